Background: an optimization exercise with open tools, aiming at small area. Do not read the settings as production practice.
In this exercise RTL edits were held to simulation tests only and were not proved equivalent to the original.
Order is by start time. A run may have started before the one above it ended, and the first run may already hold edits.
The series may have gaps, and a smaller design here may also do less where the tests do not look.
In runs 10 to 13 the design's own scripts or RTL, not TritonCTS, make the clock network.
The clock input has no modelled driver; a real chip could not lean on it and would need a root buffer or a full tree.

**flow/design.v**
```verilog
`timescale 1ns / 1ps
module ff_dce(q, clk, d, reset, en);
	input clk, reset, en, d;
	output reg q;
	always @(posedge clk)
	if (reset) q <= 0; 
	else if (en) q <= d;
endmodule
`timescale 1ns / 1ps
module register(dout, clk, din, reset, load);
		input clk, reset, load;
		input [15:0] din;
		output reg [15:0] dout;
		always @(posedge clk)
			if (reset) dout <= 16'd0;
			else if (load) dout <= din;
endmodule
`timescale 1ns / 1ps
module mux21n(q, sel, a, b);
		parameter WID = 16;
		input sel;
		input[WID-1:0] a, b;
		output[WID-1:0] q;
		assign q = sel?b:a;
endmodule
`timescale 1ns / 1ps
module ADDR2MUX(result, sel, a,b,c,d);
		parameter WID = 16;
		input[1:0] sel;
		input[WID-1:0] a,b,c,d;
		output[WID-1:0] result;
assign result  = (sel == 2'b00) ? a:
                 (sel == 2'b01) ? b:
                 (sel == 2'b10) ? c:
                      d;
endmodule
`timescale 1ns / 1ps
module PCMUX(result, sel, a, b, c, d);
		output[15:0] result;
		input[1:0] sel;
		input[15:0] a,b,c,d;
		assign result  = (sel == 2'b00) ? a:
                             (sel == 2'b01) ? b:
                             (sel == 2'b10) ? c:
                                    d;
endmodule
`timescale 1ns / 1ps
module ALU(Ra, Rb, IR, aluControl, aluOut);
	input[5:0] IR;
	input[1:0] aluControl;
	input[15:0] Ra, Rb;
	output[15:0] aluOut;
	wire[15:0] sext, b;
	wire selMux;
	assign selMux = IR[5];
	assign sext = {{11{IR[4]}} , IR[4:0]};
	mux21n m21(b, selMux, Rb, sext);
	assign aluOut  = (aluControl == 2'b00) ? Ra:
                    (aluControl == 2'b01) ? Ra + b:
                    (aluControl == 2'b10) ? Ra & b:
                                    ~Ra;				
endmodule
`timescale 1ns / 1ps
module EAB(eabOut, IR, Ra, PC, selEAB1, selEAB2);
		output[15:0] eabOut;
		input[10:0] IR;
		input[15:0] Ra, PC;
		input selEAB1;
		input[1:0] selEAB2;
		wire[15:0] temp1, temp2, a,b,c,d;
		assign eabOut = temp1 + temp2;
		assign a =  16'd0;
		assign b =  {{10{IR[5]}},IR[5:0]};
		assign c =  {{7{IR[8]}},IR[8:0]};
		assign d =  {{5{IR[10]}},IR[10:0]};
		ADDR2MUX addmux2(temp1, selEAB2, a,b,c,d);
		mux21n addmux1(temp2, selEAB1, PC, Ra);
endmodule
`timescale 1ns / 1ps
module IR(IR, clk, ldIR, reset, Buss);
	input[15:0] Buss;
	input clk, ldIR, reset;
	output[15:0] IR;
	register r1(IR, clk, Buss, reset, ldIR);
endmodule
`timescale 1ns / 1ps
module MARMux(MARMuxOut, IR, eabOut, selMAR);
		output[15:0] MARMuxOut;
		input[15:0] eabOut;
		input[7:0] IR;
		input selMAR;
		wire[15:0] temp;
		assign temp = {{8'd0},IR};
		mux21n mux1(MARMuxOut, selMAR, eabOut, temp);
endmodule
`timescale 1ns / 1ps
module NZP(N, Z, P, clk, flagWE, reset, Buss);
	input[15:0] Buss;
	input clk, flagWE, reset;
	output N, Z, P;
	wire Nn, Nz, Np;
	assign Nn = Buss[15];
	assign Nz = ~|Buss;
	assign Np = ~Buss[15] && ~Nz;
	ff_dce ffn(N, clk, Nn, reset, flagWE);
	ff_dce ffz(Z, clk, Nz, reset, flagWE);
   ff_dce ffp(P, clk, Np, reset, flagWE);
endmodule
`timescale 1ns / 1ps
module PC(Buss, clk, reset, ldPC, eabOut, selPC, PC);
		input[15:0] Buss, eabOut;
		input clk, reset, ldPC;
		input[1:0] selPC;
		output[15:0] PC;
		wire[15:0] temp;
		register R1(PC, clk, temp, reset, ldPC);	
		PCMUX p1(temp, selPC, PC+16'd1, eabOut, Buss, 16'd0);  
endmodule
`timescale 1ns / 1ps
module RegFile(Ra, Rb, Buss, clk, regWE, reset, DR, SR1, SR2);
	input[15:0] Buss;
	input clk, regWE, reset;
	input[2:0] DR, SR1, SR2;
	output[15:0] Ra, Rb;
	wire[15:0] r0, r1, r2, r3, r4, r5, r6, r7;
	wire[7:0] ld;
	assign Ra = (SR1 == 3'b000)? r0:
					(SR1 == 3'b001)? r1:
					(SR1 == 3'b010)? r2:
					(SR1 == 3'b011)? r3:
					(SR1 == 3'b100)? r4:
					(SR1 == 3'b101)? r5:
					(SR1 == 3'b110)? r6:
					r7;
	assign Rb = (SR2 == 3'b000)? r0:
					(SR2 == 3'b001)? r1:
					(SR2 == 3'b010)? r2:
					(SR2 == 3'b011)? r3:
					(SR2 == 3'b100)? r4:
					(SR2 == 3'b101)? r5:
					(SR2 == 3'b110)? r6:
					r7;
	assign ld = (regWE == 1'b1 && DR == 3'b000)? 8'd1:
					(regWE == 1'b1 && DR == 3'b001)? 8'd2:
					(regWE == 1'b1 && DR == 3'b010)? 8'd4:
					(regWE == 1'b1 && DR == 3'b011)? 8'd8:
					(regWE == 1'b1 && DR == 3'b100)? 8'd16:
					(regWE == 1'b1 && DR == 3'b101)? 8'd32:
					(regWE == 1'b1 && DR == 3'b110)? 8'd64:
					(regWE == 1'b1 && DR == 3'b111)?8'd128:
					8'd0;
	register R0(r0, clk, Buss, reset, ld[0]);
	register R1(r1, clk, Buss, reset, ld[1]);
	register R2(r2, clk, Buss, reset, ld[2]);
	register R3(r3, clk, Buss, reset, ld[3]);
	register R4(r4, clk, Buss, reset, ld[4]);
	register R5(r5, clk, Buss, reset, ld[5]);
	register R6(r6, clk, Buss, reset, ld[6]);
	register R7(r7, clk, Buss, reset, ld[7]);
endmodule
`timescale 1ns / 1ps
module Memory(mdrOut, Buss, clk, reset, ldMAR, ldMDR, selMDR, memWE, mem_addr, mem_wdata, mem_we, mem_rdata);
input [15:0] Buss;
input clk, reset, ldMAR, selMDR, ldMDR, memWE;
output [15:0] mdrOut;
output [15:0] mem_addr, mem_wdata;
output mem_we;
input [15:0] mem_rdata;
wire [15:0] MARReg, memOut;
MAR MAR0(Buss, clk, reset, ldMAR, MARReg);
MDR MDR0(Buss, memOut, selMDR, clk, reset, ldMDR, mdrOut);
assign memOut = mem_rdata;
assign mem_addr = MARReg;
assign mem_wdata = mdrOut;
assign mem_we = memWE;
endmodule
module MAR(Buss, clk, reset, ldMAR, MAR);
input [15:0] Buss;
input clk, reset, ldMAR;
output reg [15:0] MAR;
  always @(posedge clk)
    if (reset == 1'b1)
			MAR <= 0;
	else if (ldMAR)
			MAR <= Buss;
endmodule
module MDR(Buss, memOut, selMDR, clk, reset, ldMDR, MDR);
input [15:0] Buss, memOut;
input clk, reset, ldMDR, selMDR;
output reg [15:0] MDR;
  always @(posedge clk)
    if (reset == 1'b1)
			MDR <= 0;
	else if (ldMDR)
			MDR <= selMDR?memOut:Buss;
endmodule
`timescale 1ns / 1ps
module Datapath(
	 input reset,
	 input clk,
    output [15:0] IR,
    output N,
    output Z,
    output P,
    input [1:0] aluControl,
    input [2:0] SR1,
    input [2:0] SR2,
    input [2:0] DR,
    input [1:0] selPC,
    input [1:0] selEAB2,
    input enaALU,
    input regWE,
    input enaMARM,
    input selMAR,
    input selEAB1,
    input enaPC,
    input ldPC,
    input ldIR,
    input ldMAR,
    input ldMDR,
    input selMDR,
    input memWE,
    input enaMDR,
    input flagWE,
    output [15:0] mem_addr,
    output [15:0] mem_wdata,
    output mem_we,
    input [15:0] mem_rdata
    );
	wire[15:0] Ra, Rb, aluOut, eabOut, PC, Buss, MARMuxOut, mdrOut;
	assign Buss = ({16{enaMARM}} & MARMuxOut) | ({16{enaPC}} & PC) |
	              ({16{enaMDR}} & mdrOut) | ({16{enaALU}} & aluOut);
 ALU alu0(Ra, Rb, IR[5:0], aluControl, aluOut);
 EAB eab(eabOut, IR[10:0], Ra, PC, selEAB1, selEAB2);
 IR ir(IR, clk, ldIR, reset, Buss);
 MARMux marmux(MARMuxOut, IR[7:0], eabOut, selMAR);
 Memory mem0(mdrOut, Buss, clk, reset, ldMAR, ldMDR, selMDR, memWE, mem_addr, mem_wdata, mem_we, mem_rdata);
 NZP znp(N, Z, P, clk, flagWE, reset, Buss);
 PC pc(Buss, clk, reset, ldPC, eabOut, selPC, PC);
 RegFile reg0(Ra, Rb, Buss, clk, regWE, reset, DR, SR1, SR2);
endmodule
`timescale 1ns / 1ps
module LC3_Control(IR,N,Z,P,aluControl,SR1,SR2,DR,selPC,selEAB1,selEAB2,
						enaALU,regWE,flagWE,enaMARM,selMAR,enaPC,ldPC,ldIR,ldMAR,ldMDR,selMDR,memWE,enaMDR,reset,clk);
		input reset,clk;
		input[15:0] IR;
		input N,Z,P;
		output reg[1:0] aluControl,selPC,selEAB2;
		output reg[2:0] SR1,SR2,DR;
		output reg selEAB1,enaALU,regWE,flagWE,enaMARM,selMAR,enaPC,ldPC,ldIR,ldMAR,ldMDR,selMDR,memWE,enaMDR;
		reg[14:0] CS;
		wire[3:0] OPcode = IR[15:12];
		parameter fetch0 = 15'h0001;
		parameter fetch1 = 15'h0002;
		parameter fetch2 = 15'h0004;
		parameter decode = 15'h0008;
		parameter AAN = 15'h0010;
		parameter JSR0 = 15'h0020;
		parameter JSR1 = 15'h0040;
		parameter BR = 15'h0080;
		parameter LD0 = 15'h0100;
		parameter LD1 = 15'h0200;
		parameter LD2 = 15'h0400;
		parameter ST0 = 15'h0800;
		parameter ST1 = 15'h1000;
		parameter ST2 = 15'h2000;
		parameter JMRE = 15'h4000;
		always @(posedge clk)
		begin	
			if(reset)
				CS <= fetch0;
			else
				case(CS)
					fetch0:
						CS <= fetch1;
					fetch1:
						CS <= fetch2;
					fetch2:
						CS <= decode;
					decode:
					begin
						if(OPcode == 4'b0001 || OPcode == 4'b0101 || OPcode == 4'b1001)
							CS <= AAN;
						else if(OPcode == 4'b0100)
							CS <= JSR0;
						else if(OPcode == 4'b0000)
							CS <= BR;
						else if(OPcode == 4'b0010)
							CS <= LD0;
						else if(OPcode == 4'b0011)
							CS <= ST0;
						else if(OPcode == 4'b1100)
							CS <= JMRE;
						else
							CS <= fetch0;
					end
					AAN:
						CS <= fetch0;
					JSR0:
						CS <= JSR1;
					JSR1:
						CS <= fetch0;
					BR:
						CS <= fetch0;
					LD0:
						CS <= LD1;
					LD1:
						CS <= LD2;
					LD2:
						CS <= fetch0;
					ST0:
						CS <= ST1;
					ST1:
						CS <= ST2;
					ST2:
						CS <= fetch0;
					JMRE:
						CS <= fetch0;
					default:
						CS <= fetch0;
				endcase
		end
		always @(*)
		begin
			enaALU = 1'b0;
			enaMARM = 1'b0;
			enaPC = 1'b0;
			enaMDR = 1'b0;
			ldIR  = 1'b0;
			ldPC = 1'b0;
			ldMAR = 1'b0;
			ldMDR = 1'b0;
			regWE = 1'b0;
			memWE = 1'b0;
			flagWE = 1'b0;
			aluControl = 2'b00;
			selPC = 2'b00;
			selEAB2 = 2'b00;
			SR1 = 3'b000;
			SR2 = 3'b000;
			DR = 3'b000;
			selEAB1 = 1'b0;
			enaMARM = 1'b0;
			selMAR = 1'b0;
			selMDR = 1'b0;
			case(CS)
				fetch0: 
				begin
					enaPC = 1'b1;
					ldMAR  = 1'b1;
				end
				fetch1: 
				begin
					ldPC = 1'b1;
					selPC = 2'b00;
					ldMDR = 1'b1;
					selMDR = 1'b1;
				end
				fetch2: 
				begin
					ldIR = 1'b1;
					enaMDR = 1'b1;
				end
				AAN: 
				begin
					enaALU = 1'b1;
					regWE = 1'b1;
					flagWE = 1'b1;
					aluControl = (IR[15:12] == 4'b0001)? 2'b01:
									(IR[15:12] == 4'b0101)? 2'b10:
									2'b11;
					SR1 = IR[8:6];
					SR2 = IR[2:0];
					DR = IR[11:9];
				end
				JSR0: 
				begin
					DR = 3'b111;
					regWE = 1'b1;
					enaPC = 1'b1;
				end
				JSR1: 
				begin
					selPC = 2'b01;
					selEAB1 = 1'b0;
					selEAB2 = 2'b11;
					ldPC = 1'b1;
				end
				BR: 
				begin
					selPC = 2'b01;
					selEAB1 = 1'b0;
					selEAB2 = 2'b10;
					ldPC = ((N & IR[11]) | (Z & IR[10]) | (P & IR[9]));
				end
				LD0: 
				begin
					selEAB1 = 1'b0;
					selEAB2 = 2'b10;
					enaMARM = 1'b1;
					selMAR = 1'b0;
					ldMAR = 1'b1;
				end
				LD1: 
				begin
					ldMDR = 1'b1;
					selMDR = 1'b1;
				end
				LD2: 
				begin
					DR = IR[11:9];
					regWE = 1'b1;
					flagWE = 1'b1;
					enaMDR = 1'b1;
				end
				ST0: 
				begin
					selEAB1 = 1'b0;
					selEAB2 = 2'b10;
					enaMARM = 1'b1;
					selMAR = 1'b0;
					ldMAR = 1'b1;
				end
				ST1: 
				begin
					aluControl = 2'b00;
					SR1 = IR[11:9];
					enaALU = 1'b1;
					ldMDR = 1'b1;    
					selMDR = 1'b0;
				end
				ST2: 
				begin
					memWE = 1'b1;
				end
				JMRE: 
				begin
					SR1 = IR[8:6];
					selPC = 2'b01;
					selEAB1 = 1'b1;
					selEAB2 = 2'b00;
					ldPC = 1'b1;
				end				
			endcase			
		end
endmodule
`timescale 1ns / 1ps
module LC3(reset, clk, mem_addr, mem_wdata, mem_we, mem_rdata);
	input reset, clk;
	output [15:0] mem_addr, mem_wdata;
	output mem_we;
	input [15:0] mem_rdata;
	wire[15:0] IR;
	wire N,Z,P;
	wire[1:0] aluControl,selPC,selEAB2;
	wire[2:0] SR1,SR2,DR;
	wire selEAB1,enaALU,regWE,flagWE,enaMARM,selMAR,enaPC,ldPC,ldIR,ldMAR,ldMDR,selMDR,memWE,enaMDR;
	LC3_Control LC3_C(IR,N,Z,P,aluControl,SR1,SR2,DR,selPC,selEAB1,selEAB2,
					enaALU,regWE,flagWE,enaMARM,selMAR,enaPC,ldPC,ldIR,ldMAR,ldMDR,selMDR,memWE,enaMDR,reset,clk);
	Datapath DP(reset, clk, IR, N, Z, P, aluControl, SR1, SR2, DR, selPC, selEAB2, enaALU, 
	regWE, enaMARM, selMAR, selEAB1, enaPC, ldPC, ldIR, ldMAR, ldMDR, selMDR, memWE, enaMDR, flagWE,
	mem_addr, mem_wdata, mem_we, mem_rdata);
endmodule
```
**flow/run.sh**
```bash
#!/bin/bash
# synth_recipe.tcl (not shown) runs the flow's synth.tcl, then flattens the netlist and writes it again
# the make line also repeats each setting of config.mk as NAME=value (left out here)
make -C /OpenROAD-flow-scripts/flow DESIGN_CONFIG=/design/flow/config.mk WORK_HOME=/design/flow/orfs CLKGATE_MAP_FILE= SYNTH_SCRIPT=/design/flow/synth_recipe.tcl finish
```
**flow/config.mk**
```make
export PLATFORM = sky130hd
export DESIGN_NAME = LC3
export DESIGN_NICKNAME = LC3
export VERILOG_FILES = /design/flow/design.v
export SDC_FILE = /design/flow/constraint.sdc
export NUM_CORES = 4
export LEC_CHECK = 0
export CAP_MARGIN = 20
export CORE_MARGIN = 2
export CORE_UTILIZATION = 40
export SLEW_MARGIN = 20
```
**flow/constraint.sdc**
```tcl
create_clock -name core_clock -period 7.0 [get_ports {clk}]
set_input_delay 1.4000 -clock core_clock [delete_from_list [all_inputs] [get_ports {clk}]]
set_output_delay 1.4000 -clock core_clock [all_outputs]
set_load 0.01 [all_outputs]
```
==> results of run 1 <==
## cell families after synthesis
family / count (synthesis)
DFF: 210
adders and majority gates: 34
buffers and inverters: 183
AOI/OAI and AO/OA: 683
muxes: 32
xor gates and xnor gates: 31
and+or+nand+nor: 896
## path summary, 6_finish.rpt
path,start,end,slack [ns]
setup / recovery,LC3_C.CS[1]$_SDFF_PP0_,DP.znp.ffp.q$_SDFFE_PP0N_,0.31
hold / removal,DP.mem0.MAR0.MAR[13]$_SDFFE_PP0P_,DP.mem0.MAR0.MAR[13]$_SDFFE_PP0P_,0.45
setup reg to reg,LC3_C.CS[1]$_SDFF_PP0_,DP.znp.ffp.q$_SDFFE_PP0N_,0.31
hold reg to reg,DP.mem0.MAR0.MAR[13]$_SDFFE_PP0P_,DP.mem0.MAR0.MAR[13]$_SDFFE_PP0P_,0.45
## per-stage QoR
step	setup slack, ns	instances	cell area (µm²)
after CTS	0.1704	2593	16870
final	0.3107	2598	16920
after global routing	0.05234	2595	16910
after global placement	0.1946	2549	16050
after floorplan	0.4930	2069	14620
after detailed placement	0.1993	2549	16050
## routing by layer
layer | share of wire [%] | track usage [%] | vias to the layer above
met5 | 0.035 | 0 | -
met4 | 4.3 | 15.47 | 4
met3 | 10 | 8.187 | 174
met2 | 43 | 60.05 | 974
met1 | 42 | 52.66 | 8085
li1 | - | - | 7663
## Yosys cell counts, drive strengths merged, types with 28 or more instances
cell,number,area share (%)
o21ai,108,3.8
dfxtp,210,29
a211oi,62,3.2
nand2,381,9.8
nor3,62,2.1
nand3,38,1.3
clkbuf,124,3.2
nor2,226,5.8
o211ai,28,1.4
ha,32,2.7
inv,32,0.82
a21oi,230,7.9
## area by class of cell
type	count	area, µm²	share of cell area [%]
Multi-Input combinational cell	1676	9791	57.87
Antenna cell	3	7.507	0.04438
Timing Repair Buffer	165	1390	8.217
Inverter	32	120.1	0.7100
Tap cell	468	585.6	3.461
Sequential cell	210	4204	24.85
Clock buffer	34	709.4	4.193
Clock inverter	10	110.1	0.6508
## repair_timing
action	in CTS	in global routing
setup endpoints to repair	0	29
buffers inserted	0	1
hold endpoints to repair	0	0
gates resized for setup	0	6
## worst max-delay path: stages (launching register included)
cell and delay [ns]:
dfxtp_1 0.35, or4_1 0.77, nor4_2 0.53, a32o_1 0.45, buf_4 0.21, mux2i_1 0.09, o2111ai_1 0.48, a21oi_1 0.12
nor3_1 0.24, a21o_1 0.15, inv_1 0.06, fa_1 0.43, nor2b_1 0.11, o21ai_0 0.11, a211o_1 0.34, a31oi_1 0.26
xor2_1 0.14, and2_1 0.19, a221oi_1 0.35, o211ai_1 0.21, or4_1 0.55, nor4_2 0.27, o41ai_1 0.10
==> flow_summary.json, run 1 <==
{
  "max_slew.worst_pin.slew_ns": 1.147,
  "clkLatencyLatePin_ns": 0.56,
  "synthMuxAreaShare_pct": 2.234,
  "ys_async_sr_fraction_pct": 0,
  "fmax_mhz": 149.5,
  "hp-class": "flop to flop",
  "critPathMaxFanout": 7,
  "dr_total_vias": 16900,
  "synth_top_family_by_area": "compound AO/OA/AOI/OAI gates",
  "ys_seq_area_share_pct": 28.76,
  "postCtsHoldBufs": 0,
  "io_buffers": 50,
  "ios": 51,
  "grt_usage_pct": 38.80,
  "hold_ws_ns": 0.4538,
  "final_common_cell": "nand2_1",
  "cap_violations": 0,
  "synth_edf_count": 0,
  "cts_buffers": 25,
  "fill_cells": 3787,
  "final_cell_mix": "nand2_1, a21oi_1, nor2_1, dfxtp_1, buf_4",
  "path_class": "flop to flop",
  "dr.pass1.iters": 6,
  "synth-seq-cells": 210,
  "post-route-min-period_ns": 6.689,
  "utilization_pct": 46.66,
  "finalHoldViolations": 0,
  "root_buffer": "clkbuf_16",
  "synth_xor_area_share_pct": 1.857,
  "syn-instance-count": 2069,
  "overflow": 0,
  "synth-compound-area-share_pct": 30.97,
  "fin_tns_setup_ns": 0,
  "ant_nets": 0,
  "grt_max_degree": 93,
  "syn_nets": 2121,
  "rsz0062_at_grt": "no",
  "slew_headroom_pct": 23.31,
  "grt_pass1_vias": 15638,
  "clk_pin_slew_ns": 0.07,
  "rows": 70,
  "fp.dieArea_um2": 38090,
  "clock-sinks": 210,
  "fin_crit_sh_pct": 95.56,
  "vias_per_cell": 6.505,
  "layout-drive-gt1-share_pct": 9.873,
  "htreeDepth": 1,
  "netlist_area_um2": 14620,
  "holdPathStages": 2,
  "setup_viol": 0,
  "status": "timing/DRC/antenna clean",
  "post-dp-hpwl_mm": 57.58,
  "grt_first_pass_wirelength_mm": 109.4,
  "synth.avg_cell_area_um2": 7.066,
  "routed_wl_mm": 75.00,
  "r2r.worst_path.cells": 22,
  "ys.flop_type": "dfxtp_1",
  "final_max_slew_viol_count": 0,
  "synthAdderAreaFrac_pct": 3.013,
  "startpoint_type": "flop",
  "endpoint_kind": "flop",
  "die_h_um": 195.2,
  "gp_congestion": 1.041,
  "ctsLongestPathBuffers": 3,
  "yosys_warnings": 5,
  "critPathArrivalTime_ns": 7.09,
  "core-area_um2": 36260,
  "synth_cell_type_count": 83,
  "critPathRequiredTime_ns": 7.41,
  "initial_core_util_pct": 40.32,
  "clock_skew_ns": 0.01473,
  "yosys.area_share.simple_pct": 28.24,
  "synthToLayoutAreaGrowth_pct": 15.72,
  "antenna_found_initial": 3,
  "nNetsFinal": 2162,
  "cts_tree": "built",
  "remaining_drc_errors": 0,
  "drtIter0Drc": 2127,
  "die_x_um": 195.2,
  "wl_per_cell_um": 28.87
}
Power of run 1 is not shown: the default activity estimate is doubtful for this run.
==> run 2: changes to the inputs <==
==> flow/design.v (replaced) <==
`timescale 1ns / 1ps
module LC3(reset, clk, mem_addr, mem_wdata, mem_we, mem_rdata);
	input reset, clk;
	output [15:0] mem_addr, mem_wdata;
	output mem_we;
	input [15:0] mem_rdata;
	reg [3:0] ph;
	reg clr, p2;
	reg [15:0] ir, pc, mdr;
	reg [15:0] r0, r1, r2, r3, r4, r5, r6, r7;
	reg n, z, p;
	reg ac, pcc;
	wire first = ~clr & ~p2 & (ph == 4'd0);
	wire [15:0] ire = first ? mem_rdata : ir;
	wire [3:0] op = ire[15:12];
	wire isADD = (op == 4'b0001);
	wire isAND = (op == 4'b0101);
	wire isNOT = (op == 4'b1001);
	wire isBR  = (op == 4'b0000);
	wire isLD  = (op == 4'b0010);
	wire isST  = (op == 4'b0011);
	wire isJSR = (op == 4'b0100);
	wire isJMP = (op == 4'b1100);
	wire isALU = isADD | isAND | isNOT;
	wire [7:0] tail = {r7[0], r6[0], r5[0], r4[0], r3[0], r2[0], r1[0], r0[0]};
	wire [2:0] sa = isST ? ire[11:9] : ire[8:6];
	wire a = tail[sa];
	wire rb = tail[ire[2:0]];
	reg [3:0] idx;
	always @(*) begin
		if (isALU) idx = (ph > 4'd4) ? 4'd4 : ph;
		else if (isJSR) idx = (ph > 4'd10) ? 4'd10 : ph;
		else idx = (ph > 4'd8) ? 4'd8 : ph;
	end
	wire obit = ire[idx];
	wire b = ire[5] ? obit : rb;
	wire acin = (ph == 4'd0) ? 1'b0 : ac;
	wire asum = a ^ b ^ acin;
	wire ar = isADD ? asum : isAND ? (a & b) : ~a;
	wire taken = (n & ire[11]) | (z & ire[10]) | (p & ire[9]);
	wire useoff = p2 | (isBR & taken) | isLD | isST;
	wire q = useoff & (obit ^ (p2 & ~isJSR));
	wire pcin = (ph == 4'd0) ? ~(p2 & isJSR) : pcc;
	wire psum = pc[0] ^ q ^ pcin;
	wire ldbit = (ph == 4'd0) ? mem_rdata[0] : mdr[0];
	wire wen = p2 ? isLD : (isALU | isJSR);
	wire [2:0] wsel = isJSR ? 3'd7 : ire[11:9];
	wire wbit = isJSR ? psum : p2 ? ldbit : ar;
	wire setcc = ~clr & (p2 ? isLD : isALU);
	wire clearing = reset | clr;
	wire [7:0] wk;
	genvar k;
	generate for (k = 0; k < 8; k = k + 1) begin : wd
		assign wk[k] = wen & (wsel == k);
	end endgenerate
	wire [7:0] rin = clearing ? 8'd0 : ((wk & {8{wbit}}) | (~wk & tail));
	wire pnew = clearing ? 1'b0 : (isJMP & ~p2) ? a : psum;
	always @(posedge clk) begin
		ir <= ire;
		r0 <= {rin[0], r0[15:1]};
		r1 <= {rin[1], r1[15:1]};
		r2 <= {rin[2], r2[15:1]};
		r3 <= {rin[3], r3[15:1]};
		r4 <= {rin[4], r4[15:1]};
		r5 <= {rin[5], r5[15:1]};
		r6 <= {rin[6], r6[15:1]};
		r7 <= {rin[7], r7[15:1]};
		pc <= {pnew, pc[15:1]};
		ac <= (a & b) | (a & acin) | (b & acin);
		pcc <= (pc[0] & q) | (pc[0] & pcin) | (q & pcin);
		if (p2 & (ph == 4'd0))
			mdr <= {1'b0, mem_rdata[15:1]};
		else
			mdr <= {a, mdr[15:1]};
	end
	always @(posedge clk) begin
		if (reset) begin
			n <= 1'b0; z <= 1'b0; p <= 1'b0;
		end else if (setcc) begin
			if (ph == 4'd15) begin
				n <= wbit;
				z <= z & ~wbit;
				p <= ~wbit & ~z;
			end else if (ph == 4'd0)
				z <= ~wbit;
			else
				z <= z & ~wbit;
		end
	end
	always @(posedge clk) begin
		if (reset) begin
			ph <= 4'd0; clr <= 1'b1; p2 <= 1'b0;
		end else begin
			ph <= ph + 4'd1;
			if (ph == 4'd15) begin
				clr <= 1'b0;
				p2 <= ~clr & ~p2 & (isLD | isST | isJSR);
			end
		end
	end
	assign mem_addr = pc;
	assign mem_wdata = mdr;
	assign mem_we = p2 & (ph == 4'd0) & isST;
endmodule
--- a/flow/config.mk
+++ b/flow/config.mk
@@ -5,6 +5,7 @@
 export SDC_FILE = /design/flow/constraint.sdc
 export NUM_CORES = 4
 export LEC_CHECK = 0
+export ABC_AREA = 1
 export CAP_MARGIN = 20
 export CORE_MARGIN = 2
 export CORE_UTILIZATION = 40
==> run 2 against run 1 <==
Compared with the run above:
- routed wire length fell by 87%
- global-route usage is 24 points lower
- critical endpoint is now mem_we
- setup slack better by 1.9 ns
- clock-buffer cell count down 15
- flip-flop and latch count fell by 23
- still clean
==> flow_summary.json, run 2 <==
{
  "status": "timing/DRC/antenna clean",
  "crit_start": "ph[0]$_SDFF_PP0_",
  "busiest_layer": "met2",
  "slew_headroom_pct": 41.61,
  "wl_per_cell_um": 12.85,
  "startpoint_type": "flop",
  "io_buffers": 50,
  "grt_usage_pct": 14.59,
  "ys.flop_type": "dfxtp_1",
  "utilization_pct": 50.15,
  "clock_skew_ns": 0.009144,
  "die_h_um": 119.8,
  "nNetsFinal": 592,
  "drtIter0Drc": 168,
  "endpoint_kind": "output port",
  "cts.repair.resized": 0,
  "rows": 42,
  "layout-drive-gt1-share_pct": 10.31,
  "synth-seq-cells": 187,
  "fmax_mhz": 206.9,
  "post-route-min-period_ns": 4.834,
  "antenna_found_initial": 0,
  "ios": 51,
  "ys_async_sr_fraction_pct": 0,
  "critPathRequiredTime_ns": 5.60,
  "max_slew.worst_pin.slew_ns": 0.8726,
  "dr.pass1.iters": 4,
  "syn_nets": 530,
  "overflow": 0,
  "root_buffer": "clkbuf_16",
  "cts_buffers": 17,
  "ant_nets": 0,
  "cp.depth": 7,
  "grt_first_pass_wirelength_mm": 15.90,
  "critPathMaxFanout": 20,
  "dr_total_vias": 3428,
  "grt_pass1_vias": 3296,
  "reg2reg_to": "p$_SDFFE_PP0P_",
  "fin_area_um2": 6615,
  "hp-class": "flop to flop",
  "grt_max_degree": 25,
  "ctsLongestPathBuffers": 2,
  "gp_congestion": 0.8903,
  "cap_violations": 0,
  "synth_area_leaders": "dfxtp_1, nand2_1, o21ai_0",
  "use_met3_pct": 5.798,
  "syn-instance-count": 507,
  "path_cells": "inv_1 -> ha_1 -> nand2_2 -> nor2_1 -> inv_1 -> nor2_1 -> clkdlybuf4s50_1",
  "post-dp-hpwl_mm": 6.873,
  "placed_cell_area_um2": 6026,
  "ys_seq_area_share_pct": 69.82,
  "fin_crit_sh_pct": 69.06,
  "slowest_delay_ns": 0.68,
  "cpMaxStageDelayCell": "nor2_1",
  "fin_tns_setup_ns": 0,
  "grtUsageMet2_pct": 21.21,
  "yosysTopAreaCell": "dfxtp_1",
  "r2r.worst_path.cells": 25,
  "yosys_warnings": 1,
  "met1_usage_pct": 19.01,
  "core-area_um2": 13190,
  "min-delay-start": "r2[9]$_DFF_P_",
  "vias_per_cell": 4.522,
  "crit_buf_inv": 3,
  "r2r_setup_slack_ns": 2.61,
  "clock-sinks": 187,
  "synth_cell_type_count": 32,
  "cts_tree": "built",
  "fp.dieArea_um2": 14350,
  "yosysMostFrequentCell": "dfxtp_1",
  "endpoint": "mem_we",
  "htreeDepth": 4,
  "routed_wl_mm": 9.738,
  "path_class": "flop to output port",
  "critPathArrivalTime_ns": 3.43,
  "setup_viol": 0,
  "synth.avg_cell_area_um2": 10.57,
  "postCtsHoldBufs": 0,
  "synth_top_area_share_pct": 69.82,
  "rsz0062_at_grt": "no",
  "cpLargestDelayFamily": "buffers and inverters",
  "synthTopCellsByCount": "dfxtp_1, nand2_1, inv_1",
  "final_max_slew_viol_count": 0,
  "clkLatencyLatePin_ns": 0.42,
  "reg2reg_from": "ph[0]$_SDFF_PP0_",
  "final_cell_mix": "dfxtp_1, nand2_1, clkdlybuf4s50_1, inv_1, o21ai_0",
  "clk_pin_slew_ns": 0.07,
  "finalHoldViolations": 0,
  "initial_core_util_pct": 40.65,
  "synth_edf_count": 0,
  "post-cts-setup-buffer-count": 0,
  "remaining_drc_errors": 0,
  "final_common_cell": "dfxtp_1",
  "netlist_area_um2": 5361,
  "die_x_um": 119.8,
  "diodes": 0,
  "synthToLayoutAreaGrowth_pct": 23.38
}
-- run 2: worst min path at each step --
stage	endpoint	slack (ns)	cells past startpoint
global placement	r5[7]$_DFF_P_	0.31	0
CTS	r2[8]$_DFF_P_	0.32	0
detailed placement	r7[8]$_DFF_P_	0.31	0
finish	r2[8]$_DFF_P_	0.32	0
floorplan	r0[0]$_DFF_P_	0.31	0
global route	r2[8]$_DFF_P_	0.33	0
-- run 2: cells by family after synthesis --
family | share of synthesized area, %
fa+ha+maj | 1.447
simple gates | 15.40
compound gates | 8.658
buf+inv | 4.481
mux | 0.1867
flops | 69.82
-- run 2: per-stage QoR --
stage	cells	hold WS, ns	setup slack (ns)
3_3_place_gp	726	0.3103	2.056
3_5_place_dp	726	0.3121	1.900
5_1_grt	758	0.3252	1.781
6_report	758	0.3222	2.166
2_1_floorplan	507	0.3096	2.905
4_1_cts	758	0.3221	2.099
-- run 2: routing by layer --
metal	vias to the layer above	share of wire (%)	routed length [µm]
met1	1595	49	4750
met4	0	1.8	172
met5	-	0	0
li1	1747	-	-
met3	12	4.8	464
met2	74	45	4350
-- run 2: cell type report --
type	count	area, µm²
Fill cell	1198	6575
Sequential cell	187	3744
Clock buffer	19	452.9
Timing Repair Buffer	50	500.5
Inverter	49	183.9
Tap cell	176	220.2
Multi-Input combinational cell	264	1378
Clock inverter	13	136.4
Power of run 2 is not shown: the default activity estimate is doubtful for this run.
==> run 3: changes to the inputs <==
--- a/flow/design.v
+++ b/flow/design.v
@@ -8,7 +8,7 @@
 	reg clr, p2;
 	reg [15:0] ir, pc, mdr;
 	reg [15:0] r0, r1, r2, r3, r4, r5, r6, r7;
-	reg n, z, p;
+	reg f1, f0;	 
 	reg ac, pcc;
 	wire first = ~clr & ~p2 & (ph == 4'd0);
 	wire [15:0] ire = first ? mem_rdata : ir;
@@ -37,7 +37,7 @@
 	wire acin = (ph == 4'd0) ? 1'b0 : ac;
 	wire asum = a ^ b ^ acin;
 	wire ar = isADD ? asum : isAND ? (a & b) : ~a;
-	wire taken = (n & ire[11]) | (z & ire[10]) | (p & ire[9]);
+	wire taken = (~f1 & f0 & ire[11]) | (f1 & ~f0 & ire[10]) | (f1 & f0 & ire[9]);
 	wire useoff = p2 | (isBR & taken) | isLD | isST;
 	wire q = useoff & (obit ^ (p2 & ~isJSR));
 	wire pcin = (ph == 4'd0) ? ~(p2 & isJSR) : pcc;
@@ -53,7 +53,9 @@
 	generate for (k = 0; k < 8; k = k + 1) begin : wd
 		assign wk[k] = wen & (wsel == k);
 	end endgenerate
-	wire [7:0] rin = clearing ? 8'd0 : ((wk & {8{wbit}}) | (~wk & tail));
+	wire [7:0] wkc = wk | {8{clearing}};
+	wire wbc = wbit & ~clearing;
+	wire [7:0] rin = (wkc & {8{wbc}}) | (~wkc & tail);
 	wire pnew = clearing ? 1'b0 : (isJMP & ~p2) ? a : psum;
 	always @(posedge clk) begin
 		ir <= ire;
@@ -75,16 +77,15 @@
 	end
 	always @(posedge clk) begin
 		if (reset) begin
-			n <= 1'b0; z <= 1'b0; p <= 1'b0;
+			f1 <= 1'b0; f0 <= 1'b0;
 		end else if (setcc) begin
 			if (ph == 4'd15) begin
-				n <= wbit;
-				z <= z & ~wbit;
-				p <= ~wbit & ~z;
+				f1 <= ~wbit;
+				f0 <= wbit | ~f1;
 			end else if (ph == 4'd0)
-				z <= ~wbit;
+				f1 <= ~wbit;
 			else
-				z <= z & ~wbit;
+				f1 <= f1 & ~wbit;
 		end
 	end
 	always @(posedge clk) begin
--- a/flow/config.mk
+++ b/flow/config.mk
@@ -8,5 +8,6 @@
 export ABC_AREA = 1
 export CAP_MARGIN = 20
 export CORE_MARGIN = 2
-export CORE_UTILIZATION = 40
+export CORE_UTILIZATION = 70
+export CTS_BUF_LIST = sky130_fd_sc_hd__clkbuf_2 sky130_fd_sc_hd__clkbuf_4 sky130_fd_sc_hd__clkbuf_8
 export SLEW_MARGIN = 20
==> run 3 against run 2 <==
Compared with the run above:
- utilization up 34 points
- register-to-register slack is essentially flat
- first-iteration DRC count is 54% higher
- routed wire length increased by 30%
- critical path depth is the same
- die area shrank 41%
- cell count down 7.8%
- fmax fell by 3.2%
- via count rose by 10%
- critical path type unchanged
==> flow_summary.json, run 3 <==
{
  "status": "timing/DRC/antenna clean",
  "synthTopCellsByCount": "dfxtp_1, nand2_1, inv_1",
  "dr_total_vias": 3786,
  "synthToLayoutAreaGrowth_pct": 18.37,
  "grt_usage_pct": 32.04,
  "layout-drive-gt1-share_pct": 12.90,
  "placed_cell_area_um2": 6031,
  "slew_headroom_pct": 38.51,
  "syn-instance-count": 521,
  "root_buffer": "clkbuf_8",
  "die_x_um": 92.17,
  "initial_core_util_pct": 71.16,
  "endpoint": "mem_we",
  "ant_nets": 0,
  "synth_edf_count": 0,
  "ios": 51,
  "dr.pass1.iters": 5,
  "diodes": 0,
  "grt_max_degree": 24,
  "rows": 32,
  "crit_start": "ph[0]$_SDFF_PP0_",
  "critPathArrivalTime_ns": 3.59,
  "hp-class": "flop to flop",
  "clkLatencyLatePin_ns": 0.47,
  "cts_buffers": 17,
  "synth_top_area_share_pct": 68.43,
  "finalHoldViolations": 0,
  "io_buffers": 50,
  "vias_per_cell": 5.416,
  "grt_first_pass_wirelength_mm": 19.98,
  "fmax_mhz": 200.2,
  "fill_cells": 381,
  "synth_cell_type_count": 33,
  "ctsLongestPathBuffers": 2,
  "synth_area_leaders": "dfxtp_1, nand2_1, nand3_1",
  "netlist_area_um2": 5441,
  "r2r_setup_slack_ns": 2.61,
  "fin_crit_sh_pct": 71.35,
  "ys_async_sr_fraction_pct": 0,
  "overflow": 0,
  "reg2reg_to": "r4[15]$_DFF_P_",
  "core-area_um2": 7647,
  "routed_wl_mm": 12.63,
  "drtIter0Drc": 259,
  "endpoint_kind": "output port",
  "clock_skew_ns": 0.02319,
  "yosysMostFrequentCell": "dfxtp_1",
  "fin_area_um2": 6441,
  "grt_pass1_vias": 3835,
  "max_slew.worst_pin.slew_ns": 0.9189,
  "critPathMaxFanout": 20,
  "yosys_warnings": 1,
  "cap_violations": 0,
  "r2r.worst_path.cells": 24,
  "cts_tree": "built",
  "nNetsFinal": 607,
  "place_ws_ns": 1.985,
  "fp.dieArea_um2": 8494,
  "post-cts-setup-buffer-count": 0,
  "postCtsHoldBufs": 0,
  "wl_per_cell_um": 18.07,
  "rsz0062_at_grt": "no",
  "ys_seq_area_share_pct": 68.43,
  "post-dp-hpwl_mm": 8.294,
  "startpoint_type": "flop",
  "final_max_slew_viol_count": 0,
  "cts.repair.resized": 0,
  "htreeDepth": 4,
  "post-route-min-period_ns": 4.994,
  "yosysTopAreaCell": "dfxtp_1",
  "min-delay-start": "r0[13]$_DFF_P_",
  "die_h_um": 92.17,
  "antenna_found_initial": 0,
  "clk_pin_slew_ns": 0.12,
  "gp_congestion": 0.9193,
  "setup_viol": 0,
  "synth.avg_cell_area_um2": 10.44,
  "syn_nets": 544,
  "synth-seq-cells": 186,
  "fin_tns_setup_ns": 0,
  "clock-sinks": 186,
  "remaining_drc_errors": 0,
  "path_class": "flop to output port",
  "reg2reg_from": "ph[0]$_SDFF_PP0_",
  "final_cell_mix": "dfxtp_1, nand2_1, inv_1, clkdlybuf4s50_1, nand3_1",
  "critPathRequiredTime_ns": 5.60,
  "ys.flop_type": "dfxtp_1",
  "setup_ws_ns": 2.006,
  "final_common_cell": "dfxtp_1"
}
run 3: cell types whose count changed in the layout (fill, tap and decap cells not counted), sizes merged, moves of 2 or more:
cell / previous run / this run
o21ai: 51 / 42
nand3b: 3 / 1
o31ai: 0 / 2
inv: 52 / 64
nand3: 29 / 42
a21oi: 23 / 19
clkinv: 7 / 3
o221ai: 2 / 0
nand2: 99 / 110
run 3: cell type report:
cell class,count,area [µm²],share of cell area [%]
multi-input cells,274,1473,22.86
repair buffers,50,500.5,7.770
clock inverters,14,162.7,2.525
flip-flops and latches,186,3724,57.81
inverters,55,206.4,3.205
clock buffers,18,247.7,3.846
well taps,102,127.6,1.981
run 3: kinds of logic after synthesis:
logic type / Yosys count / share of synthesized area [%]
fa+ha+maj: 5 / 1.426
flops: 186 / 68.43
compound gates: 70 / 7.634
simple gates: 199 / 18.00
buf+inv: 61 / 4.507
run 3: layer usage:
metal,GRT usage (%),vias up,part of all wire (%)
li1,-,1795,-
met1,38.03,1781,40
met2,55.02,171,51
met3,8.217,39,6.0
met4,14.05,0,3.0
met5,0,-,0
run 3: how the worst min path moves through the flow:
stage | endpoint | slack [ns] | cells past startpoint
6_report | r0[12]$_DFF_P_ | 0.32 | 0
5_1_grt | r5[14]$_DFF_P_ | 0.33 | 0
3_3_place_gp | r5[7]$_DFF_P_ | 0.31 | 0
4_1_cts | r5[14]$_DFF_P_ | 0.33 | 0
2_1_floorplan | r0[0]$_DFF_P_ | 0.31 | 0
3_5_place_dp | r5[2]$_DFF_P_ | 0.31 | 0
run 3: stage by stage:
stage	hold slack (ns)	std cells	util, %
4_1_cts	0.3260	699	84.23
6_report	0.3250	699	84.23
2_1_floorplan	0.3096	521	-
3_3_place_gp	0.3103	667	78.86
5_1_grt	0.3337	699	84.23
3_5_place_dp	0.3121	667	78.86
run 3: worst max-delay path, cell delays in order, from the launching register on:
cell             delay, ns
dfxtp_1               0.38
inv_1                 0.12
ha_1                  0.34
nand2_1               0.19
nor2_1                0.73
inv_1                 0.57
nor2_1                0.23
clkdlybuf4s50_1       0.56
Power of run 3 is not shown: the default activity estimate is doubtful for this run.
==> run 4: changes to the inputs <==
==> flow/flow/run.sh (new file) <==
#!/bin/bash
set -euo pipefail
bash standard.sh "BUFFER_PORTS_ARGS=-buffer_cell sky130_fd_sc_hd__buf_1" finish > standard_flow.log 2>&1
==> flow/standard.sh (new file) <==
#!/bin/bash
# synth_recipe.tcl (not shown) runs the flow's synth.tcl, then flattens the netlist and writes it again
# the make line also repeats each setting of config.mk as NAME=value (left out here)
make -C /OpenROAD-flow-scripts/flow DESIGN_CONFIG=/design/flow/config.mk WORK_HOME=/design/flow/orfs CLKGATE_MAP_FILE= SYNTH_SCRIPT=/design/flow/synth_recipe.tcl "${@:-finish}"
removed: flow/run.sh
==> run 4 against run 3 <==
Compared with the run above:
- highest routed layer unchanged
- cell count is the same
- still clean
- flip-flop and latch count did not move
- sequential share of layout area rose by 3.2 points
==> flow_summary.json, run 4 <==
{
  "grt_pass1_vias": 3632,
  "reg2reg_from": "ph[0]$_SDFF_PP0_",
  "synth_cell_type_count": 33,
  "wl_per_cell_um": 15.32,
  "vias_per_cell": 5.280,
  "syn-instance-count": 521,
  "synth-seq-cells": 186,
  "startpoint_type": "flop",
  "dr_total_vias": 3691,
  "ys.flop_type": "dfxtp_1",
  "endpoint_kind": "output port",
  "core-area_um2": 7647,
  "ys_async_sr_fraction_pct": 0,
  "die_x_um": 92.17,
  "finalHoldViolations": 0,
  "fin_tns_setup_ns": 0,
  "critPathRequiredTime_ns": 5.60,
  "grt_usage_pct": 27.56,
  "synthToLayoutAreaGrowth_pct": 12.16,
  "dr.pass1.iters": 5,
  "final_max_slew_viol_count": 0,
  "yosysMostFrequentCell": "dfxtp_1",
  "htreeDepth": 4,
  "cts_tree": "built",
  "post-route-min-period_ns": 4.626,
  "post-dp-hpwl_mm": 7.512,
  "cap_violations": 0,
  "netlist_area_um2": 5441,
  "status": "timing/DRC/antenna clean",
  "initial_core_util_pct": 71.16,
  "clk_pin_slew_ns": 0.11,
  "r2r_setup_slack_ns": 2.68,
  "die_h_um": 92.17,
  "hold_ws_ns": 0.3326,
  "gp_congestion": 0.9722,
  "fin_area_um2": 6103,
  "slew_headroom_pct": 41.16,
  "ant_nets": 0,
  "cpMaxStageDelayCell": "nor2_1",
  "fin_crit_sh_pct": 66.08,
  "fmax_mhz": 216.2,
  "ios": 51,
  "final_cell_mix": "dfxtp_1, nand2_1, inv_1, buf_1, nand3_1",
  "antenna_found_initial": 0,
  "slowest_delay_ns": 0.71,
  "yosysTopAreaCell": "dfxtp_1",
  "crit_start": "ph[0]$_SDFF_PP0_",
  "synth_area_leaders": "dfxtp_1, nand2_1, nand3_1",
  "ctsLongestPathBuffers": 2,
  "cts_buffers": 17,
  "setup_viol": 0,
  "overflow": 0,
  "critPathMaxFanout": 20,
  "ys_seq_area_share_pct": 68.43,
  "path_class": "flop to output port",
  "grt_max_degree": 24,
  "synth_edf_count": 0,
  "root_buffer": "clkbuf_8",
  "routed_wl_mm": 10.71,
  "syn_nets": 544,
  "synth.avg_cell_area_um2": 10.44,
  "rows": 32,
  "layout-drive-gt1-share_pct": 12.90,
  "min-delay-start": "r1[13]$_DFF_P_",
  "nNetsFinal": 607,
  "io_buffers": 50,
  "final_common_cell": "dfxtp_1",
  "rsz0062_at_grt": "no",
  "clock_skew_ns": 0.02114,
  "postCtsHoldBufs": 0,
  "yosys_warnings": 1,
  "synthTopCellsByCount": "dfxtp_1, nand2_1, inv_1",
  "fp.dieArea_um2": 8494,
  "r2r.worst_path.cells": 24,
  "placed_cell_area_um2": 5718,
  "reg2reg_to": "r1[15]$_DFF_P_",
  "cts.repair.resized": 0,
  "clock-sinks": 186,
  "grt_first_pass_wirelength_mm": 17.64,
  "hp-class": "flop to flop",
  "remaining_drc_errors": 0,
  "path_cells": "inv_1 -> ha_1 -> nand2_1 -> nor2_1 -> inv_1 -> nor2_1 -> buf_1",
  "max_slew.worst_pin.slew_ns": 0.8794,
  "utilization_pct": 79.81,
  "clkLatencyLatePin_ns": 0.45,
  "drtIter0Drc": 235,
  "endpoint": "mem_we",
  "diodes": 0,
  "synth_top_area_share_pct": 68.43,
  "post-cts-setup-buffer-count": 0,
  "critPathArrivalTime_ns": 3.23
}
[run 4: cell count changes in the layout (fill, tap and decap cells not counted), sizes merged]
cell / change
buf: +50
clkbuf: +1
clkdlybuf4s50: -50
clkinv: +3
clkinvlp: -1
inv: -3
[run 4: logic make-up (layout without fill, tap and decap cells)]
group / after synthesis / in the layout / synth area share [%]
compound gates: 70 / 70 / 7.634
simple gates: 199 / 199 / 18.00
fa+ha+maj: 5 / 5 / 1.426
buf+inv: 61 / 137 / 4.507
flops: 186 / 186 / 68.43
[run 4: final cells by class]
class / count / area, µm²
Sequential cell: 186 / 3724
Fill cell: 459 / 1544
Multi-Input combinational cell: 274 / 1473
Clock buffer: 19 / 255.2
Inverter: 55 / 206.4
Timing Repair Buffer: 50 / 187.7
Clock inverter: 13 / 130.1
Tap cell: 102 / 127.6
[run 4: per-layer routing]
metal | global-route usage [%] | vias up | part of all wire (%)
met2 | 44.42 | 143 | 48
met1 | 35.52 | 1732 | 44
met4 | 11.32 | 0 | 2.0
met3 | 7.231 | 28 | 5.9
li1 | - | 1788 | -
met5 | 0 | - | 0
[run 4: worst min path at each step]
stage	endpoint	slack [ns]	cells after the start
floorplan	r0[0]$_DFF_P_	0.31	0
global placement	r5[7]$_DFF_P_	0.31	0
detailed placement	r5[7]$_DFF_P_	0.31	0
CTS	r1[3]$_DFF_P_	0.33	0
global route	r6[2]$_DFF_P_	0.33	0
finish	r1[12]$_DFF_P_	0.33	0
[run 4: stage by stage]
step | instances | setup slack (ns)
finish | 699 | 2.374
global route | 699 | 2.017
CTS | 699 | 2.363
detailed placement | 667 | 2.415
floorplan | 521 | 3.036
global placement | 667 | 2.494
[run 4: worst max-delay path: cells and delay by family (launching register included)]
kind | cells | cell delay [ns]
AND/OR/NAND/NOR | 3 | 1.13
buffers and inverters | 3 | 0.90
flip-flops | 1 | 0.39
adder cells (fa/ha/maj) | 1 | 0.34
Power of run 4 is not shown: the default activity estimate is doubtful for this run.
==> run 5: changes to the inputs <==
==> flow/flow/run.sh (replaced) <==
#!/bin/bash
# The standard layout, with two changes:
#  - synthesis maps the logic with ABC's area-oriented amap (flow/abc_area.script) instead of
#    ORFS's area script; otherwise it is synth_recipe.tcl unchanged (same registers and names)
#  - the port buffers use the smallest buffer cell
set -euo pipefail
here=$(pwd)
{
  echo "proc abc {args} { set i [lsearch \$args -script]; if {\$i >= 0} { lset args [expr {\$i+1}] $here/flow/abc_area.script }; yosys abc {*}\$args }"
  cat synth_recipe.tcl
} > own_synth.tcl
bash standard.sh "SYNTH_SCRIPT=$here/own_synth.tcl" "BUFFER_PORTS_ARGS=-buffer_cell sky130_fd_sc_hd__buf_1" finish > standard_flow.log 2>&1
==> flow/flow/abc_area.script (new file) <==
strash
dch
amap
topo
==> run 5 against run 4 <==
Compared with the run above:
- still clean on timing, DRC and antenna
- synthesized cell count down 23%
- cell count shrank 17%
- fmax fell by 28%
- non-clock buffer count rose by 2
- routed wire length decreased by 7.6%
- area after synthesis fell by 10%
- register-to-register slack got worse by 2.1 ns
- global-route usage about the same
- flip-flop and latch count is the same
- utilization grew 3.3 points
- critical path type is now flop to flop
- critical endpoint is now f1$_SDFFE_PP0P_
==> flow_summary.json, run 5 <==
{
  "status": "timing/DRC/antenna clean",
  "slew_headroom_pct": 45.01,
  "diodes": 0,
  "holdPathEnd": "r4[11]$_DFF_P_",
  "min-delay-start": "r4[12]$_DFF_P_",
  "yosysTopAreaCell": "dfxtp_1",
  "r2r.worst_path.cells": 28,
  "path_class": "flop to flop",
  "vias_per_cell": 5.650,
  "ctsLongestPathBuffers": 2,
  "met1_usage_pct": 32.41,
  "routed_wl_mm": 9.894,
  "initial_core_util_pct": 71.99,
  "core-area_um2": 6794,
  "remaining_drc_errors": 0,
  "grt_usage_pct": 27.54,
  "synthToLayoutAreaGrowth_pct": 15.40,
  "critPathRequiredTime_ns": 7.33,
  "overflow": 0,
  "post-cts-setup-buffer-count": 0,
  "clock_skew_ns": 0.02293,
  "ant_nets": 0,
  "fin_crit_sh_pct": 91.35,
  "hp-class": "flop to flop",
  "die_x_um": 87.59,
  "antenna_found_initial": 0,
  "fp.dieArea_um2": 7672,
  "fill_cells": 344,
  "cts_tree": "built",
  "rsz0062_at_grt": "no",
  "synth_cell_type_count": 29,
  "fin_tns_setup_ns": 0,
  "nNetsFinal": 495,
  "cpMaxStageDelayCell": "fa_1",
  "dr.pass1.iters": 13,
  "finalHoldViolations": 0,
  "setup_viol": 0,
  "critPathArrivalTime_ns": 6.72,
  "endpoint_kind": "flop",
  "wl_per_cell_um": 17.06,
  "yosys_warnings": 1,
  "synth.avg_cell_area_um2": 12.20,
  "startpoint_type": "flop",
  "netlist_area_um2": 4891,
  "cap_violations": 0,
  "io_buffers": 50,
  "ys.flop_type": "dfxtp_1",
  "postCtsHoldBufs": 0,
  "yosysMostFrequentCell": "dfxtp_1",
  "grt_first_pass_wirelength_mm": 15.50,
  "reg2reg_to": "f1$_SDFFE_PP0P_",
  "slowest_delay_ns": 0.52,
  "dr_total_vias": 3277,
  "synth_top_area_share_pct": 76.13,
  "busiest_layer": "met2",
  "synthTopCellsByCount": "dfxtp_1, clkinv_1, nor2_1",
  "clkLatencyLatePin_ns": 0.45,
  "post-dp-hpwl_mm": 6.510,
  "r2r_setup_slack_ns": 0.61,
  "syn-instance-count": 401,
  "synth-seq-cells": 186,
  "ios": 51,
  "final_max_slew_viol_count": 0,
  "root_buffer": "clkbuf_8",
  "grt_max_degree": 23,
  "critPathMaxFanout": 18,
  "reg2reg_from": "ph[0]$_SDFF_PP0_",
  "rows": 30,
  "clk_pin_slew_ns": 0.09,
  "drtIter0Drc": 248,
  "synth_edf_count": 0,
  "syn_nets": 424,
  "ys_seq_area_share_pct": 76.13,
  "crit_top_cell": "clkinv_1",
  "fmax_mhz": 156.4,
  "grtUsageMet2_pct": 43.94,
  "grt_pass1_vias": 3185,
  "gp_congestion": 0.9378,
  "final_cell_mix": "dfxtp_1, buf_1, clkinv_1, nor2_1, o22ai_1",
  "cts_buffers": 17,
  "clock-sinks": 186,
  "layout-drive-gt1-share_pct": 7.025,
  "htreeDepth": 4,
  "max_slew.worst_pin.slew_ns": 0.8218,
  "post-route-min-period_ns": 6.395,
  "holdPathStages": 0,
  "final_common_cell": "dfxtp_1",
  "ys_async_sr_fraction_pct": 0,
  "die_h_um": 87.59,
  "use_met3_pct": 8.483,
  "synth_area_leaders": "dfxtp_1, o22ai_1, clkinv_1"
}
-- run 5: metal layers --
metal  part of all wire, %  wire length, µm
met3                   7.5              746
met4                   4.2              416
met5                     0                0
met2                    48             4735
met1                    40             3995
-- run 5: through the flow --
step / util [%] / std cells / setup slack, ns / hold WS, ns / instance area, µm²
6_report: 83.08 / 580 / 0.6054 / 0.3232 / 5644
3_5_place_dp: 76.74 / 549 / 0.7138 / 0.3121 / 5214
5_1_grt: 83.08 / 580 / 0.02573 / 0.3299 / 5644
3_3_place_gp: 76.74 / 549 / 1.050 / 0.3100 / 5214
4_1_cts: 83.04 / 580 / 0.6047 / 0.3253 / 5642
2_1_floorplan: - / 401 / 1.191 / 0.3096 / 4891
-- run 5: worst max-delay path: cells and delay by family, from the launching register on --
family	cells	cell delay [ns]
buffers and inverters	8	1.53
adder cells (fa/ha/maj)	2	0.67
flip-flops	1	0.36
AO/OA/AOI/OAI	11	2.07
AND/OR/NAND/NOR	7	1.67
-- run 5: worst max path at each step --
stage	startpoint	cells past startpoint	end	slack, ns
2_1_floorplan	ph[0]$_SDFF_PP0_	26	f1$_SDFFE_PP0P_	1.19
5_1_grt	ph[0]$_SDFF_PP0_	28	f1$_SDFFE_PP0P_	0.03
3_5_place_dp	ph[0]$_SDFF_PP0_	28	f1$_SDFFE_PP0P_	0.71
3_3_place_gp	ph[0]$_SDFF_PP0_	26	pc[15]$_SDFF_PN0_	1.05
4_1_cts	ph[0]$_SDFF_PP0_	28	f1$_SDFFE_PP0P_	0.60
6_report	ph[0]$_SDFF_PP0_	28	f1$_SDFFE_PP0P_	0.61
-- run 5: cell families (layout without fill, tap and decap cells) --
logic type | count (synthesis) | after routing | share of synthesized area, %
AND/OR/NAND/NOR | 73 | 73 | 6.191
adder cells (fa/ha/maj) | 5 | 5 | 1.586
flip-flops | 186 | 186 | 76.13
buffers and inverters | 36 | 119 | 2.763
AO/OA/AOI/OAI | 101 | 101 | 13.33
-- run 5: repair_timing --
item | 4_1_cts | 5_1_grt
endpoints found under the hold margin | 0 | 0
resized for setup | 0 | 1
endpoints found under the setup margin | 0 | 9
-- run 5: final cells by class --
cell class	instances	area, µm²	share of cell area (%)
clock buffers	18	241.5	4.278
clock inverters	13	186.4	3.303
inverters	36	135.1	2.394
multi-input cells	179	1035	18.33
flip-flops and latches	186	3724	65.97
well taps	96	120.1	2.128
repair buffers	52	202.7	3.591
Power of run 5 is not shown: the default activity estimate is doubtful for this run.
==> run 6: changes to the inputs <==
--- a/flow/flow/run.sh
+++ b/flow/flow/run.sh
@@ -9,4 +9,4 @@
   echo "proc abc {args} { set i [lsearch \$args -script]; if {\$i >= 0} { lset args [expr {\$i+1}] $here/flow/abc_area.script }; yosys abc {*}\$args }"
   cat synth_recipe.tcl
 } > own_synth.tcl
-bash standard.sh "SYNTH_SCRIPT=$here/own_synth.tcl" "BUFFER_PORTS_ARGS=-buffer_cell sky130_fd_sc_hd__buf_1" finish > standard_flow.log 2>&1
+bash standard.sh "SYNTH_SCRIPT=$here/own_synth.tcl" "BUFFER_PORTS_ARGS=-buffer_cell sky130_fd_sc_hd__buf_1" "CTS_ARGS=-sink_clustering_enable -repair_clock_nets -dont_use_dummy_load -buf_list {sky130_fd_sc_hd__clkbuf_2 sky130_fd_sc_hd__clkbuf_4 sky130_fd_sc_hd__clkbuf_8}" finish > standard_flow.log 2>&1
==> run 6 against run 5 <==
Compared with the run above:
- still clean on timing, DRC and antenna
- setup slack improved by 0.094 ns
- synthesized cell count is the same
- first-iteration DRC count down 1.2%
- non-clock buffer count stayed put
- area after synthesis unchanged
- worst hold slack got worse by 0.019 ns
==> flow_summary.json, run 6 <==
{
  "clock-sinks": 186,
  "syn-instance-count": 401,
  "slew_headroom_pct": 44.89,
  "remaining_drc_errors": 0,
  "nNetsFinal": 495,
  "fin_tns_setup_ns": 0,
  "endpoint_kind": "flop",
  "critPathRequiredTime_ns": 7.30,
  "r2r_setup_slack_ns": 0.70,
  "overflow": 0,
  "die_x_um": 87.59,
  "ys.flop_type": "dfxtp_1",
  "endpoint": "f1$_SDFFE_PP0P_",
  "yosysTopAreaCell": "dfxtp_1",
  "synth.avg_cell_area_um2": 12.20,
  "path_class": "flop to flop",
  "setup_viol": 0,
  "synthTopCellsByCount": "dfxtp_1, clkinv_1, nor2_1",
  "critPathMaxFanout": 18,
  "hp-class": "flop to flop",
  "post-route-min-period_ns": 6.301,
  "clk_pin_slew_ns": 0.08,
  "reg2reg_from": "ph[1]$_SDFF_PP0_",
  "core-area_um2": 6794,
  "status": "timing/DRC/antenna clean",
  "max_slew.worst_pin.slew_ns": 0.8236,
  "critPathArrivalTime_ns": 6.60,
  "grt_first_pass_wirelength_mm": 14.73,
  "fp.dieArea_um2": 7672,
  "crit_top_cell": "clkinv_1",
  "final_common_cell": "dfxtp_1",
  "finalHoldViolations": 0,
  "r2r.worst_path.cells": 28,
  "cp.depth": 28,
  "layout-drive-gt1-share_pct": 4.255,
  "wl_per_cell_um": 16.50,
  "hold_ws_ns": 0.3042,
  "post-dp-hpwl_mm": 6.510,
  "reg2reg_to": "f1$_SDFFE_PP0P_",
  "startpoint_type": "flop",
  "final_cell_mix": "dfxtp_1, buf_1, clkinv_1, nor2_1, o22ai_1",
  "yosysMostFrequentCell": "dfxtp_1",
  "root_buffer": "clkbuf_8",
  "rsz0062_at_grt": "no",
  "fin_crit_sh_pct": 90.01,
  "vias_per_cell": 5.624,
  "cpLargestDelayFamily": "compound AO/OA/AOI/OAI gates",
  "routed_wl_mm": 9.338,
  "ys_async_sr_fraction_pct": 0,
  "grt_pass1_vias": 3027,
  "crit_buf_inv": 8,
  "syn_nets": 424,
  "grt_usage_pct": 26.22,
  "drtIter0Drc": 245,
  "cap_violations": 0,
  "ctsLongestPathBuffers": 2,
  "postCtsHoldBufs": 0,
  "clkLatencyLatePin_ns": 0.43,
  "synth_edf_count": 0,
  "cpMaxStageDelayCell": "fa_1",
  "dr.pass1.iters": 5,
  "fmax_mhz": 158.7,
  "initial_core_util_pct": 71.99,
  "gp_congestion": 0.9378,
  "synth_cell_type_count": 29,
  "diodes": 0,
  "ys_seq_area_share_pct": 76.13,
  "grt_max_degree": 23,
  "synth_area_leaders": "dfxtp_1, o22ai_1, clkinv_1",
  "io_buffers": 50,
  "rows": 30,
  "netlist_area_um2": 4891,
  "htreeDepth": 4,
  "ios": 51,
  "synthToLayoutAreaGrowth_pct": 11.44,
  "final_max_slew_viol_count": 0,
  "post-cts-setup-buffer-count": 0,
  "ant_nets": 0,
  "cts_tree": "built",
  "yosys_warnings": 1,
  "antenna_found_initial": 0,
  "synth-seq-cells": 186,
  "crit_start": "ph[1]$_SDFF_PP0_",
  "dr_total_vias": 3183,
  "clock_skew_ns": 0.03255,
  "synth_top_area_share_pct": 76.13,
  "die_h_um": 87.59,
  "slowest_delay_ns": 0.52,
  "cts_buffers": 17
}
## run 6: cell count changes in the layout (fill, tap and decap cells not counted), sizes merged
cell and change:
inv -5, bufinv -3, clkinv -3, clkinvlp -2, clkbuf -1
## run 6: worst register-to-register path, delay by kind of cell (launching register included)
family                     cells  cell delay (ns)
AOI/OAI and AO/OA             11             2.07
adders and majority gates      2             0.66
buffers and inverters          8             1.44
DFF                            1             0.34
and+or+nand+nor                7             1.65
## run 6: kinds of logic (layout without fill, tap and decap cells)
logic type / Yosys count / count (layout) / share of synthesized area (%)
fa+ha+maj: 5 / 5 / 1.586
buf+inv: 36 / 105 / 2.763
flops: 186 / 186 / 76.13
compound gates: 101 / 101 / 13.33
simple gates: 73 / 73 / 6.191
## run 6: worst min path at each step
stage	end	startpoint	cells after the start
6_report	r6[14]$_DFF_P_	r6[15]$_DFF_P_	0
5_1_grt	r6[9]$_DFF_P_	r6[10]$_DFF_P_	0
4_1_cts	r4[11]$_DFF_P_	r4[12]$_DFF_P_	0
3_5_place_dp	r3[14]$_DFF_P_	r3[15]$_DFF_P_	0
3_3_place_gp	r2[3]$_DFF_P_	r2[4]$_DFF_P_	0
2_1_floorplan	r0[0]$_DFF_P_	r0[1]$_DFF_P_	0
## run 6: routing by layer
layer	part of all wire [%]	track usage, %	up-vias	routed length [µm]
li1	-	-	1513	-
met1	42	32.09	1468	3960
met2	49	43.80	170	4545
met3	6.5	6.880	32	611
met4	2.4	11.89	0	221
met5	0	0	-	0
## run 6: cell type report
cell class / count / area, µm²
well taps: 96 / 120.1
flip-flops and latches: 186 / 3724
inverters: 36 / 135.1
repair buffers: 52 / 202.7
clock buffers: 17 / 234.0
fillers: 384 / 1344
multi-input cells: 179 / 1035
## run 6: stage by stage
step	std cells	utilization (%)	setup slack [ns]	area (µm²)
6_report	566	80.22	0.6993	5450
5_1_grt	566	80.22	0.08076	5450
4_1_cts	566	80.18	0.6607	5448
3_5_place_dp	549	76.74	0.7138	5214
3_3_place_gp	549	76.74	1.050	5214
2_1_floorplan	401	-	1.191	4891
## run 6: repair_timing
item | in CTS | in global routing
resized for setup | 0 | 1
setup endpoints to repair | 0 | 1
hold endpoints to repair | 0 | 0
Power of run 6 is not shown: the default activity estimate is doubtful for this run.
==> run 7: changes to the inputs <==
==> flow/design.v (replaced) <==
`timescale 1ns / 1ps
module LC3(reset, clk, mem_addr, mem_wdata, mem_we, mem_rdata);
	input reset, clk;
	output [15:0] mem_addr, mem_wdata;
	output mem_we;
	input [15:0] mem_rdata;
	reg [3:0] ph;
	reg clr, p2;
	reg [15:0] irr;
	reg [15:0] pc, mdr;
	reg [15:0] r0, r1, r2, r3, r4, r5, r6, r7;
	reg f1, f0;	 
	reg ac, pcc;
	wire first = ~clr & ~p2 & (ph == 4'd0);
	wire [15:0] ir = {irr[15:4], 1'b0, irr[2:0]};
	wire [15:0] ire = first ? mem_rdata : ir;
	wire [3:0] op = ire[15:12];
	wire isADD = (op == 4'b0001);
	wire isAND = (op == 4'b0101);
	wire isNOT = (op == 4'b1001);
	wire isBR  = (op == 4'b0000);
	wire isLD  = (op == 4'b0010);
	wire isST  = (op == 4'b0011);
	wire isJSR = (op == 4'b0100);
	wire isJMP = (op == 4'b1100);
	wire isALU = isADD | isAND | isNOT;
	wire isMEM = isLD | isST;
	wire [7:0] tail = {r7[0], r6[0], r5[0], r4[0], r3[0], r2[0], r1[0], r0[0]};
	wire [2:0] sa = isMEM ? ire[11:9] : ire[8:6];
	wire a = tail[sa];
	wire rb = tail[ire[2:0]];
	wire ext = isALU ? (ph > 4'd4) : isJSR ? (ph > 4'd10) : (ph > 4'd8);
	wire sgn = isALU ? ir[4] : isJSR ? ir[10] : ir[8];
	wire obit = first ? mem_rdata[0] : ext ? sgn : mdr[0];
	wire b = ire[5] ? obit : rb;
	wire acin = (ph == 4'd0) ? 1'b0 : ac;
	wire asum = a ^ b ^ acin;
	wire ar = isADD ? asum : isAND ? (a & b) : ~a;
	wire taken = (~f1 & f0 & ire[11]) | (f1 & ~f0 & ire[10]) | (f1 & f0 & ire[9]);
	wire pin = (isJMP | (p2 & isMEM)) ? a : pc[0];
	wire q = (p2 ? isJSR : ((isBR & taken) | isMEM)) & obit;
	wire pcin = (ph == 4'd0) ? ~(isJMP | (p2 & isJSR)) : pcc;
	wire psum = pin ^ q ^ pcin;
	wire ldbit = (isLD & (ph == 4'd0)) ? mem_rdata[0] : mdr[0];
	wire wen = p2 ? isMEM : (isALU | isJSR | isMEM);
	wire [2:0] wsel = isJSR ? 3'd7 : ire[11:9];
	wire wbit = p2 ? ldbit : isJSR ? psum : isMEM ? pc[0] : ar;
	wire setcc = ~clr & (p2 ? isLD : isALU);
	wire clearing = reset | clr;
	wire [7:0] wk;
	genvar k;
	generate for (k = 0; k < 8; k = k + 1) begin : wd
		assign wk[k] = wen & (wsel == k);
	end endgenerate
	wire [7:0] wkc = wk | {8{clearing}};
	wire wbc = wbit & ~clearing;
	wire [7:0] rin = (wkc & {8{wbc}}) | (~wkc & tail);
	wire pnew = ~clearing & psum;
	wire cap = first | (p2 & isLD & (ph == 4'd0));
	wire sin = (isJSR & ~p2) ? obit : a;
	always @(posedge clk) begin
		irr <= ire;
		r0 <= {rin[0], r0[15:1]};
		r1 <= {rin[1], r1[15:1]};
		r2 <= {rin[2], r2[15:1]};
		r3 <= {rin[3], r3[15:1]};
		r4 <= {rin[4], r4[15:1]};
		r5 <= {rin[5], r5[15:1]};
		r6 <= {rin[6], r6[15:1]};
		r7 <= {rin[7], r7[15:1]};
		pc <= {pnew, pc[15:1]};
		ac <= (a & b) | (a & acin) | (b & acin);
		pcc <= (pin & q) | (pin & pcin) | (q & pcin);
		mdr <= {sin, cap ? mem_rdata[15:1] : mdr[15:1]};
	end
	always @(posedge clk) begin
		if (reset) begin
			f1 <= 1'b0; f0 <= 1'b0;
		end else if (setcc) begin
			if (ph == 4'd15) begin
				f1 <= ~wbit;
				f0 <= wbit | ~f1;
			end else if (ph == 4'd0)
				f1 <= ~wbit;
			else
				f1 <= f1 & ~wbit;
		end
	end
	always @(posedge clk) begin
		if (reset) begin
			ph <= 4'd0; clr <= 1'b1; p2 <= 1'b0;
		end else begin
			ph <= ph + 4'd1;
			if (ph == 4'd15) begin
				clr <= 1'b0;
				p2 <= ~clr & ~p2 & (isMEM | isJSR);
			end
		end
	end
	assign mem_addr = pc;
	assign mem_wdata = mdr;
	assign mem_we = p2 & (ph == 4'd0) & isST;
endmodule
==> flow/flow/run.sh (replaced) <==
#!/bin/bash
# The standard layout, with two changes:
#  - synthesis maps the logic with ABC's area-oriented amap (flow/abc_area.script) instead of
#    ORFS's area script; otherwise it is synth_recipe.tcl unchanged (same registers and names)
#  - the port buffers use the smallest buffer cell
set -euo pipefail
here=$(pwd)
{
  echo "proc abc {args} { set i [lsearch \$args -script]; if {\$i >= 0} { lset args [expr {\$i+1}] $here/flow/abc_area.script }; yosys abc {*}\$args }"
  cat synth_recipe.tcl
} > own_synth.tcl
bash standard.sh "SYNTH_SCRIPT=$here/own_synth.tcl" "BUFFER_PORTS_ARGS=-buffer_cell sky130_fd_sc_hd__buf_1" "CTS_ARGS=-sink_clustering_enable -repair_clock_nets -dont_use_dummy_load -buf_list {sky130_fd_sc_hd__clkbuf_8 sky130_fd_sc_hd__clkbuf_16} -sink_clustering_size 40 -sink_clustering_max_diameter 150" finish > standard_flow.log 2>&1
==> run 7 against run 6 <==
Compared with the run above:
- critical path depth down 5
- flip-flop and latch count down 1
- via count up 0.50%
- critical endpoint is now r0[15]$_DFF_P_
==> flow_summary.json, run 7 <==
{
  "vias_per_cell": 6.070,
  "routed_wl_mm": 11.13,
  "antenna_found_initial": 0,
  "critPathMaxFanout": 18,
  "syn_nets": 400,
  "ios": 51,
  "post-dp-hpwl_mm": 6.270,
  "multi_input_area_um2": 983.4,
  "synth_cell_type_count": 28,
  "clk_pin_slew_ns": 0.08,
  "dr.pass1.iters": 5,
  "fmax_mhz": 152.0,
  "post-route-min-period_ns": 6.577,
  "overflow": 0,
  "layout-drive-gt1-share_pct": 4.474,
  "grt_usage_pct": 31.27,
  "holdPathStages": 0,
  "synthTopCellsByCount": "dfxtp_1, nor2_1, clkinv_1",
  "rsz0062_at_grt": "no",
  "path_class": "flop to flop",
  "dr_total_vias": 3199,
  "reg2reg_from": "ph[0]$_SDFF_PP0_",
  "grt_first_pass_wirelength_mm": 17.09,
  "fp.dieArea_um2": 7513,
  "ys.flop_type": "dfxtp_1",
  "ys_seq_area_share_pct": 77.62,
  "die_x_um": 86.68,
  "nNetsFinal": 470,
  "gp_congestion": 0.9646,
  "wl_per_cell_um": 21.12,
  "placed_cell_area_um2": 5080,
  "r2r_setup_slack_ns": 0.42,
  "rows": 30,
  "max_slew.worst_pin.slew_ns": 0.7264,
  "clock-sinks": 185,
  "r2r.worst_path.cells": 23,
  "min-delay-start": "r7[9]$_DFF_P_",
  "fin_cells": 527,
  "cap_violations": 0,
  "synth_edf_count": 1,
  "clock_skew_ns": 0.02643,
  "ctsLongestPathBuffers": 2,
  "ys_async_sr_fraction_pct": 0,
  "fin_crit_sh_pct": 93.96,
  "die_h_um": 86.68,
  "cts_tree": "built",
  "endpoint_kind": "flop",
  "final-seq-area_um2": 3714,
  "finalHoldViolations": 0,
  "yosysTopAreaCell": "dfxtp_1",
  "core-area_um2": 6719,
  "synth_area_leaders": "dfxtp_1, nor2_1, a22o_1",
  "utilization_pct": 82.03,
  "htreeDepth": 4,
  "postCtsHoldBufs": 0,
  "fin_tns_setup_ns": 0,
  "grt_pass1_vias": 3216,
  "crit_start": "ph[0]$_SDFF_PP0_",
  "yosysMostFrequentCell": "dfxtp_1",
  "yosys_warnings": 1,
  "fin_area_um2": 5512,
  "io_buffers": 50,
  "drtIter0Drc": 390,
  "synthToLayoutAreaGrowth_pct": 15.19,
  "grt_max_degree": 21,
  "reg2reg_to": "r0[15]$_DFF_P_",
  "fill_cells": 325,
  "ant_nets": 0,
  "netlist_area_um2": 4785,
  "setup_viol": 0,
  "root_buffer": "clkbuf_8",
  "slew_headroom_pct": 51.20,
  "startpoint_type": "flop",
  "holdPathEnd": "r7[8]$_DFF_P_",
  "synth.avg_cell_area_um2": 12.62,
  "critPathArrivalTime_ns": 6.96,
  "cts_buffers": 17,
  "syn-instance-count": 379,
  "diodes": 0,
  "clkLatencyLatePin_ns": 0.52,
  "place_inst": 510,
  "critPathRequiredTime_ns": 7.38,
  "hp-class": "flop to flop",
  "synth_top_area_share_pct": 76.99,
  "remaining_drc_errors": 0,
  "final_common_cell": "dfxtp_1",
  "initial_core_util_pct": 71.21,
  "final_cell_mix": "dfxtp_1, buf_1, nor2_1, clkinv_1, o22ai_1",
  "synth-seq-cells": 185,
  "final_max_slew_viol_count": 0,
  "status": "timing/DRC/antenna clean"
}
[run 7: cell types whose count changed after synthesis, sizes merged, moves of 4 or more]
| cell | change |
|---|---|
| a211oi | +10 |
| clkinv | -8 |
| nand2 | -7 |
| nand3 | -4 |
| nor3 | +8 |
| o21ai | -13 |
| o22ai | -7 |
[run 7: cell families (layout without fill, tap and decap cells)]
family / after synthesis / after routing / share of synthesized area [%]
adder cells (fa/ha/maj): 3 / 3 / 0.9414
AND/OR/NAND/NOR: 75 / 75 / 6.721
buffers and inverters: 28 / 96 / 2.197
AO/OA/AOI/OAI: 88 / 88 / 12.53
flip-flops: 185 / 185 / 77.62
[run 7: stage by stage]
| stage | hold WS (ns) | worst slack, ns |
|---|---|---|
| finish | 0.3162 | 0.4225 |
| floorplan | 0.3096 | 0.7912 |
| global route | 0.3176 | 0.04385 |
| detailed placement | 0.3121 | 0.4406 |
| CTS | 0.3174 | 0.1858 |
| global placement | 0.3101 | 0.8797 |
[run 7: cell type report]
type | count | area share, %
Clock buffer | 17 | 7.514
Inverter | 28 | 1.907
Multi-Input combinational cell | 166 | 17.84
Sequential cell | 185 | 67.38
Tap cell | 80 | 1.816
Timing Repair Buffer | 51 | 3.541
[run 7: critical path, stage by stage, from the launching register on]
cell and delay, ns:
dfxtp_1 0.34, clkinv_1 0.09, ha_1 0.23, nand3_1 0.28, nor3_1 0.31, clkinv_1 0.47
o22ai_1 0.43, nand2_1 0.19, nor2_1 0.45, clkinv_1 0.36, o22ai_1 0.47, clkinv_1 0.25
a221oi_1 0.36, a21oi_1 0.09, o21ai_0 0.44, clkinv_1 0.18, nor2b_1 0.19, nor2_1 0.08
nor2_1 0.08, a21oi_1 0.04, o32ai_1 0.28, a221o_1 0.24, a31oi_4 0.19, a211oi_1 0.40
[run 7: how the worst max path moves through the flow]
stage                                 end  cells after the start
after detailed placement   r0[15]$_DFF_P_                     22
after CTS                  r2[15]$_DFF_P_                     22
final                      r0[15]$_DFF_P_                     23
after global placement    f1$_SDFFE_PP0P_                     22
after global routing       r0[15]$_DFF_P_                     23
after floorplan           f1$_SDFFE_PP0P_                     22
[run 7: timing repair]
action                                  CTS  global route
gates resized for setup                   0             1
setup buffers                             0             0
endpoints found under the setup margin    0            10
hold endpoints to repair                  0             0
[run 7: layer usage]
metal	vias up	share of wire (%)	global-route usage, %
li1	1442	-	-
met1	1507	40	37.13
met2	205	50	53.50
met3	45	6.9	8.286
met4	0	3.2	13.64
met5	-	0	0
Power of run 7 is not shown: the default activity estimate is doubtful for this run.
==> run 8: changes to the inputs <==
==> flow/flow/run.sh (replaced) <==
#!/bin/bash
# The standard layout, with two changes:
#  - synthesis maps the logic with ABC's area-oriented amap (flow/abc_area.script) instead of
#    ORFS's area script; otherwise it is synth_recipe.tcl unchanged (same registers and names)
#  - the port buffers use the smallest buffer cell
set -euo pipefail
here=$(pwd)
{
  echo "proc abc {args} { set i [lsearch \$args -script]; if {\$i >= 0} { lset args [expr {\$i+1}] $here/flow/abc_area.script }; yosys abc {*}\$args }"
  cat synth_recipe.tcl
} > own_synth.tcl
bash standard.sh "SYNTH_SCRIPT=$here/own_synth.tcl" "BUFFER_PORTS_ARGS=-buffer_cell sky130_fd_sc_hd__buf_1" "CTS_ARGS=-sink_clustering_enable -repair_clock_nets -dont_use_dummy_load -buf_list {sky130_fd_sc_hd__clkbuf_2 sky130_fd_sc_hd__clkbuf_4 sky130_fd_sc_hd__clkbuf_8}" finish > standard_flow.log 2>&1
==> run 8 against run 7 <==
Compared with the run above:
- via count is 5.3% lower
- critical path type unchanged
- clock-buffer cell count is the same
- critical endpoint is now r4[15]$_DFF_P_
- synthesized cell count stayed put
- setup slack better by 0.014 ns
- worst hold slack lost 0.0072 ns
==> flow_summary.json, run 8 <==
{
  "nNetsFinal": 470,
  "setup_viol": 0,
  "final_max_slew_viol_count": 0,
  "drtIter0Drc": 291,
  "ys.flop_type": "dfxtp_1",
  "synthToLayoutAreaGrowth_pct": 11.24,
  "dr_total_vias": 3029,
  "slew_headroom_pct": 55.03,
  "hp-class": "flop to flop",
  "finalHoldViolations": 0,
  "cap_violations": 0,
  "diodes": 0,
  "wl_per_cell_um": 17.30,
  "io_buffers": 50,
  "synth_top_area_share_pct": 76.99,
  "core-area_um2": 6719,
  "synthTopCellsByCount": "dfxtp_1, nor2_1, clkinv_1",
  "grt_pass1_vias": 2988,
  "yosysTopAreaCell": "dfxtp_1",
  "path_cells": "clkinv_1 -> ha_1 -> nand3_1 -> nor3_1 -> clkinv_1 -> o22ai_1 -> nand2_1 -> nor2_1 -> clkinv_1 -> o22ai_1 -> clkinv_1 -> a221oi_1 -> a21oi_1 -> o21ai_0 -> clkinv_1 -> nor2b_1 -> nor2_1 -> a21oi_1 -> o32ai_1 -> a221o_1 -> a31oi_2 -> a211oi_1",
  "post-cts-setup-buffer-count": 0,
  "critPathMaxFanout": 18,
  "syn_nets": 400,
  "ant_nets": 0,
  "die_h_um": 86.68,
  "vias_per_cell": 5.748,
  "post-route-min-period_ns": 6.563,
  "fp.dieArea_um2": 7513,
  "ys_async_sr_fraction_pct": 0,
  "fill_cells": 399,
  "antenna_found_initial": 0,
  "postCtsHoldBufs": 0,
  "path_class": "flop to flop",
  "final-seq-area_um2": 3714,
  "fin_tns_setup_ns": 0,
  "cts_buffers": 17,
  "grt_max_degree": 21,
  "fmax_mhz": 152.4,
  "synth-seq-cells": 185,
  "fin_cells": 527,
  "max_slew.worst_pin.slew_ns": 0.6738,
  "routed_wl_mm": 9.118,
  "gp_congestion": 0.9646,
  "yosysMostFrequentCell": "dfxtp_1",
  "dr.pass1.iters": 5,
  "synth_edf_count": 1,
  "remaining_drc_errors": 0,
  "ctsLongestPathBuffers": 2,
  "critPathArrivalTime_ns": 6.81,
  "ios": 51,
  "critPathRequiredTime_ns": 7.25,
  "status": "timing/DRC/antenna clean",
  "grt_usage_pct": 26.36,
  "initial_core_util_pct": 71.21,
  "endpoint_kind": "flop",
  "cts_tree": "built",
  "clock_skew_ns": 0.03683,
  "crit_top_cell": "clkinv_1",
  "fin_crit_sh_pct": 93.76,
  "post-dp-hpwl_mm": 6.270,
  "clkLatencyLatePin_ns": 0.44,
  "synth.avg_cell_area_um2": 12.62,
  "multi_input_area_um2": 974.7,
  "synth_cell_type_count": 28,
  "ys_seq_area_share_pct": 77.62,
  "die_x_um": 86.68,
  "htreeDepth": 4,
  "synth_area_leaders": "dfxtp_1, nor2_1, a22o_1",
  "cpMaxStageDelayCell": "a31oi_2",
  "startpoint_type": "flop",
  "final_common_cell": "dfxtp_1",
  "final_cell_mix": "dfxtp_1, buf_1, nor2_1, clkinv_1, o22ai_1",
  "layout-drive-gt1-share_pct": 4.474,
  "grt_first_pass_wirelength_mm": 14.59,
  "netlist_area_um2": 4785,
  "clk_pin_slew_ns": 0.10,
  "syn-instance-count": 379,
  "clock-sinks": 185,
  "overflow": 0,
  "place_inst": 510,
  "yosys_warnings": 1,
  "root_buffer": "clkbuf_8",
  "slowest_delay_ns": 0.53,
  "rsz0062_at_grt": "no",
  "rows": 30
}
==> run 8: cell types whose count changed in the layout (fill, tap and decap cells not counted) <==
cell / delta
clkbuf_8: +16
a31oi_4: -1
clkbuf_16: -16
a31oi_2: +1
==> run 8: cell families after synthesis <==
logic type                 after synthesis  share of synthesized area [%]
DFF                                    185                          77.62
AOI/OAI and AO/OA                       88                          12.53
and+or+nand+nor                         75                          6.721
buffers and inverters                   28                          2.197
adders and majority gates                3                         0.9414
==> run 8: final cells by class <==
cell class	count	area share, %
Inverter	28	1.975
Multi-Input combinational cell	166	18.31
Tap cell	80	1.881
Sequential cell	185	69.77
Clock buffer	17	4.396
Timing Repair Buffer	51	3.667
==> run 8: per-stage QoR <==
step / hold slack [ns] / area, µm² / util [%] / setup slack (ns)
final: 0.3091 / 5323 / 79.22 / 0.4368
after global routing: 0.3103 / 5323 / 79.22 / 0.02493
after CTS: 0.3115 / 5314 / 79.09 / 0.3569
after detailed placement: 0.3121 / 5080 / 75.61 / 0.4406
after global placement: 0.3101 / 5080 / 75.61 / 0.8797
after floorplan: 0.3096 / 4785 / - / 0.7912
==> run 8: timing repair <==
action	in CTS	in global routing
endpoints found under the hold margin	0	0
gates resized for setup	0	1
setup endpoints to repair	0	10
==> run 8: path summary, 6_finish.rpt <==
check	end	cells after the start	startpoint	slack, ns
max	r4[15]$_DFF_P_	22	ph[0]$_SDFF_PP0_	0.44
min	r7[8]$_DFF_P_	0	r7[9]$_DFF_P_	0.31
max reg2reg	r4[15]$_DFF_P_	22	ph[0]$_SDFF_PP0_	0.44
min reg2reg	r7[8]$_DFF_P_	0	r7[9]$_DFF_P_	0.31
==> run 8: layer usage <==
metal	vias to the layer above	routed length (µm)	share of wire, %	global-route usage, %
met5	-	0	0	0
met2	151	4336	48	41.82
met4	0	217	2.4	12.36
li1	1448	-	-	-
met3	26	647	7.1	8.381
met1	1404	3917	43	32.99
==> run 8: critical path: cells and delay by family (launching register included) <==
kind | cells | cell delay [ns]
AOI/OAI and AO/OA | 10 | 3.03
adders and majority gates | 1 | 0.22
buffers and inverters | 5 | 1.29
DFF | 1 | 0.35
and+or+nand+nor | 6 | 1.47
Power of run 8 is not shown: the default activity estimate is doubtful for this run.
==> run 9: changes to the inputs <==
==> flow/flow/run.sh (replaced) <==
#!/bin/bash
# The standard layout, with two changes:
#  - synthesis maps the logic with ABC's area-oriented amap (flow/abc_area.script) instead of
#    ORFS's area script; otherwise it is synth_recipe.tcl unchanged (same registers and names)
#  - the port buffers use the smallest buffer cell
set -euo pipefail
here=$(pwd)
{
  echo "proc abc {args} { set i [lsearch \$args -script]; if {\$i >= 0} { lset args [expr {\$i+1}] $here/flow/abc_area.script }; yosys abc {*}\$args }"
  cat synth_recipe.tcl
} > own_synth.tcl
bash standard.sh "SYNTH_SCRIPT=$here/own_synth.tcl" "BUFFER_PORTS_ARGS=-buffer_cell sky130_fd_sc_hd__buf_1" "CTS_ARGS=-sink_clustering_enable -repair_clock_nets -dont_use_dummy_load -buf_list {sky130_fd_sc_hd__clkbuf_4 sky130_fd_sc_hd__clkbuf_8} -sink_clustering_size 25 -sink_clustering_max_diameter 100 -sink_clustering_levels 1" finish > standard_flow.log 2>&1
==> run 9 against run 8 <==
Compared with the run above:
- synthesized cell count is the same
- non-clock buffer count did not move
- utilization unchanged
- area after synthesis stayed put
- sequential share of layout area did not move
- clock-buffer cell count unchanged
- clock skew did not move
- cell count unchanged
- global-route usage did not move
==> flow_summary.json, run 9 <==
{
  "status": "timing/DRC/antenna clean",
  "clock_skew_ns": 0.03683,
  "ys.flop_type": "dfxtp_1",
  "critPathMaxFanout": 18,
  "rsz0062_at_grt": "no",
  "ios": 51,
  "root_buffer": "clkbuf_8",
  "ant_nets": 0,
  "antenna_found_initial": 0,
  "cpLargestDelayFamily": "compound AO/OA/AOI/OAI gates",
  "post-route-min-period_ns": 6.563,
  "fin_crit_sh_pct": 93.76,
  "netlist_area_um2": 4785,
  "critPathRequiredTime_ns": 7.25,
  "wl_per_cell_um": 17.30,
  "cts_tree": "built",
  "path_cells": "clkinv_1 -> ha_1 -> nand3_1 -> nor3_1 -> clkinv_1 -> o22ai_1 -> nand2_1 -> nor2_1 -> clkinv_1 -> o22ai_1 -> clkinv_1 -> a221oi_1 -> a21oi_1 -> o21ai_0 -> clkinv_1 -> nor2b_1 -> nor2_1 -> a21oi_1 -> o32ai_1 -> a221o_1 -> a31oi_2 -> a211oi_1",
  "setup_viol": 0,
  "gp_congestion": 0.9646,
  "io_buffers": 50,
  "final_max_slew_viol_count": 0,
  "finalHoldViolations": 0,
  "cap_violations": 0,
  "cp.depth": 22,
  "core-area_um2": 6719,
  "setup_ws_ns": 0.4368,
  "final_cell_mix": "dfxtp_1, buf_1, nor2_1, clkinv_1, o22ai_1",
  "syn-instance-count": 379,
  "htreeDepth": 4,
  "endpoint_kind": "flop",
  "ctsLongestPathBuffers": 2,
  "yosysTopAreaCell": "dfxtp_1",
  "fill_cells": 399,
  "clkLatencyLatePin_ns": 0.44,
  "path_class": "flop to flop",
  "final-seq-area_um2": 3714,
  "r2r.worst_path.cells": 22,
  "remaining_drc_errors": 0,
  "max_slew.worst_pin.slew_ns": 0.6738,
  "utilization_pct": 79.22,
  "yosys_warnings": 1,
  "crit_top_cell": "clkinv_1",
  "synth_area_leaders": "dfxtp_1, nor2_1, a22o_1",
  "fp.dieArea_um2": 7513,
  "fin_tns_setup_ns": 0,
  "ys_async_sr_fraction_pct": 0,
  "die_x_um": 86.68,
  "syn_nets": 400,
  "clk_pin_slew_ns": 0.10,
  "rows": 30,
  "synthTopCellsByCount": "dfxtp_1, nor2_1, clkinv_1",
  "synth_cell_type_count": 28,
  "grt_usage_pct": 26.36,
  "multi_input_area_um2": 974.7,
  "synth-seq-cells": 185,
  "layout-drive-gt1-share_pct": 4.474,
  "cpMaxStageDelayCell": "a31oi_2",
  "post-dp-hpwl_mm": 6.270,
  "slew_headroom_pct": 55.03,
  "slowest_delay_ns": 0.53,
  "postCtsHoldBufs": 0,
  "drtIter0Drc": 291,
  "synthToLayoutAreaGrowth_pct": 11.24,
  "cts_buffers": 17,
  "routed_wl_mm": 9.118,
  "startpoint_type": "flop",
  "yosysMostFrequentCell": "dfxtp_1",
  "nNetsFinal": 470,
  "vias_per_cell": 5.748,
  "die_h_um": 86.68,
  "place_ws_ns": 0.4406,
  "ys_seq_area_share_pct": 77.62,
  "final_common_cell": "dfxtp_1",
  "diodes": 0,
  "crit_buf_inv": 5,
  "initial_core_util_pct": 71.21,
  "hp-class": "flop to flop",
  "post-cts-setup-buffer-count": 0,
  "synth_edf_count": 1,
  "grt_first_pass_wirelength_mm": 14.59,
  "holdPathStages": 0,
  "dr_total_vias": 3029,
  "synth.avg_cell_area_um2": 12.62,
  "clock-sinks": 185,
  "grt_max_degree": 21,
  "overflow": 0,
  "fmax_mhz": 152.4,
  "grt_pass1_vias": 2988,
  "critPathArrivalTime_ns": 6.81,
  "synth_top_area_share_pct": 76.99,
  "dr.pass1.iters": 5
}
-- run 9: what timing repair did --
item                                    in CTS  in global routing
endpoints found under the hold margin        0                  0
endpoints found under the setup margin       0                 10
resized for setup                            0                  1
-- run 9: layout make-up --
| cell class | count | area share [%] |
|---|---|---|
| Timing Repair Buffer | 51 | 3.667 |
| Inverter | 28 | 1.975 |
| Tap cell | 80 | 1.881 |
| Multi-Input combinational cell | 166 | 18.31 |
| Sequential cell | 185 | 69.77 |
| Clock buffer | 17 | 4.396 |
-- run 9: through the flow --
step	hold WS, ns	std cells	cell area [µm²]
3_5_place_dp	0.3121	510	5080
4_1_cts	0.3115	527	5314
6_report	0.3091	527	5323
3_3_place_gp	0.3101	510	5080
5_1_grt	0.3103	527	5323
2_1_floorplan	0.3096	379	4785
-- run 9: logic make-up after synthesis --
logic type | after synthesis | share of synthesized area, %
adders and majority gates | 3 | 0.9414
and+or+nand+nor | 75 | 6.721
AOI/OAI and AO/OA | 88 | 12.53
DFF | 185 | 77.62
buffers and inverters | 28 | 2.197
-- run 9: per-layer routing --
metal  share of wire (%)  vias up  wire length [µm]  global-route usage, %
met1                  43     1404              3917                  32.99
met2                  48      151              4336                  41.82
li1                    -     1448                 -                      -
met5                   0        -                 0                      0
met4                 2.4        0               217                  12.36
met3                 7.1       26               647                  8.381
-- run 9: path summary, 6_finish.rpt --
check	start	endpoint	slack, ns
setup / recovery	ph[0]$_SDFF_PP0_	r4[15]$_DFF_P_	0.44
hold / removal	r7[9]$_DFF_P_	r7[8]$_DFF_P_	0.31
setup reg to reg	ph[0]$_SDFF_PP0_	r4[15]$_DFF_P_	0.44
hold reg to reg	r7[9]$_DFF_P_	r7[8]$_DFF_P_	0.31
-- run 9: worst register-to-register path: stages (launching register included) --
cell and delay, ns:
dfxtp_1 0.35, clkinv_1 0.08, ha_1 0.22, nand3_1 0.27
nor3_1 0.30, clkinv_1 0.47, o22ai_1 0.43, nand2_1 0.19
nor2_1 0.45, clkinv_1 0.33, o22ai_1 0.45, clkinv_1 0.24
a221oi_1 0.33, a21oi_1 0.07, o21ai_0 0.44, clkinv_1 0.18
nor2b_1 0.19, nor2_1 0.07, a21oi_1 0.14, o32ai_1 0.10
a221o_1 0.35, a31oi_2 0.53, a211oi_1 0.20
Power of run 9 is not shown: the default activity estimate is doubtful for this run.
==> run 10: changes to the inputs <==
==> flow/flow/run.sh (replaced) <==
#!/bin/bash
# The standard layout, with two changes:
#  - synthesis maps the logic with ABC's area-oriented amap (flow/abc_area.script) instead of
#    ORFS's area script; otherwise it is synth_recipe.tcl unchanged (same registers and names)
#  - the port buffers use the smallest buffer cell
#  - the clock tree is built by flow/cts_pre.tcl instead of TritonCTS
set -euo pipefail
here=$(pwd)
{
  echo "proc abc {args} { set i [lsearch \$args -script]; if {\$i >= 0} { lset args [expr {\$i+1}] $here/flow/abc_area.script }; yosys abc {*}\$args }"
  cat synth_recipe.tcl
} > own_synth.tcl
bash standard.sh "SYNTH_SCRIPT=$here/own_synth.tcl" "BUFFER_PORTS_ARGS=-buffer_cell sky130_fd_sc_hd__buf_1" "PRE_CTS_TCL=$here/flow/cts_pre.tcl" finish > standard_flow.log 2>&1
==> flow/flow/clock_tree.tcl (new file) <==
# Hand-built clock tree. The flip-flop clock pins are split into NCOL x NROW groups
# of equal size (columns by x, then rows by y inside each column); each group gets
# a leaf clock buffer at its centre of gravity. With ROOT set, the clock port drives
# one root buffer at the centre of the leaves, which drives the leaves; else the
# port drives the leaves itself.
proc build_clock_tree {ncol nrow leafbuf rootbuf} {
  set db [ord::get_db]
  set block [ord::get_db_block]
  set clkNet [$block findNet clk]
  set pts {}
  foreach it [$clkNet getITerms] {
    set bb [[$it getInst] getBBox]
    lappend pts [list $it [expr {([$bb xMin] + [$bb xMax]) / 2}] [expr {([$bb yMin] + [$bb yMax]) / 2}]]
  }
  set n [llength $pts]
  set byx [lsort -integer -index 1 $pts]
  set groups {}
  for {set c 0} {$c < $ncol} {incr c} {
    set col [lrange $byx [expr {$c * $n / $ncol}] [expr {($c + 1) * $n / $ncol - 1}]]
    set m [llength $col]
    set byy [lsort -integer -index 2 $col]
    for {set r 0} {$r < $nrow} {incr r} {
      lappend groups [lrange $byy [expr {$r * $m / $nrow}] [expr {($r + 1) * $m / $nrow - 1}]]
    }
  }
  set lmaster [$db findMaster $leafbuf]
  set k 0
  set leaves {}
  set sx 0; set sy 0
  foreach g $groups {
    set gx 0; set gy 0
    foreach p $g { incr gx [lindex $p 1]; incr gy [lindex $p 2] }
    set gx [expr {$gx / [llength $g]}]; set gy [expr {$gy / [llength $g]}]
    set inst [odb::dbInst_create $block $lmaster "clkleaf_$k"]
    set net [odb::dbNet_create $block "clkleaf_net_$k"]
    $net setSigType CLOCK
    [$inst findITerm X] connect $net
    foreach p $g { set it [lindex $p 0]; $it disconnect; $it connect $net }
    $inst setLocation $gx $gy
    $inst setPlacementStatus PLACED
    lappend leaves $inst
    incr sx $gx; incr sy $gy
    incr k
  }
  if {$rootbuf ne ""} {
    set rinst [odb::dbInst_create $block [$db findMaster $rootbuf] "clkroot"]
    set rnet [odb::dbNet_create $block "clkroot_net"]
    $rnet setSigType CLOCK
    [$rinst findITerm A] connect $clkNet
    [$rinst findITerm X] connect $rnet
    $rinst setLocation [expr {$sx / $k}] [expr {$sy / $k}]
    $rinst setPlacementStatus PLACED
    foreach inst $leaves { [$inst findITerm A] connect $rnet }
  } else {
    foreach inst $leaves { [$inst findITerm A] connect $clkNet }
  }
  puts "custom clock tree: $k x $leafbuf, root '$rootbuf', $n sinks"
}
==> flow/flow/cts_pre.tcl (new file) <==
# Sourced by ORFS's cts.tcl (PRE_CTS_TCL) before clock_tree_synthesis: builds the clock
# tree by hand (flow/clock_tree.tcl: the port drives one root clkbuf_8, which drives ten
# clkbuf_8 leaves, each feeding an equal-sized group of nearby flip-flops) and turns the
# clock_tree_synthesis call that follows into setting the clock as propagated.
source [file join [file dirname [info script]] clock_tree.tcl]
build_clock_tree 5 2 sky130_fd_sc_hd__clkbuf_8 sky130_fd_sc_hd__clkbuf_8
proc clock_tree_synthesis {args} {
  set_propagated_clock [all_clocks]
  puts "clock tree built by flow/cts_pre.tcl"
}
==> run 10 against run 9 <==
Compared with the run above:
- routed wire length fell by 1.6%
- synthesized cell count stayed put
- worst hold slack improved by 0.019 ns
- area after synthesis stayed put
- first-iteration DRC count down 7.6%
- global-route usage decreased by 2.5 points
- utilization down 1.2 points
- fmax fell by 1.3%
- setup slack got worse by 0.086 ns
- cell count down 1.1%
- via count shrank 0.83%
- die area did not move
==> flow_summary.json, run 10 <==
{
  "core-area_um2": 6719,
  "yosys_warnings": 1,
  "fin_tns_setup_ns": 0,
  "yosysMostFrequentCell": "dfxtp_1",
  "status": "timing/DRC/antenna clean",
  "setup_viol": 0,
  "post-cts-setup-buffer-count": 0,
  "gp_congestion": 0.9646,
  "diodes": 0,
  "overflow": 0,
  "grt_pass1_vias": 2912,
  "postCtsHoldBufs": 0,
  "rows": 30,
  "grt_max_degree": 20,
  "hp-class": "flop to flop",
  "ys_seq_area_share_pct": 77.62,
  "cap_violations": 0,
  "synth_edf_count": 1,
  "ant_nets": 0,
  "synth_area_leaders": "dfxtp_1, nor2_1, a22o_1",
  "place_inst": 510,
  "ys.flop_type": "dfxtp_1",
  "clkLatencyLatePin_ns": 0.40,
  "synthTopCellsByCount": "dfxtp_1, nor2_1, clkinv_1",
  "post-route-min-period_ns": 6.649,
  "fin_crit_sh_pct": 94.99,
  "reg2reg_from": "ph[0]$_SDFF_PP0_",
  "fin_cells": 521,
  "startpoint_type": "flop",
  "post-dp-hpwl_mm": 6.270,
  "reg2reg_to": "r0[15]$_DFF_P_",
  "antenna_found_initial": 0,
  "r2r_setup_slack_ns": 0.35,
  "ios": 51,
  "multi_input_area_um2": 974.7,
  "syn-instance-count": 379,
  "max_slew.worst_pin.slew_ns": 0.6751,
  "dr.pass1.iters": 5,
  "r2r.worst_path.cells": 22,
  "critPathMaxFanout": 18,
  "wl_per_cell_um": 17.23,
  "rsz0062_at_grt": "no",
  "fill_cells": 409,
  "die_x_um": 86.68,
  "dr_total_vias": 3004,
  "synth-seq-cells": 185,
  "utilization_pct": 77.99,
  "fp.dieArea_um2": 7513,
  "final-seq-area_um2": 3714,
  "cts.repair.resized": 0,
  "critPathArrivalTime_ns": 6.90,
  "clock_skew_ns": 0.01193,
  "critPathRequiredTime_ns": 7.25,
  "nNetsFinal": 464,
  "routed_wl_mm": 8.975,
  "yosysTopAreaCell": "dfxtp_1",
  "final_common_cell": "dfxtp_1",
  "synthToLayoutAreaGrowth_pct": 9.519,
  "path_class": "flop to flop",
  "finalHoldViolations": 0,
  "endpoint": "r0[15]$_DFF_P_",
  "slew_headroom_pct": 54.94,
  "synth_cell_type_count": 28,
  "initial_core_util_pct": 71.21,
  "netlist_area_um2": 4785,
  "grt_first_pass_wirelength_mm": 14.17,
  "clk_pin_slew_ns": 0.11,
  "layout-drive-gt1-share_pct": 3.175,
  "final_max_slew_viol_count": 0,
  "die_h_um": 86.68,
  "endpoint_kind": "flop",
  "drtIter0Drc": 269,
  "remaining_drc_errors": 0,
  "synth.avg_cell_area_um2": 12.62,
  "grt_usage_pct": 23.83,
  "vias_per_cell": 5.766,
  "syn_nets": 400,
  "crit_start": "ph[0]$_SDFF_PP0_",
  "fmax_mhz": 150.4,
  "synth_top_area_share_pct": 76.99,
  "final_cell_mix": "dfxtp_1, buf_1, nor2_1, clkinv_1, o22ai_1",
  "ys_async_sr_fraction_pct": 0,
  "io_buffers": 50
}
[run 10: cell types whose count changed in the layout (fill, tap and decap cells not counted), sizes merged]
cell | previous run | this run
clkbuf | 17 | 11
[run 10: through the flow]
stage               area (µm²)  hold WS, ns  setup slack, ns
global placement          5080       0.3101           0.8797
detailed placement        5080       0.3121           0.4406
CTS                       5231       0.3319           0.3625
global route              5240       0.3408          0.07695
finish                    5240       0.3278           0.3507
floorplan                 4785       0.3096           0.7912
[run 10: final cells by class]
type	instances	area share, %
multi-input cells	166	18.60
flip-flops and latches	185	70.87
well taps	80	1.910
repair buffers	51	3.725
plain buffers	11	2.889
inverters	28	2.006
[run 10: layer usage]
layer / wire, µm / GRT usage, % / vias up
li1: - / - / 1433
met1: 3775 / 30.82 / 1392
met2: 4386 / 42.87 / 154
met3: 600 / 2.857 / 25
met4: 212 / 5.682 / 0
met5: 0 / 0 / -
[run 10: worst min path at each step]
stage,cells past startpoint,endpoint,from,slack [ns]
global route,0,r1[4]$_DFF_P_,r1[5]$_DFF_P_,0.34
finish,0,r0[0]$_DFF_P_,r0[1]$_DFF_P_,0.33
floorplan,0,r0[0]$_DFF_P_,r0[1]$_DFF_P_,0.31
global placement,0,r4[7]$_DFF_P_,r4[8]$_DFF_P_,0.31
CTS,0,r0[0]$_DFF_P_,r0[1]$_DFF_P_,0.33
detailed placement,0,r0[0]$_DFF_P_,r0[1]$_DFF_P_,0.31
[run 10: cells by family after synthesis]
logic type | count (synthesis) | share of synthesized area, %
flops | 185 | 77.62
buf+inv | 28 | 2.197
compound gates | 88 | 12.53
fa+ha+maj | 3 | 0.9414
simple gates | 75 | 6.721
[run 10: worst max-delay path: stages (launching register included)]
cell      delay (ns)
dfxtp_1         0.34
clkinv_1        0.09
ha_1            0.22
nand3_1         0.27
nor3_1          0.32
clkinv_1        0.50
o22ai_1         0.45
nand2_1         0.19
nor2_1          0.45
clkinv_1        0.33
o22ai_1         0.45
clkinv_1        0.24
a221oi_1        0.33
a21oi_1         0.09
o21ai_0         0.46
clkinv_1        0.19
nor2b_1         0.19
nor2_1          0.07
a21oi_1         0.14
o32ai_1         0.10
a221o_1         0.34
a31oi_2         0.54
a211oi_1        0.19
Power of run 10 is not shown: the default activity estimate is doubtful for this run.
==> run 11: changes to the inputs <==
--- a/flow/flow/run.sh
+++ b/flow/flow/run.sh
@@ -1,5 +1,5 @@
 #!/bin/bash
-# The standard layout, with two changes:
+# The standard layout, with three changes:
 #  - synthesis maps the logic with ABC's area-oriented amap (flow/abc_area.script) instead of
 #    ORFS's area script; otherwise it is synth_recipe.tcl unchanged (same registers and names)
 #  - the port buffers use the smallest buffer cell
==> run 11 against run 10 <==
Compared with the run above:
- still clean
- routed wire length unchanged
- fmax did not move
- register-to-register slack is essentially flat
- final area did not move
- worst hold slack did not move
- die area did not move
- global-route usage is the same
- synthesized cell count is the same
- setup slack is the same
- sequential share of layout area unchanged
- clock skew is the same
- first-iteration DRC count unchanged
- critical endpoint unchanged
- largest cell class unchanged
==> flow_summary.json, run 11 <==
{
  "grt_first_pass_wirelength_mm": 14.17,
  "ys_seq_area_share_pct": 77.62,
  "setup_viol": 0,
  "synth-seq-cells": 185,
  "clkLatencyLatePin_ns": 0.40,
  "grt_pass1_vias": 2912,
  "die_h_um": 86.68,
  "post-route-min-period_ns": 6.649,
  "reg2reg_to": "r0[15]$_DFF_P_",
  "synth_area_leaders": "dfxtp_1, nor2_1, a22o_1",
  "final_common_cell": "dfxtp_1",
  "reg2reg_from": "ph[0]$_SDFF_PP0_",
  "endpoint_kind": "flop",
  "rows": 30,
  "final_cell_mix": "dfxtp_1, buf_1, nor2_1, clkinv_1, o22ai_1",
  "yosysTopAreaCell": "dfxtp_1",
  "finalHoldViolations": 0,
  "core-area_um2": 6719,
  "post-dp-hpwl_mm": 6.270,
  "startpoint_type": "flop",
  "nNetsFinal": 464,
  "fin_crit_sh_pct": 94.99,
  "fin_tns_setup_ns": 0,
  "die_x_um": 86.68,
  "final_max_slew_viol_count": 0,
  "cap_violations": 0,
  "utilization_pct": 77.99,
  "clk_pin_slew_ns": 0.11,
  "layout-drive-gt1-share_pct": 3.175,
  "critPathArrivalTime_ns": 6.90,
  "diodes": 0,
  "syn_nets": 400,
  "min-delay-start": "r0[1]$_DFF_P_",
  "yosys_warnings": 1,
  "status": "timing/DRC/antenna clean",
  "fmax_mhz": 150.4,
  "synthToLayoutAreaGrowth_pct": 9.519,
  "synth_cell_type_count": 28,
  "path_class": "flop to flop",
  "dr.pass1.iters": 5,
  "synth_edf_count": 1,
  "fp.dieArea_um2": 7513,
  "holdPathStages": 0,
  "hp-class": "flop to flop",
  "slew_headroom_pct": 54.94,
  "synthTopCellsByCount": "dfxtp_1, nor2_1, clkinv_1",
  "critPathMaxFanout": 18,
  "dr_total_vias": 3004,
  "yosysMostFrequentCell": "dfxtp_1",
  "netlist_area_um2": 4785,
  "holdPathEnd": "r0[0]$_DFF_P_",
  "r2r_setup_slack_ns": 0.35,
  "r2r.worst_path.cells": 22,
  "synth_top_area_share_pct": 76.99,
  "grt_max_degree": 20,
  "critPathRequiredTime_ns": 7.25,
  "ios": 51,
  "ys.flop_type": "dfxtp_1",
  "clock_skew_ns": 0.01193,
  "routed_wl_mm": 8.975,
  "io_buffers": 50,
  "antenna_found_initial": 0,
  "vias_per_cell": 5.766,
  "overflow": 0,
  "remaining_drc_errors": 0,
  "drtIter0Drc": 269,
  "wl_per_cell_um": 17.23,
  "syn-instance-count": 379,
  "ant_nets": 0,
  "synth.avg_cell_area_um2": 12.62,
  "gp_congestion": 0.9646,
  "ys_async_sr_fraction_pct": 0,
  "post-cts-setup-buffer-count": 0,
  "grt_usage_pct": 23.83,
  "rsz0062_at_grt": "no",
  "initial_core_util_pct": 71.21,
  "max_slew.worst_pin.slew_ns": 0.6751
}
## run 11: cell counts after synthesis
No cell type changed its count.
## run 11: worst max-delay path by stage
stage,endpoint,slack [ns],from
after global routing,r0[15]$_DFF_P_,0.08,ph[0]$_SDFF_PP0_
final,r0[15]$_DFF_P_,0.35,ph[0]$_SDFF_PP0_
after CTS,r0[15]$_DFF_P_,0.36,ph[0]$_SDFF_PP0_
after global placement,f1$_SDFFE_PP0P_,0.88,ph[0]$_SDFF_PP0_
after floorplan,f1$_SDFFE_PP0P_,0.79,ph[0]$_SDFF_PP0_
after detailed placement,r0[15]$_DFF_P_,0.44,ph[0]$_SDFF_PP0_
## run 11: metrics by stage
step / cell area, µm² / hold WS [ns] / cells / worst slack, ns
after floorplan: 4785 / 0.3096 / 379 / 0.7912
after global placement: 5080 / 0.3101 / 510 / 0.8797
after detailed placement: 5080 / 0.3121 / 510 / 0.4406
after CTS: 5231 / 0.3319 / 521 / 0.3625
after global routing: 5240 / 0.3408 / 521 / 0.07695
final: 5240 / 0.3278 / 521 / 0.3507
## run 11: final cells by class
type / count / area [µm²]
plain buffers: 11 / 151.4
flip-flops and latches: 185 / 3714
repair buffers: 51 / 195.2
multi-input cells: 166 / 974.7
inverters: 28 / 105.1
well taps: 80 / 100.1
fillers: 409 / 1479
## run 11: kinds of logic (layout without fill, tap and decap cells)
group | count (synthesis) | count (layout) | share of synthesized area (%)
flops | 185 | 185 | 77.62
compound gates | 88 | 88 | 12.53
simple gates | 75 | 75 | 6.721
buf+inv | 28 | 90 | 2.197
fa+ha+maj | 3 | 3 | 0.9414
## run 11: critical path, cell delays in order (launching register included)
cell	delay, ns
dfxtp_1	0.34
clkinv_1	0.09
ha_1	0.22
nand3_1	0.27
nor3_1	0.32
clkinv_1	0.50
o22ai_1	0.45
nand2_1	0.19
nor2_1	0.45
clkinv_1	0.33
o22ai_1	0.45
clkinv_1	0.24
a221oi_1	0.33
a21oi_1	0.09
o21ai_0	0.46
clkinv_1	0.19
nor2b_1	0.19
nor2_1	0.07
a21oi_1	0.14
o32ai_1	0.10
a221o_1	0.34
a31oi_2	0.54
a211oi_1	0.19
## run 11: metal layers
| layer | routed length (µm) | track usage [%] | share of wire (%) |
|---|---|---|---|
| met1 | 3775 | 30.82 | 42 |
| met2 | 4386 | 42.87 | 49 |
| met5 | 0 | 0 | 0 |
| met4 | 212 | 5.682 | 2.4 |
| met3 | 600 | 2.857 | 6.7 |
## run 11: what timing repair did
action | in CTS | in global routing
gates resized for setup | 0 | 1
hold buffers | 0 | 0
endpoints found under the setup margin | 0 | 10
Power of run 11 is not shown: the default activity estimate is doubtful for this run.
==> run 12: changes to the inputs <==
--- a/flow/design.v
+++ b/flow/design.v
@@ -10,7 +10,7 @@
 	reg [15:0] pc, mdr;
 	reg [15:0] r0, r1, r2, r3, r4, r5, r6, r7;
 	reg f1, f0;	 
-	reg ac, pcc;
+	reg cy;
 	wire first = ~clr & ~p2 & (ph == 4'd0);
 	wire [15:0] ir = {irr[15:4], 1'b0, irr[2:0]};
 	wire [15:0] ire = first ? mem_rdata : ir;
@@ -26,26 +26,25 @@
 	wire isALU = isADD | isAND | isNOT;
 	wire isMEM = isLD | isST;
 	wire [7:0] tail = {r7[0], r6[0], r5[0], r4[0], r3[0], r2[0], r1[0], r0[0]};
-	wire [2:0] sa = isMEM ? ire[11:9] : ire[8:6];
+	wire [2:0] sa = (isALU & ~p2) ? ire[2:0] : isMEM ? ire[11:9] : ire[8:6];
 	wire a = tail[sa];
-	wire rb = tail[ire[2:0]];
 	wire ext = isALU ? (ph > 4'd4) : isJSR ? (ph > 4'd10) : (ph > 4'd8);
 	wire sgn = isALU ? ir[4] : isJSR ? ir[10] : ir[8];
 	wire obit = first ? mem_rdata[0] : ext ? sgn : mdr[0];
-	wire b = ire[5] ? obit : rb;
-	wire acin = (ph == 4'd0) ? 1'b0 : ac;
-	wire asum = a ^ b ^ acin;
-	wire ar = isADD ? asum : isAND ? (a & b) : ~a;
+	wire alu2 = p2 & isALU;
+	wire b = mdr[0];
 	wire taken = (~f1 & f0 & ire[11]) | (f1 & ~f0 & ire[10]) | (f1 & f0 & ire[9]);
-	wire pin = (isJMP | (p2 & isMEM)) ? a : pc[0];
+	wire x = (alu2 | isJMP | (p2 & isMEM)) ? a : pc[0];
 	wire q = (p2 ? isJSR : ((isBR & taken) | isMEM)) & obit;
-	wire pcin = (ph == 4'd0) ? ~(isJMP | (p2 & isJSR)) : pcc;
-	wire psum = pin ^ q ^ pcin;
+	wire y = alu2 ? b : q;
+	wire cin = (ph == 4'd0) ? ~(alu2 | isJMP | (p2 & isJSR)) : cy;
+	wire sum = x ^ y ^ cin;
+	wire ar = isADD ? sum : isAND ? (a & b) : ~a;
 	wire ldbit = (isLD & (ph == 4'd0)) ? mem_rdata[0] : mdr[0];
-	wire wen = p2 ? isMEM : (isALU | isJSR | isMEM);
+	wire wen = p2 ? (isMEM | isALU) : (isJSR | isMEM);
 	wire [2:0] wsel = isJSR ? 3'd7 : ire[11:9];
-	wire wbit = p2 ? ldbit : isJSR ? psum : isMEM ? pc[0] : ar;
-	wire setcc = ~clr & (p2 ? isLD : isALU);
+	wire wbit = p2 ? (isALU ? ar : ldbit) : isJSR ? sum : pc[0];
+	wire setcc = ~clr & p2 & (isLD | isALU);
 	wire clearing = reset | clr;
 	wire [7:0] wk;
 	genvar k;
@@ -55,9 +54,9 @@
 	wire [7:0] wkc = wk | {8{clearing}};
 	wire wbc = wbit & ~clearing;
 	wire [7:0] rin = (wkc & {8{wbc}}) | (~wkc & tail);
-	wire pnew = ~clearing & psum;
+	wire pnew = ~clearing & (alu2 ? pc[0] : sum);
 	wire cap = first | (p2 & isLD & (ph == 4'd0));
-	wire sin = (isJSR & ~p2) ? obit : a;
+	wire sin = (~p2 & (isJSR | (isALU & ire[5]))) ? obit : a;
 	always @(posedge clk) begin
 		irr <= ire;
 		r0 <= {rin[0], r0[15:1]};
@@ -69,8 +68,7 @@
 		r6 <= {rin[6], r6[15:1]};
 		r7 <= {rin[7], r7[15:1]};
 		pc <= {pnew, pc[15:1]};
-		ac <= (a & b) | (a & acin) | (b & acin);
-		pcc <= (pin & q) | (pin & pcin) | (q & pcin);
+		cy <= (x & y) | (x & cin) | (y & cin);
 		mdr <= {sin, cap ? mem_rdata[15:1] : mdr[15:1]};
 	end
 	always @(posedge clk) begin
@@ -93,7 +91,7 @@
 			ph <= ph + 4'd1;
 			if (ph == 4'd15) begin
 				clr <= 1'b0;
-				p2 <= ~clr & ~p2 & (isMEM | isJSR);
+				p2 <= ~clr & ~p2 & (isMEM | isJSR | isALU);
 			end
 		end
 	end
==> run 12 against run 11 <==
Compared with the run above:
- critical endpoint is now r4[15]$_DFF_P_
- setup slack improved by 0.36 ns
- worst hold slack got worse by 0.0070 ns
- first-iteration DRC count decreased by 25%
- synthesized cell count decreased by 0.26%
- final area decreased by 0.38%
- utilization increased by 0.14 points
- flip-flop and latch count decreased by 1
- critical path depth increased by 3
==> flow_summary.json, run 12 <==
{
  "holdPathStages": 0,
  "max_slew.worst_pin.slew_ns": 0.6283,
  "min-delay-start": "r7[9]$_DFF_P_",
  "place_ws_ns": 0.5386,
  "critPathRequiredTime_ns": 7.27,
  "crit_start": "ph[0]$_SDFF_PP0_",
  "vias_per_cell": 5.634,
  "critPathArrivalTime_ns": 6.56,
  "ys_seq_area_share_pct": 77.66,
  "dr_total_vias": 2941,
  "netlist_area_um2": 4756,
  "die_x_um": 86.43,
  "cap_violations": 0,
  "synth_top_area_share_pct": 77.03,
  "clock_skew_ns": 0.01869,
  "hp-class": "flop to flop",
  "reg2reg_from": "ph[0]$_SDFF_PP0_",
  "slowest_delay_ns": 0.53,
  "core-area_um2": 6681,
  "ys_async_sr_fraction_pct": 0,
  "grt_max_degree": 20,
  "synth.avg_cell_area_um2": 12.58,
  "layout-drive-gt1-share_pct": 3.620,
  "grt_first_pass_wirelength_mm": 14.11,
  "place_inst": 511,
  "rows": 30,
  "critPathMaxFanout": 16,
  "remaining_drc_errors": 0,
  "post-route-min-period_ns": 6.290,
  "diodes": 0,
  "io_buffers": 50,
  "startpoint_type": "flop",
  "grt_pass1_vias": 2802,
  "synth_cell_type_count": 31,
  "synth_area_leaders": "dfxtp_1, nor2_1, a22o_1",
  "antenna_found_initial": 0,
  "dr.pass1.iters": 4,
  "final_common_cell": "dfxtp_1",
  "initial_core_util_pct": 71.18,
  "final_max_slew_viol_count": 0,
  "grt_usage_pct": 23.97,
  "reg2reg_to": "r4[15]$_DFF_P_",
  "gp_congestion": 0.9643,
  "fp.dieArea_um2": 7469,
  "syn-instance-count": 378,
  "syn_nets": 399,
  "setup_viol": 0,
  "r2r.worst_path.cells": 25,
  "routed_wl_mm": 8.920,
  "wl_per_cell_um": 17.09,
  "path_class": "flop to flop",
  "cpMaxStageDelayCell": "nor2_2",
  "yosys_warnings": 1,
  "crit_top_cell": "clkinv_1",
  "ant_nets": 0,
  "synth_edf_count": 1,
  "hold_ws_ns": 0.3208,
  "slew_headroom_pct": 58.07,
  "clkLatencyLatePin_ns": 0.40,
  "endpoint_kind": "flop",
  "drtIter0Drc": 203,
  "synth-seq-cells": 184,
  "postCtsHoldBufs": 0,
  "yosysMostFrequentCell": "dfxtp_1",
  "final_cell_mix": "dfxtp_1, nor2_1, buf_1, clkinv_1, nand2_1",
  "status": "timing/DRC/antenna clean",
  "nNetsFinal": 465,
  "synthTopCellsByCount": "dfxtp_1, nor2_1, clkinv_1",
  "fin_tns_setup_ns": 0,
  "yosysTopAreaCell": "dfxtp_1",
  "die_h_um": 86.43,
  "post-dp-hpwl_mm": 6.482,
  "finalHoldViolations": 0,
  "r2r_setup_slack_ns": 0.71,
  "ys.flop_type": "dfxtp_1",
  "setup_ws_ns": 0.7104,
  "synthToLayoutAreaGrowth_pct": 9.761,
  "rsz0062_at_grt": "no",
  "overflow": 0,
  "holdPathEnd": "r7[8]$_DFF_P_",
  "ios": 51,
  "fmax_mhz": 159.0,
  "fin_crit_sh_pct": 89.85,
  "fin_cells": 522,
  "clk_pin_slew_ns": 0.10
}
-- run 12: kinds of logic after synthesis --
logic type      share of synthesized area, %
simple gates                           7.419
compound gates                         11.52
flops                                  77.66
buf+inv                                2.447
fa+ha+maj                             0.9471
-- run 12: how the worst max path moves through the flow --
stage | endpoint | slack [ns] | cells past startpoint
2_1_floorplan | f0$_SDFFE_PP0P_ | 1.41 | 23
3_3_place_gp | r3[15]$_DFF_P_ | 0.82 | 25
3_5_place_dp | r4[15]$_DFF_P_ | 0.54 | 25
4_1_cts | r4[15]$_DFF_P_ | 0.50 | 25
5_1_grt | r4[15]$_DFF_P_ | 0.17 | 25
6_report | r4[15]$_DFF_P_ | 0.71 | 25
-- run 12: critical path: cells and delay by family (launching register included) --
family,cells,cell delay [ns]
AOI/OAI and AO/OA,10,2.32
adders and majority gates,2,0.64
buffers and inverters,7,1.39
DFF,1,0.35
and+or+nand+nor,6,1.46
-- run 12: timing repair --
item | in CTS | in global routing
buffers inserted | 0 | 0
hold endpoints to repair | 0 | 0
setup endpoints to repair | 0 | 10
gates resized for setup | 0 | 1
-- run 12: cell type report --
class                           count  area [µm²]
Inverter                           29       108.9
Buffer                             11       151.4
Fill cell                         411        1461
Timing Repair Buffer               54       217.7
Multi-Input combinational cell    164       948.4
Tap cell                           80       100.1
Sequential cell                   184        3694
-- run 12: metrics by stage --
stage | instance area (µm²) | utilization, %
after floorplan | 4756 | -
final | 5220 | 78.13
after CTS | 5218 | 78.09
after global routing | 5220 | 78.13
after global placement | 5066 | 75.82
after detailed placement | 5066 | 75.82
-- run 12: layer usage --
metal	GRT usage, %	vias up	part of all wire [%]
met5	0	-	0
met4	6.108	0	2.6
met3	2.667	24	7.3
met2	41.33	142	48
met1	32.67	1359	42
li1	-	1416	-
Power of run 12 is not shown: the default activity estimate is doubtful for this run.
==> run 13: changes to the inputs <==
--- a/flow/design.v
+++ b/flow/design.v
@@ -32,14 +32,13 @@
 	wire sgn = isALU ? ir[4] : isJSR ? ir[10] : ir[8];
 	wire obit = first ? mem_rdata[0] : ext ? sgn : mdr[0];
 	wire alu2 = p2 & isALU;
-	wire b = mdr[0];
 	wire taken = (~f1 & f0 & ire[11]) | (f1 & ~f0 & ire[10]) | (f1 & f0 & ire[9]);
 	wire x = (alu2 | isJMP | (p2 & isMEM)) ? a : pc[0];
 	wire q = (p2 ? isJSR : ((isBR & taken) | isMEM)) & obit;
-	wire y = alu2 ? b : q;
+	wire y = alu2 ? mdr[0] : q;
 	wire cin = (ph == 4'd0) ? ~(alu2 | isJMP | (p2 & isJSR)) : cy;
 	wire sum = x ^ y ^ cin;
-	wire ar = isADD ? sum : isAND ? (a & b) : ~a;
+	wire ar = isADD ? sum : isAND ? (a & mdr[0]) : ~a;
 	wire ldbit = (isLD & (ph == 4'd0)) ? mem_rdata[0] : mdr[0];
 	wire wen = p2 ? (isMEM | isALU) : (isJSR | isMEM);
 	wire [2:0] wsel = isJSR ? 3'd7 : ire[11:9];
==> run 13 against run 12 <==
Compared with the run above:
- cell count decreased by 0.19%
- area after synthesis decreased by 0.16%
- still clean
- first-iteration DRC count increased by 20%
- fmax decreased by 0.11%
- register-to-register slack about the same
==> flow_summary.json, run 13 <==
{
  "syn_nets": 398,
  "cap_violations": 0,
  "die_h_um": 86.36,
  "fmax_mhz": 158.8,
  "slew_headroom_pct": 53.29,
  "dr.pass1.iters": 5,
  "grt_max_degree": 20,
  "grt_usage_pct": 22.71,
  "remaining_drc_errors": 0,
  "drtIter0Drc": 244,
  "core-area_um2": 6681,
  "vias_per_cell": 5.666,
  "max_slew.worst_pin.slew_ns": 0.6985,
  "synth_cell_type_count": 30,
  "clkLatencyLatePin_ns": 0.41,
  "synth-seq-cells": 184,
  "fin_tns_setup_ns": 0,
  "hp-class": "flop to flop",
  "ys_seq_area_share_pct": 77.79,
  "setup_viol": 0,
  "synth_edf_count": 1,
  "grt_pass1_vias": 2734,
  "clock_skew_ns": 0.01456,
  "clk_pin_slew_ns": 0.11,
  "ios": 51,
  "yosysTopAreaCell": "dfxtp_1",
  "ys_async_sr_fraction_pct": 0,
  "dr_total_vias": 2952,
  "synth_top_area_share_pct": 77.15,
  "routed_wl_mm": 8.608,
  "fin_crit_sh_pct": 89.95,
  "post-dp-hpwl_mm": 6.100,
  "crit_top_cell": "clkinv_1",
  "synthToLayoutAreaGrowth_pct": 9.776,
  "initial_core_util_pct": 71.07,
  "fill_cells": 428,
  "cpMaxStageDelayCell": "nor2_2",
  "antenna_found_initial": 0,
  "rsz0062_at_grt": "no",
  "diodes": 0,
  "die_x_um": 86.36,
  "grt_first_pass_wirelength_mm": 13.50,
  "yosysMostFrequentCell": "dfxtp_1",
  "nNetsFinal": 464,
  "wl_per_cell_um": 16.52,
  "critPathArrivalTime_ns": 6.59,
  "final_cell_mix": "dfxtp_1, nor2_1, buf_1, clkinv_1, nand2_1",
  "ant_nets": 0,
  "synthTopCellsByCount": "dfxtp_1, nor2_1, clkinv_1",
  "overflow": 0,
  "io_buffers": 50,
  "gp_congestion": 0.9905,
  "synth.avg_cell_area_um2": 12.59,
  "status": "timing/DRC/antenna clean",
  "final_max_slew_viol_count": 0,
  "critPathRequiredTime_ns": 7.29,
  "post-route-min-period_ns": 6.297,
  "endpoint_kind": "flop",
  "rows": 30,
  "final_common_cell": "dfxtp_1",
  "layout-drive-gt1-share_pct": 3.401,
  "yosys_warnings": 1,
  "syn-instance-count": 377,
  "critPathMaxFanout": 16,
  "finalHoldViolations": 0,
  "synth_area_leaders": "dfxtp_1, nor2_1, a22o_1",
  "ys.flop_type": "dfxtp_1",
  "path_class": "flop to flop",
  "netlist_area_um2": 4748,
  "fp.dieArea_um2": 7458,
  "slowest_delay_ns": 0.53,
  "startpoint_type": "flop"
}
run 13: changes by cell type after synthesis:
cell | before | now
buf_4 | 1 | 0
run 13: cell type report:
type / instances / area (µm²) / area share [%]
Buffer: 11 / 151.4 / 2.904
Inverter: 29 / 108.9 / 2.088
Multi-Input combinational cell: 164 / 948.4 / 18.19
Sequential cell: 184 / 3694 / 70.86
Tap cell: 80 / 100.1 / 1.920
Timing Repair Buffer: 53 / 210.2 / 4.033
run 13: path summary, 6_finish.rpt:
path | from | endpoint | slack (ns) | depth (start not counted)
max | ph[0]$_SDFF_PP0_ | r3[15]$_DFF_P_ | 0.70 | 25
min | r5[12]$_DFF_P_ | r5[11]$_DFF_P_ | 0.32 | 0
max reg2reg | ph[0]$_SDFF_PP0_ | r3[15]$_DFF_P_ | 0.70 | 25
min reg2reg | r5[12]$_DFF_P_ | r5[11]$_DFF_P_ | 0.32 | 0
run 13: stage by stage:
stage	util, %	worst slack (ns)	cells	hold slack, ns	instance area (µm²)
after floorplan	-	1.408	377	0.3096	4748
after global placement	75.71	0.8759	510	0.3108	5059
after detailed placement	75.71	0.6211	510	0.3121	5059
after CTS	77.98	0.5403	521	0.3330	5210
after global routing	78.02	0.2344	521	0.3354	5213
final	78.02	0.7032	521	0.3250	5213
run 13: cells by family after synthesis:
kind of cell / after synthesis / share of synthesized area, %
and+or+nand+nor: 85 / 7.431
DFF: 184 / 77.79
AOI/OAI and AO/OA: 76 / 11.54
buffers and inverters: 29 / 2.292
adders and majority gates: 3 / 0.9485
run 13: critical path, delay by kind of cell (launching register included):
| kind | cells | cell delay (ns) |
|---|---|---|
| flip-flops | 1 | 0.34 |
| AO/OA/AOI/OAI | 10 | 2.32 |
| buffers and inverters | 7 | 1.39 |
| adder cells (fa/ha/maj) | 2 | 0.66 |
| AND/OR/NAND/NOR | 6 | 1.45 |
run 13: per-layer routing:
| metal | part of all wire [%] | vias up | GRT usage [%] |
|---|---|---|---|
| met2 | 47 | 144 | 38.74 |
| met1 | 43 | 1373 | 31.28 |
| met5 | 0 | - | 0 |
| li1 | - | 1411 | - |
| met4 | 2.7 | 0 | 5.824 |
| met3 | 7.3 | 24 | 2.571 |
run 13: repair_timing:
action / in CTS / in global routing
setup endpoints to repair: 0 / 7
setup buffers: 0 / 0
hold buffers: 0 / 0
gates resized for setup: 0 / 1
Power of run 13 is not shown: the default activity estimate is doubtful for this run.
==> run 14: changes to the inputs <==
--- a/flow/config.mk
+++ b/flow/config.mk
@@ -8,6 +8,6 @@
 export ABC_AREA = 1
 export CAP_MARGIN = 20
 export CORE_MARGIN = 2
-export CORE_UTILIZATION = 70
+export CORE_UTILIZATION = 85
 export CTS_BUF_LIST = sky130_fd_sc_hd__clkbuf_2 sky130_fd_sc_hd__clkbuf_4 sky130_fd_sc_hd__clkbuf_8
 export SLEW_MARGIN = 20
==> run 14 against run 13 <==
Compared with the run above:
- the run now fails in global routing
- synthesized cell count stayed put
- area after synthesis stayed put
==> flow_summary.json, run 14 <==
{
  "status": "stopped before the end",
  "stop_stage": "global routing",
  "error_line": "[ERROR GRT-0116] Global routing finished with congestion. Check the congestion regions in the DRC Viewer.",
  "grt_max_degree": 20,
  "postCtsHoldBufs": 0,
  "yosys_warnings": 1,
  "syn-instance-count": 377,
  "syn_nets": 398,
  "io_buffers": 50,
  "placed_cell_area_um2": 5049,
  "place_inst": 502,
  "grt_pass1_vias": 4348,
  "initial_core_util_pct": 87.30,
  "synth.avg_cell_area_um2": 12.59,
  "die_x_um": 78.74,
  "synth_top_area_share_pct": 77.15,
  "netlist_area_um2": 4748,
  "die_h_um": 78.74,
  "gp_congestion": 0.8826,
  "ys_async_sr_fraction_pct": 0,
  "yosysTopAreaCell": "dfxtp_1",
  "synth_edf_count": 1,
  "ys.flop_type": "dfxtp_1",
  "ys_seq_area_share_pct": 77.79,
  "grt_usage_pct": 69.40,
  "synthTopCellsByCount": "dfxtp_1, nor2_1, clkinv_1",
  "synth_area_leaders": "dfxtp_1, nor2_1, a22o_1",
  "ios": 51,
  "rows": 27,
  "post-dp-hpwl_mm": 9.864,
  "yosysMostFrequentCell": "dfxtp_1",
  "grt_first_pass_wirelength_mm": 29.42,
  "overflow": 11,
  "synth-seq-cells": 184,
  "synth_cell_type_count": 30
}
==> run 14: cell counts after synthesis <==
No cell type changed its count.
==> run 14: cell families after synthesis <==
family | share of synthesized area, %
adders and majority gates | 0.9485
DFF | 77.79
AOI/OAI and AO/OA | 11.54
buffers and inverters | 2.292
and+or+nand+nor | 7.431
==> run 14: repair_timing <==
| action | in CTS |
|---|---|
| setup endpoints to repair | 11 |
| buffers inserted | 1 |
| cloned | 0 |
| resized for setup | 5 |
| pin swaps | 1 |
==> run 14: per-stage QoR <==
step | setup TNS, ns | util [%] | hold slack (ns) | setup WS (ns)
detailed placement | -2.906 | 92.82 | 0.3121 | -0.3768
floorplan | 0 | - | 0.3096 | 1.408
global placement | 0 | 92.82 | 0.3110 | 1.050
CTS | 0 | 96.18 | 0.3252 | 0.1129
==> run 14: worst min path at each step <==
stage	from	endpoint	slack, ns	depth (start not counted)
floorplan	r0[1]$_DFF_P_	r0[0]$_DFF_P_	0.31	0
global placement	r5[14]$_DFF_P_	r5[13]$_DFF_P_	0.31	0
CTS	r6[9]$_DFF_P_	r6[8]$_DFF_P_	0.33	0
detailed placement	r0[8]$_DFF_P_	r0[7]$_DFF_P_	0.31	0
==> run 14: per-layer routing <==
| metal | overflow | global-route usage (%) |
|---|---|---|
| met3 | 0 | 50.11 |
| met1 | 0 | 69.86 |
| met5 | 0 | 6.364 |
| met2 | 6 | 87.26 |
| met4 | 5 | 73.68 |

## what the ideal ports hide
The flow's constraints put no driver on any port. The routed layouts listed below were extracted and timed again, unchanged, in two steps. Step 1 assumes that a clkbuf_16 drives the clock port and a buf_2 every other input. Step 2 also shifts input and output timing later by t, the mid clock arrival at the registers, as if the neighbouring blocks saw the same clock. a / b / c = ideal / step 1 / step 2; a / b = the first two.
run	shift t [ns]	setup WS [ns]	hold WS [ns]	clock arrival spread, ns	pins driven straight from the clock port
run 1	0.606	0.311 / 0.311 / 0.311	0.454 / 0.454 / 0.454	0.015 / 0.014	1
run 2	0.455	2.166 / 2.127 / 1.829	0.322 / 0.322 / 0.322	0.010 / 0.009	1
run 3	0.490	2.006 / 1.970 / 1.941	0.325 / 0.325 / 0.325	0.023 / 0.024	1
run 4	0.477	2.374 / 2.341 / 2.368	0.333 / 0.333 / 0.333	0.021 / 0.021	1
run 5	0.467	0.605 / 0.605 / 0.605	0.323 / 0.323 / 0.323	0.023 / 0.023	1
run 6	0.448	0.699 / 0.699 / 0.699	0.304 / 0.304 / 0.304	0.042 / 0.042	1
run 7	0.544	0.423 / 0.423 / 0.423	0.316 / 0.316 / 0.316	0.034 / 0.033	1
run 8	0.459	0.437 / 0.437 / 0.437	0.309 / 0.309 / 0.309	0.037 / 0.037	1
run 9	0.459	0.437 / 0.437 / 0.437	0.309 / 0.309 / 0.309	0.037 / 0.037	1
run 10	0.426	0.351 / 0.351 / 0.351	0.328 / 0.328 / 0.328	0.013 / 0.013	1
run 11	0.426	0.351 / 0.351 / 0.351	0.328 / 0.328 / 0.328	0.013 / 0.013	1
run 12	0.418	0.710 / 0.710 / 0.710	0.321 / 0.321 / 0.321	0.019 / 0.020	1
run 13	0.431	0.703 / 0.703 / 0.703	0.325 / 0.325 / 0.325	0.015 / 0.016	1
After both steps every run listed still meets setup and hold. For run 2, which loses most, drivers alone change the setup slack by -0.039 ns; drivers and shift together by -0.337 ns.
